This is an optimization exercise on Yosys and OpenROAD, whose aim is small area, not a production implementation. RTL that was checked went through simulation tests only; none was proved equivalent to the original. The runs stand in the order in which they began. Some may have run side by side, so a run need not build on the results above it, and the first need not be the original design. Not every run is shown, and edits may drop behaviour that the tests do not exercise. Only the layout flow was run in runs 3 and 13; the RTL was not checked for function there. The clock input has no modelled driver; a real chip could not lean on it and would need a root buffer or a full tree.

`flow/design.v`:
```
`timescale 1ns / 1ps
module top(
    input clk,
    input rst,
    input start,
    input [7:0] txin,
    output reg tx, 
    input rx,
    output [7:0] rxout,
    output rxdone, 
    output txdone
);
parameter clk_value = 100_000;
parameter baud = 9600;
parameter wait_count = clk_value / baud;
reg bitDone;
integer count;
parameter idle = 0, send = 1, check = 2;
reg [1:0] state;
always@(posedge clk) begin
    if(rst) begin
        bitDone <= 1'b0;
        count   <= 0;
    end else if(state == idle) begin 
        count <= 0;
    end else begin
        if(count == wait_count) begin
            bitDone <= 1'b1;
            count   <= 0;  
        end else begin
            count   <= count + 1;
            bitDone <= 1'b0;  
        end    
    end
end
reg [9:0] txData;   
integer bitIndex;
reg [9:0] shifttx;
always@(posedge clk) begin
    if(rst) begin
        state    <= idle;
        tx       <= 1'b1;
        txData   <= 0;
        bitIndex <= 0;
        shifttx  <= 0;
    end else
    case(state)
        idle: begin
            tx       <= 1'b1;
            txData   <= 0;
            bitIndex <= 0;
            shifttx  <= 0;
            if(start == 1'b1) begin
                txData <= {1'b1, txin, 1'b0};  
                state  <= send;
            end else begin
                state <= idle;
            end
        end
        send: begin
            tx      <= (bitIndex <= 9) ? txData[bitIndex] : 1'b1;
            state   <= check;
            shifttx <= {((bitIndex <= 9) ? txData[bitIndex] : 1'b1), shifttx[9:1]};
        end
        check: begin
            if(bitIndex <= 9) begin
                if(bitDone == 1'b1) begin
                    state <= send;
                    bitIndex <= bitIndex + 1;
                end
            end else begin
                state <= idle;
                bitIndex <= 0;
            end
        end
        default: state <= idle;
    endcase
end
assign txdone = (bitIndex == 9 && bitDone == 1'b1) ? 1'b1 : 1'b0;
integer rcount;
integer rindex;
parameter ridle = 0, rwait = 1, recv = 2;
reg [1:0] rstate;
reg [9:0] rxdata;
always@(posedge clk) begin
    if(rst) begin
        rstate <= ridle;
        rxdata <= 0;
        rindex <= 0;
        rcount <= 0;
    end else
    case(rstate)
        ridle: begin
            rxdata <= 0;
            rindex <= 0;
            rcount <= 0;
            if(rx == 1'b0) begin
                rstate <= rwait;
            end else begin
                rstate <= ridle;
            end
        end
        rwait: begin
            if(rcount < wait_count / 2) begin
                rcount <= rcount + 1;
                rstate <= rwait;
            end else begin
                rcount <= 0;
                rstate <= recv;
                rxdata <= {rxdata[8:0], rx};  
            end
        end
        recv: begin
            if(rindex <= 9) begin
                if(bitDone == 1'b1) begin
                    rindex <= rindex + 1;
                    rstate <= rwait;
                end
            end else begin
                rstate <= ridle;
                rindex <= 0;
            end
        end
        default: rstate <= ridle;
    endcase
end
assign rxout = rxdata[8:1];  
assign rxdone = (rindex == 9 && bitDone == 1'b1) ? 1'b1 : 1'b0;
endmodule
```
`flow/constraint.sdc`:
```
create_clock -name core_clock -period 5.0 [get_ports {clk}]
set_input_delay 1.0000 -clock core_clock [delete_from_list [all_inputs] [get_ports {clk}]]
set_output_delay 1.0000 -clock core_clock [all_outputs]
set_load 0.01 [all_outputs]
```
`flow/run.sh`:
```
#!/bin/bash
# synth_recipe.tcl (not shown) runs the flow's synth.tcl, then flattens the netlist and writes it again
# the make line also repeats each setting of config.mk as NAME=value (left out here)
make -C /OpenROAD-flow-scripts/flow DESIGN_CONFIG=/design/flow/config.mk WORK_HOME=/design/flow/orfs CLKGATE_MAP_FILE= SYNTH_SCRIPT=/design/flow/synth_recipe.tcl finish
```
`flow/config.mk`:
```
export PLATFORM = sky130hd
export DESIGN_NAME = top
export DESIGN_NICKNAME = top
export VERILOG_FILES = /design/flow/design.v
export SDC_FILE = /design/flow/constraint.sdc
export NUM_CORES = 4
export LEC_CHECK = 0
export CAP_MARGIN = 20
export CORE_MARGIN = 2
export CORE_UTILIZATION = 40
export SLEW_MARGIN = 20
```
==> results of run 1 <==
-- registers in the layout, summed over array words and instances (netlist names) --
name	cells
state	2
rindex	32
rcount	32
tx	1
rstate	2
count	32
rxdata	9
bitIndex	32
bitDone	1
txData	9
-- per-stage QoR --
step	util, %	worst slack, ns	std cells	instance area (µm²)	hold WS (ns)
global placement	42.7	1.75	1159	7980	0.440
floorplan	-	2.43	952	7630	0.425
detailed placement	42.7	1.70	1160	7990	0.438
CTS	45.8	1.22	1192	8580	0.453
global route	45.8	1.13	1192	8580	0.468
finish	45.8	1.25	1192	8580	0.453
-- critical path, stage by stage (launching register included) --
cell and delay, ns:
dfxtp_1 0.39, nor4_1 0.38, nand4_1 0.29, or2_1 0.32
nor4_1 0.34, clkdlybuf4s50_1 0.61
-- area by class of cell --
type,instances,area [µm²],share of cell area (%)
Clock buffer,18,429,5.00
Clock inverter,14,154,1.79
Inverter,31,116,1.36
Multi-Input combinational cell,712,4250,49.6
Sequential cell,152,3040,35.5
Tap cell,234,293,3.41
Timing Repair Buffer,31,287,3.34
-- logic make-up after synthesis --
| group | Yosys count | share of synthesized area (%) |
|---|---|---|
| simple gates | 473 | 31.8 |
| compound gates | 156 | 13.4 |
| fa+ha+maj | 10 | 1.64 |
| xor+xnor | 64 | 7.35 |
| buf+inv | 88 | 4.74 |
| mux | 9 | 1.20 |
| flops | 152 | 39.9 |
-- layout by cell type, fill, tap and decap left out, drive strengths merged, types with 3 or more instances in the layout --
| cell | count |
|---|---|
| nand2 | 108 |
| or3 | 20 |
| a41oi | 4 |
| xor2 | 24 |
| and2 | 8 |
| o31ai | 9 |
| ha | 10 |
| dfxtp | 152 |
| mux2i | 8 |
| nand4 | 32 |
| o21ai | 37 |
| or2 | 5 |
| xnor2 | 40 |
| clkdlybuf4s50 | 21 |
| nand3 | 64 |
| nor4 | 49 |
| and4 | 12 |
| nor3 | 37 |
| o211ai | 4 |
| o22ai | 9 |
| o32ai | 3 |
| nor2b | 3 |
| a21o | 5 |
| o21a | 3 |
| buf | 10 |
| nor2 | 94 |
| clkbuf | 18 |
| and3 | 22 |
| nor4b | 7 |
| or4 | 6 |
| a21oi | 41 |
| inv | 41 |
| clkinv | 3 |
| a31oi | 16 |
-- final timing paths --
check	end	slack, ns	cells past startpoint
max	rxdone	1.25	5
min	txData[8]	0.45	2
max reg2reg	rindex[26]	2.18	7
min reg2reg	txData[8]	0.45	2
-- per-layer routing --
metal	part of all wire [%]	wire [µm]
met3	3.1	548
met4	1.3	231
met2	45	7830
met1	51	8960
met5	0	0
==> summary.txt, run 1 <==
Outcome
  • Outcome: finished clean

Floorplanning
  • Die height: 142 µm
  • Die area: 20200 µm²
  • Core area: 18700 µm²
  • Rows: 50
  • Io pins: 23
  • Die X: 142 µm
  • Initial Util: 40.8%

GRT
  • GRT Max-Usage Layer: met2
  • Met1 usage: 25.5%
  • Met3 usage: 3.26%
  • Gr usage total: 18.1%
  • Largest net degree at the start of global routing: 43
  • Overflow after GRT: 0
  • First-pass GRT wire length: 30100 µm
  • Number of global-route vias before repair: 6207
  • Initial antenna violation count: 0
  • M2 GR Usage: 28.2%

Cells and area
  • Nets: 967
  • Synth-to-Final Area Change: 12.4%
  • Share of cells above drive strength 1: 6.26%
  • # diodes: 0
  • Fill cells: 1783

Worst setup path
  • FF-to-FF Start: rindex[0]
  • Critical Path RT: 4.00 ns
  • CP startpoint kind: register
  • CP Capture Type: primary output
  • CP Class: reg2out
  • Critical path peak fanout: 8
  • Critical path arrival: 2.75 ns
  • CP Launch Point: rindex[14]

Synth
  • FFs w/ async S/R, synth: 0%
  • Syn Area/Cell: 8.01 µm²
  • Gate count after technology mapping: 952
  • Count leader, synth: dfxtp_1
  • Cell Area, Synth: 7630 µm²
  • Top_reg_cell synth: dfxtp_1
  • Synth top area share: 39.9%
  • Syn Nets: 974
  • Synth Warn #: 1
  • Leading area contributor after synthesis: dfxtp_1
  • #FFs+latches synth: 152
  • Distinct cells, synth: 65
  • Sequential area share after synthesis: 39.9%
  • Synth area leaders: dfxtp_1 40%, nand2_1 5.3%, nor2_1 4.6%, xnor2_1 4.6%, nand3_1 4.2%
  • Number of flops mapped to enable cells by yosys: 0
  • Leading cell types by count after synthesis: 152 x dfxtp_1, 108 x nand2_1, 94 x nor2_1

Clock tree
  • Number of CTS-inserted buffers: 17
  • Reg clk slew, reported paths: 0.07 ns
  • CTS-repair resized insts: 0
  • H-tree levels: 4
  • Clock Path Buffers: 2
  • Sink Count: 152
  • Setup Buffers After CTS: 0
  • Clk Latency, worst-skew pair: 0.43 ns
  • CTS tree: built
  • Hold_buf cts: 0
  • Clock root cell: clkbuf_16

Detailed routing
  • Initial drt markers: 486
  • Drt total wl: 17600 µm
  • Antenna Nets Post-Route: 0
  • Via count: 6675
  • Residual DRC: 0
  • Drt wl/cell: 14.7 µm
  • Via/cell ratio: 5.60
  • First-pass DRT Iterations: 4

Timing
  • Final setup fails: 0
  • Fin. max-slew vios: 0
  • Slew headroom: 33.0%
  • Worst clock skew: 0.0104 ns
  • Tmin final: 3.75 ns
  • RSZ-0062 raised after global routing: false
  • Total negative slack: 0 ns
  • Final worst-path cycle share: 74.9%
  • Worst-margin pin slew: 0.996 ns
  • FMAX: 0.267 GHz
  • Final hold viol count: 0

Flow run
  • Max-cap check violation count: 0

Place
  • Detailed Place HPWL: 11800 µm
  • Placer congestion estimate: 0.787
  • Buffers added on ports: 22

Worst hold path
  • Hold wc startpoint: txData[8]
  • Hold crit path type: reg2reg
Power of run 1 is not shown: the default activity estimate is doubtful for this run.
==> inputs of run 2 (changes only) <==
==> flow/design.v (replaced) <==
`timescale 1ns / 1ps
module top(
    input clk,
    input rst,
    input start,
    input [7:0] txin,
    output reg tx,
    input rx,
    output [7:0] rxout,
    output rxdone,
    output txdone
);
parameter clk_value = 100_000;
parameter baud = 9600;
parameter wait_count = clk_value / baud;
reg [3:0] tcnt;
reg [3:0] tidx;
reg [7:0] sh;       
wire tidle  = &tidx;
wire tfirst = (tidx == 4'd4);
wire twrap  = (tcnt == 4'd10);
wire bitDone = (tcnt == 4'd8) & ~tidle & ~tfirst;
always @(posedge clk) begin
    if (rst) begin
        tidx <= 4'd15;
    end else if (tidle) begin
        if (start) tidx <= 4'd4;
    end else if (twrap) begin
        tidx <= tidx + 4'd1;
    end
end
always @(posedge clk) begin
    if (tidle) tcnt <= 4'd8;
    else if (twrap) tcnt <= 4'd0;
    else tcnt <= tcnt + 4'd1;
end
always @(posedge clk) begin
    if (tidle) sh <= txin;
    else sh <= {sh[2:0], sh[7:3]};
end
always @(posedge clk) begin
    if (rst | tidle) tx <= 1'b1;
    else if (tfirst) tx <= 1'b0;
    else if (tcnt == 4'd9) tx <= (tidx[3] & tidx[2] & (tidx[1] | tidx[0])) ? 1'b1 : sh[4];
end
assign txdone = bitDone & (tidx == 4'd14);
reg [2:0] rsub;
reg [3:0] rindex;
reg [8:0] rxdata;
wire ridle = &rsub;
wire recv  = (rsub == 3'd6);
wire rlast = rindex[3] & rindex[1];    
always @(posedge clk) begin
    if (rst) rsub <= 3'd7;
    else if (ridle) begin
        if (!rx) rsub <= 3'd0;
    end else if (recv) begin
        if (rlast) rsub <= 3'd7;
        else if (bitDone) rsub <= 3'd0;
    end else
        rsub <= rsub + 3'd1;
end
always @(posedge clk) begin
    if (ridle) rindex <= 4'd0;
    else if (recv & bitDone & ~rlast) rindex <= rindex + 4'd1;
end
always @(posedge clk) begin
    if (rst | ridle) rxdata <= 9'd0;
    else if (rsub == 3'd5) rxdata <= {rxdata[7:0], rx};
end
assign rxout = rxdata[8:1];
assign rxdone = bitDone & (rindex == 4'd9);
endmodule
==> run 2 against run 1 <==
  * Still clean on timing, DRC and antenna
  * Global-route usage down 1.1 points
  * Clock skew down 0.0042 ns
  * Design area down 78%
  * Synthesized cell count down 80%
==> summary.txt, run 2 <==
Synth
  • Distinct cells, synth: 36
  • Syn Nets: 214
  • Synth Warn #: 1
  • Largest family of logic cells by synthesized area: simple AND/OR/NAND/NOR gates
  • Syn Area/Cell: 8.49 µm²
  • FFs w/ async S/R, synth: 0%
  • Simple-gate portion of the synthesized area: 22.9%
  • Gate count after technology mapping: 189
  • Top_reg_cell synth: dfxtp_1
  • Post-synthesis mux area share: 1.56%
  • Cell Area, Synth: 1600 µm²
  • Number of flops mapped to enable cells by yosys: 0
  • Compound-cell area share of the yosys netlist: 14.4%
  • #FFs+latches synth: 33
  • Sequential area share after synthesis: 41.2%
  • Leading area contributor after synthesis: dfxtp_1
  • Count leader, synth: nand2_1
  • Synth top area share: 41.2%
  • Area share of xor/xnor cells in the synthesized design: 1.64%
  • Adder-cell area share of the yosys netlist: 10.1%
  • Synth area leaders: dfxtp_1 41%, nand2_1 10%, ha_1 10%, a21oi_1 5.0%, nand3_1 4.4%
  • Leading cell types by count after synthesis: 44 x nand2_1, 33 x dfxtp_1, 16 x a21oi_1

Worst setup path
  • Crit path max-delay family: buffers and inverters
  • Critical Path RT: 4.00 ns
  • Slowest CP cell: clkdlybuf4s50_1
  • Register-to-Register Path Depth: 6
  • CP startpoint kind: register
  • Reg2Reg Setup Slack: 3.07 ns
  • CP Cell Sequence: inv_1, ha_1, mux2_4, a21o_2, nor3_1, clkdlybuf4s50_1
  • FF-to-FF Start: tidx[0]
  • Worst path bufs/invs: 2
  • CP Class: reg2out
  • RR Endpoint: rsub[1]
  • CP Capture Type: primary output
  • Critical path arrival: 2.25 ns
  • Critical path peak fanout: 5
  • Stages on worst setup path: 6
  • Max incr delay on CP: 0.56 ns

Clock tree
  • Clk Latency, worst-skew pair: 0.29 ns
  • Sink Count: 33
  • Hold_buf cts: 0
  • Number of CTS-inserted buffers: 5
  • Reg clk slew, reported paths: 0.07 ns
  • Clock Path Buffers: 2
  • CTS tree: built
  • H-tree levels: 2
  • Clock root cell: clkbuf_8
  • CTS-repair resized insts: 0
  • Setup Buffers After CTS: 0

Cells and area
  • Max reg flops: 9
  • Synth-to-Final Area Change: 20.0%
  • Commonest cells after routing, fill and taps aside: 44 x nand2_1, 33 x dfxtp_1, 22 x clkdlybuf4s50_1
  • Most common cell after layout, fill and taps aside: nand2_1
  • Share of cells above drive strength 1: 8.33%
  • # diodes: 0
  • Fill cells: 370
  • Largest register by flop count: rxdata
  • Largest regs: rxdata: 9 flops, sh: 8 flops
  • Nets: 228

GRT
  • Number of global-route vias before repair: 1324
  • Largest net degree at the start of global routing: 15
  • Initial antenna violation count: 0
  • M2 GR Usage: 27.8%
  • GRT Max-Usage Layer: met2
  • Gr usage total: 17.0%
  • Overflow after GRT: 0
  • Met3 usage: 4.17%
  • Met1 usage: 20.5%
  • First-pass GRT wire length: 5790 µm

Outcome
  • Outcome: finished clean

Worst hold path
  • Hold wc startpoint: sh[6]
  • Hold crit path type: reg2reg
  • Worst Hold Depth: 2
  • Min-Delay Endpoint: sh[3]

Floorplanning
  • Die height: 67.3 µm
  • Rows: 23
  • Initial Util: 40.7%
  • Die X: 67.3 µm
  • Core area: 3940 µm²
  • Die area: 4530 µm²
  • Io pins: 23

Detailed routing
  • Via count: 1301
  • First-pass DRT Iterations: 4
  • Initial drt markers: 67
  • Antenna Nets Post-Route: 0
  • Via/cell ratio: 5.12
  • Residual DRC: 0
  • Drt wl/cell: 12.6 µm
  • Drt total wl: 3200 µm

Timing
  • Worst clock skew: 0.00625 ns
  • RSZ-0062 raised after global routing: false
  • Final worst-path cycle share: 65.0%
  • Final setup fails: 0
  • Total negative slack: 0 ns
  • Slew headroom: 66.2%
  • FMAX: 0.308 GHz
  • Fin. max-slew vios: 0
  • Worst hold slack: 0.423 ns
  • Worst-margin pin slew: 0.505 ns
  • Tmin final: 3.25 ns
  • Final hold viol count: 0

Flow run
  • Max-cap check violation count: 0

Place
  • Buffers added on ports: 22
  • Detailed Place HPWL: 2240 µm
  • Placer congestion estimate: 0.810
==> run 2: changes by cell type in the layout (fill, tap and decap cells not counted), moves of 29 or more <==
| cell | delta |
|---|---|
| dfxtp_1 | -119 |
| nand2_1 | -64 |
| nand3_1 | -50 |
| nand4_1 | -29 |
| nor2_1 | -87 |
| nor3_1 | -32 |
| nor4_1 | -44 |
| o21ai_0 | -34 |
| xnor2_1 | -38 |
==> run 2: worst reg2reg max path, delay by kind of cell (launching register included) <==
family / cells / cell delay (ns)
buffers and inverters: 1 / 0.09
flip-flops: 1 / 0.40
multiplexers: 1 / 0.31
AND/OR/NAND/NOR: 1 / 0.12
adder cells (fa/ha/maj): 1 / 0.22
AO/OA/AOI/OAI: 2 / 0.68
==> run 2: worst max-delay path by stage <==
stage                  from  slack [ns]     end
global placement    tidx[0]        2.11  rxdone
CTS                 tidx[0]        1.73  rxdone
floorplan           tidx[0]        2.55  rxdone
finish              tidx[0]        1.75  rxdone
detailed placement  tidx[0]        2.04  rxdone
global route        tidx[0]        1.60  rxdone
==> run 2: area by class of cell <==
class                      count  area [µm²]  share of cell area, %
multi-input combinational    131         811                   42.1
clock buffer                   5        68.8                   3.57
inverter                      10        37.5                   1.95
clock inverter                 3        65.1                   3.38
timing repair buffer          22         220                   11.4
tap                           50        62.6                   3.25
sequential                    33         661                   34.3
==> run 2: metal layers <==
layer	part of all wire [%]	vias up	routed length [µm]
li1	-	662	-
met4	1.9	0	61
met1	46	601	1460
met3	4.2	8	135
met5	0	-	0
met2	48	30	1540
==> run 2: per-stage QoR <==
| stage | cell area [µm²] | utilization, % | std cells | setup WS (ns) |
|---|---|---|---|---|
| global route | 1930 | 48.8 | 254 | 1.60 |
| CTS | 1930 | 48.8 | 254 | 1.73 |
| finish | 1930 | 48.8 | 254 | 1.75 |
| floorplan | 1600 | - | 189 | 2.55 |
| detailed placement | 1790 | 45.4 | 246 | 2.04 |
| global placement | 1790 | 45.4 | 246 | 2.11 |
==> run 2: kinds of logic after synthesis <==
family / Yosys count
flops: 33
buf+inv: 25
mux: 2
fa+ha+maj: 13
simple gates: 81
xor+xnor: 3
compound gates: 32
Power of run 2 is not shown: the default activity estimate is doubtful for this run.
==> inputs of run 3 (changes only) <==
==> flow/design.v (replaced) <==
`timescale 1ns / 1ps
module top(
    input clk,
    input rst,
    input start,
    input [7:0] txin,
    output reg tx,
    input rx,
    output [7:0] rxout,
    output rxdone,
    output txdone
);
parameter clk_value = 100_000;
parameter baud = 9600;
parameter wait_count = clk_value / baud;
reg [3:0] tcnt;
reg [3:0] tidx;
reg [7:0] sh;       
wire tidle  = &tidx;
wire tfirst = ~tidx[3] & ~tidx[1] & ~tidx[0];        
wire tc8    = tcnt[3] & ~tcnt[1] & ~tcnt[0];         
wire tc9    = tcnt[3] & tcnt[0];
wire twrap  = tcnt[3] & tcnt[1];
wire bitDone = tc8 & ~tidle & ~tfirst;
always @(posedge clk) begin
    if (rst) tidx <= 4'd15;
    else if (tidle) tidx <= start ? 4'd4 : 4'd15;
    else begin
        tidx[0] <= tidx[0] ^ twrap;
        tidx[1] <= tidx[1] ^ (twrap & tidx[0]);
        tidx[2] <= tidx[2] ^ (twrap & tidx[0] & tidx[1]);
        tidx[3] <= tidx[3] | (twrap & tidx[0] & tidx[1] & tidx[2]);
    end
end
always @(posedge clk) begin
    tcnt[0] <= ~tidle & ~tcnt[0] & ~twrap;
    tcnt[1] <= ~tidle & (tcnt[0] ? ~tcnt[1] : (tcnt[1] & ~tcnt[3]));
    tcnt[2] <= ~tidle & (tcnt[2] ^ (tcnt[1] & tcnt[0]));
    tcnt[3] <= tidle | (tcnt[3] & ~tcnt[1]) | (tcnt[2] & tcnt[1] & tcnt[0]);
end
always @(posedge clk) begin
    if (tidle) sh <= txin;
    else sh <= {sh[2:0], sh[7:3]};
end
always @(posedge clk) begin
    if (rst | tidle) tx <= 1'b1;
    else if (tfirst) tx <= 1'b0;
    else if (tc9) tx <= (tidx[3] & tidx[2] & (tidx[1] | tidx[0])) | sh[4];
end
assign txdone = tc8 & tidx[3] & tidx[2] & tidx[1] & ~tidx[0];
reg [2:0] rsub;
reg [3:0] rindex;
reg [8:0] rxdata;
wire ridle = ~rsub[2] & ~rsub[1] & ~rsub[0];
wire recv  = rsub[2] & ~rsub[1] & ~rsub[0];
wire smp   = rsub[2] & rsub[1] & ~rsub[0];
wire rlast = rindex[3] & rindex[1];    
wire radv  = recv & bitDone;
always @(posedge clk) begin
    rsub[2] <= ~rst & (rsub[1] | (recv & ~bitDone & ~rlast));
    rsub[1] <= ~rst & rsub[0];
    rsub[0] <= ~rst & (ridle ? ~rx : recv ? (bitDone & ~rlast) : (rsub[2] ^ rsub[1]));
end
always @(posedge clk) begin
    if (ridle) rindex <= 4'd0;
    else if (radv) begin
        rindex[0] <= ~rindex[0];
        rindex[1] <= rindex[1] ^ rindex[0];
        rindex[2] <= rindex[2] ^ (rindex[1] & rindex[0]);
        rindex[3] <= rindex[3] | (rindex[2] & rindex[1] & rindex[0]);
    end
end
wire rclr = rst | ridle;
wire rhold = ~rclr & ~smp;
always @(posedge clk) begin
    rxdata <= ({9{smp & ~rst}} & {rxdata[7:0], rx}) | ({9{rhold}} & rxdata);
end
assign rxout = rxdata[8:1];
assign rxdone = bitDone & rindex[3] & rindex[0];    
endmodule
==> flow/flow/run.sh (new file) <==
#!/bin/bash
# Standard ORFS layout, with the port buffers made as buf_1 cells and a clock
# tree built without dummy loads.
set -euo pipefail
export BUFFER_PORTS_ARGS="-buffer_cell sky130_fd_sc_hd__buf_1"
export CTS_ARGS="-sink_clustering_enable -repair_clock_nets -dont_use_dummy_load"
bash standard.sh > flow.log 2>&1
==> flow/standard.sh (new file) <==
#!/bin/bash
# synth_recipe.tcl (not shown) runs the flow's synth.tcl, then flattens the netlist and writes it again
# the make line also repeats each setting of config.mk as NAME=value (left out here)
make -C /OpenROAD-flow-scripts/flow DESIGN_CONFIG=/design/flow/config.mk WORK_HOME=/design/flow/orfs CLKGATE_MAP_FILE= SYNTH_SCRIPT=/design/flow/synth_recipe.tcl "${@:-finish}"
removed: flow/run.sh
==> run 3 against run 2 <==
  * Design area shrank 24%
  * Clock-buffer cell count is the same
  * Non-clock buffer count is the same
  * Synthesized cell count shrank 24%
  * Core utilization shrank 4.5 points
  * Global-route usage shrank 4.2 points
  * Maximum frequency grew 16%
  * Worst setup slack gained 0.45 ns
  * Final cell count shrank 19%
  * Routed wire length shrank 30%
==> summary.txt, run 3 <==
GRT
  • Number of global-route vias before repair: 900
  • Overflow after GRT: 0
  • Gr usage total: 12.8%
  • Initial antenna violation count: 0
  • Largest net degree at the start of global routing: 19
  • First-pass GRT wire length: 3850 µm

Floorplanning
  • Initial Util: 41.3%
  • Die area: 3880 µm²
  • Rows: 21
  • Die height: 62.3 µm
  • Core area: 3280 µm²
  • Io pins: 23
  • Die X: 62.3 µm

Place
  • Dpl cells: 200
  • Detailed Place HPWL: 1620 µm
  • Buffers added on ports: 22
  • Placer congestion estimate: 0.739
  • Area after DPL: 1420 µm²

Synth
  • Distinct cells, synth: 37
  • Post-synthesis mux area share: 0%
  • Compound-cell area share of the yosys netlist: 13.2%
  • Synth top area share: 48.7%
  • Simple-gate portion of the synthesized area: 23.1%
  • Sequential area share after synthesis: 48.7%
  • #FFs+latches synth: 33
  • Leading cell types by count after synthesis: 33 x dfxtp_1, 27 x nand2_1, 9 x a22o_1, 9 x buf_4, 9 x nor2_1
  • Syn Nets: 163
  • Gate count after technology mapping: 144
  • Count leader, synth: dfxtp_1
  • Leading area contributor after synthesis: dfxtp_1
  • Cell Area, Synth: 1360 µm²
  • FFs w/ async S/R, synth: 0%
  • Synth Warn #: 1
  • Syn Area/Cell: 9.43 µm²
  • Top_reg_cell synth: dfxtp_1
  • Largest family of logic cells by synthesized area: simple AND/OR/NAND/NOR gates
  • Number of flops mapped to enable cells by yosys: 0
  • Synth area leaders: dfxtp_1 49%, nand2_1 7.5%, ha_1 6.5%, a22o_1 5.8%, buf_4 5.0%
  • Adder-cell area share of the yosys netlist: 6.45%
  • Area share of xor/xnor cells in the synthesized design: 1.94%

Worst setup path
  • Critical path arrival: 1.80 ns
  • FF-to-FF Start: tcnt[0]
  • Critical Path RT: 4.00 ns
  • Register-to-Register Path Depth: 4
  • Critical path peak fanout: 8
  • CP Capture Type: primary output
  • CP startpoint kind: register
  • Worst path bufs/invs: 1
  • Reg2Reg Setup Slack: 3.30 ns
  • CP Cell Sequence: or3b_4, nor3_1, and3_1, buf_1
  • CP Launch Point: tcnt[0]
  • Slowest CP cell: or3b_4
  • Max incr delay on CP: 0.44 ns
  • Crit path max-delay family: simple AND/OR/NAND/NOR gates
  • RR Endpoint: rindex[0]
  • CP Class: reg2out

Detailed routing
  • Drt total wl: 2260 µm
  • Via count: 1012
  • First-pass DRT Iterations: 4
  • Antenna Nets Post-Route: 0
  • Residual DRC: 0
  • Drt wl/cell: 11.0 µm
  • Initial drt markers: 35
  • Via/cell ratio: 4.94

Cells and area
  • Nets: 180
  • Max reg flops: 9
  • Final Util: 44.3%
  • Largest regs: rxdata: 9 flops, sh: 8 flops
  • Share of cells above drive strength 1: 8.18%
  • Commonest cells after routing, fill and taps aside: 33 x dfxtp_1, 27 x nand2_1, 22 x buf_1
  • Synth-to-Final Area Change: 7.28%
  • # diodes: 0
  • Final Non-Filler Cells: 205
  • Most common cell after layout, fill and taps aside: dfxtp_1
  • Largest register by flop count: rxdata
  • Post-route cell area: 1460 µm²

Timing
  • Final worst-path cycle share: 56.0%
  • Worst clock skew: 0.0281 ns
  • FMAX: 0.357 GHz
  • Slew headroom: 32.6%
  • Fin. max-slew vios: 0
  • Total negative slack: 0 ns
  • Final hold viol count: 0
  • Tmin final: 2.80 ns
  • Final setup fails: 0
  • RSZ-0062 raised after global routing: false
  • Worst-margin pin slew: 1.01 ns

Clock tree
  • Hold_buf cts: 0
  • Number of CTS-inserted buffers: 5
  • Clock root cell: clkbuf_4
  • CTS tree: built
  • CTS-repair resized insts: 0
  • Reg clk slew, reported paths: 0.10 ns
  • Sink Count: 33
  • Clk Latency, worst-skew pair: 0.33 ns
  • Setup Buffers After CTS: 0
  • H-tree levels: 2
  • Clock Path Buffers: 2

Worst hold path
  • Hold wc startpoint: sh[3]
  • Hold crit path type: reg2reg
  • Min-Delay Endpoint: sh[0]
  • Worst Hold Depth: 2

Flow run
  • Max-cap check violation count: 0

Outcome
  • Outcome: finished clean
[run 3: changes by cell type after synthesis, moves of 6 or more]
cell	previous run	this run
nand2_1	44	27
nand3_1	14	2
a21oi_1	16	5
a22o_1	0	9
inv_1	10	3
ha_1	13	7
[run 3: layer usage]
layer | global-route usage, % | routed length (µm) | share of wire, % | vias to the layer above
met5 | 0 | 0 | 0 | -
met4 | 5.83 | 29 | 1.3 | 0
met3 | 6.16 | 107 | 4.7 | 5
met2 | 19.8 | 1040 | 46 | 20
met1 | 15.0 | 1080 | 48 | 462
li1 | - | - | - | 525
[run 3: tightest hold or removal path, stage by stage (launching register included)]
cell,delay [ns]
dfxtp_1,0.31
nand2_1,0.05
nand2_1,0.04
[run 3: logic make-up after synthesis]
kind of cell,count (synthesis)
compound gates,24
xor+xnor,3
simple gates,62
flops,33
buf+inv,15
fa+ha+maj,7
[run 3: layout make-up]
cell class / instances / area [µm²]
clock buffers: 5 / 37.5
multi-input cells: 96 / 607
flip-flops and latches: 33 / 661
repair buffers: 22 / 82.6
well taps: 46 / 57.6
fillers: 353 / 1830
inverters: 3 / 11.3
[run 3: worst max path at each step]
stage,to,slack (ns),cells past startpoint
finish,rxdone,2.20,4
floorplan,rxdone,2.78,3
global route,rxdone,2.06,4
CTS,rxdone,2.16,4
global placement,rxdone,2.60,4
detailed placement,rxdone,2.54,4
[run 3: metrics by stage]
stage	worst slack (ns)	hold slack (ns)
after floorplan	2.78	0.399
after global placement	2.60	0.402
after detailed placement	2.54	0.409
after CTS	2.16	0.434
after global routing	2.06	0.452
final	2.20	0.431
Power of run 3 is not shown: the default activity estimate is doubtful for this run.
==> inputs of run 4 (changes only) <==
--- a/flow/design.v
+++ b/flow/design.v
@@ -16,27 +16,22 @@
 reg [3:0] tcnt;
 reg [3:0] tidx;
 reg [7:0] sh;       
-wire tidle  = &tidx;
-wire tfirst = ~tidx[3] & ~tidx[1] & ~tidx[0];        
-wire tc8    = tcnt[3] & ~tcnt[1] & ~tcnt[0];         
-wire tc9    = tcnt[3] & tcnt[0];
-wire twrap  = tcnt[3] & tcnt[1];
-wire bitDone = tc8 & ~tidle & ~tfirst;
+wire tidle  = ~tidx[3] & ~tidx[2];                   
+wire tload  = tidle | rst;
+wire bitDone = tcnt[3] & ~tcnt[2] & ~tcnt[1] & ~tcnt[0];
+wire tc9    = tcnt[3] & ~tcnt[2] & tcnt[0];           
+wire twrap  = tcnt[3] & tcnt[1];                     
+wire tfirst = tcnt[3] & tcnt[2] & ~tcnt[0];          
 always @(posedge clk) begin
-    if (rst) tidx <= 4'd15;
-    else if (tidle) tidx <= start ? 4'd4 : 4'd15;
-    else begin
-        tidx[0] <= tidx[0] ^ twrap;
-        tidx[1] <= tidx[1] ^ (twrap & tidx[0]);
-        tidx[2] <= tidx[2] ^ (twrap & tidx[0] & tidx[1]);
-        tidx[3] <= tidx[3] | (twrap & tidx[0] & tidx[1] & tidx[2]);
-    end
+    tcnt[0] <= ~tload & ~tcnt[0] & ~twrap;
+    tcnt[1] <= ~tload & (tcnt[0] ? ~tcnt[1] : (tcnt[1] & ~tcnt[3]));
+    tcnt[2] <= tload | (~tcnt[3] & (tcnt[2] ^ (tcnt[1] & tcnt[0]))) | (tcnt[3] & tcnt[2] & ~tcnt[0]);
+    tcnt[3] <= tload | (tcnt[3] & ~tcnt[1]) | (tcnt[2] & tcnt[1] & tcnt[0]);
 end
 always @(posedge clk) begin
-    tcnt[0] <= ~tidle & ~tcnt[0] & ~twrap;
-    tcnt[1] <= ~tidle & (tcnt[0] ? ~tcnt[1] : (tcnt[1] & ~tcnt[3]));
-    tcnt[2] <= ~tidle & (tcnt[2] ^ (tcnt[1] & tcnt[0]));
-    tcnt[3] <= tidle | (tcnt[3] & ~tcnt[1]) | (tcnt[2] & tcnt[1] & tcnt[0]);
+    if (rst) tidx <= 4'd0;
+    else if (tidle) tidx <= start ? 4'd5 : 4'd0;
+    else if (twrap) tidx <= tidx + 4'd1;
 end
 always @(posedge clk) begin
     if (tidle) sh <= txin;
@@ -45,9 +40,9 @@
 always @(posedge clk) begin
     if (rst | tidle) tx <= 1'b1;
     else if (tfirst) tx <= 1'b0;
-    else if (tc9) tx <= (tidx[3] & tidx[2] & (tidx[1] | tidx[0])) | sh[4];
+    else if (tc9) tx <= (tidx[3] & tidx[2] & tidx[1]) | sh[4];
 end
-assign txdone = tc8 & tidx[3] & tidx[2] & tidx[1] & ~tidx[0];
+assign txdone = bitDone & (&tidx);
 reg [2:0] rsub;
 reg [3:0] rindex;
 reg [8:0] rxdata;
==> flow/flow/run.sh (replaced) <==
#!/bin/bash
# ORFS layout through standard.sh, with three changes:
#  - synthesis maps the logic with an area-oriented ABC script (flow/area.abc)
#    and without half/full-adder cells; registers are mapped as usual;
#  - the port buffers are buf_1 cells;
#  - the clock tree is built without dummy loads.
set -euo pipefail
here=$(pwd)
flowdir=$here/flow

# Synthesis script: ORFS's synth.tcl with the ABC script swapped, then what
# synth_recipe.tcl does after it.
sed "s#log_cmd abc {\*}\$abc_args#lset abc_args 1 $flowdir/area.abc; log_cmd abc {*}\$abc_args#" \
    "$FLOW_HOME/scripts/synth.tcl" > "$here/area_synth.tcl"
grep -q "area.abc" "$here/area_synth.tcl"
sed "s#source \$::env(SCRIPTS_DIR)/synth.tcl#source $here/area_synth.tcl#" \
    "$here/synth_recipe.tcl" > "$here/my_synth.tcl"
grep -q "area_synth.tcl" "$here/my_synth.tcl"
sed "s#SYNTH_SCRIPT=[^ ]*synth_recipe.tcl#SYNTH_SCRIPT=$here/my_synth.tcl ADDER_MAP_FILE=#" \
    "$here/standard.sh" > "$here/my_standard.sh"
grep -q "my_synth.tcl" "$here/my_standard.sh"

export BUFFER_PORTS_ARGS="-buffer_cell sky130_fd_sc_hd__buf_1"
export CTS_ARGS="-sink_clustering_enable -repair_clock_nets -dont_use_dummy_load"
bash "$here/my_standard.sh" > "$here/flow.log" 2>&1
==> flow/flow/area.abc (new file) <==
strash
dc2
&get -n
&deepsyn -T 20
&dch -f
&nf -R 1000 -p
&put
topo
==> run 4 against run 3 <==
  * Still clean on timing, DRC and antenna
  * Hold slack improved by 0.012 ns
  * Via count fell by 12%
  * Global-route usage up 0.77 points
  * Critical path depth is 1 lower
  * Register-to-register slack lost 0.21 ns
  * Routed wire length fell by 12%
  * Clock skew is 0.010 ns lower
  * Core utilization shrank 0.057 points
  * First-iteration DRC count shrank 34%
  * Non-clock buffer count stayed put
  * Worst setup slack worse by 0.10 ns
  * Critical endpoint is now txdone
==> summary.txt, run 4 <==
Synth
  • FFs w/ async S/R, synth: 0%
  • Synth Warn #: 1
  • Number of flops mapped to enable cells by yosys: 0
  • Syn Nets: 133
  • #FFs+latches synth: 33
  • Syn Area/Cell: 10.1 µm²
  • Gate count after technology mapping: 121
  • Leading area contributor after synthesis: dfxtp_1
  • Leading cell types by count after synthesis: 33 x dfxtp_1, 14 x nor2_1, 9 x a22o_1
  • Sequential area share after synthesis: 54.3%
  • Top_reg_cell synth: dfxtp_1
  • Synth top area share: 54.3%
  • Count leader, synth: dfxtp_1
  • Distinct cells, synth: 24
  • Cell Area, Synth: 1220 µm²
  • Synth area leaders: dfxtp_1 54%, mux2_1 7.4%, a22o_1 6.5%, buf_4 4.9%, nor2_1 4.3%

Detailed routing
  • Drt wl/cell: 11.5 µm
  • Drt total wl: 1980 µm
  • Via/cell ratio: 5.17
  • Via count: 895
  • First-pass DRT Iterations: 4
  • Residual DRC: 0
  • Initial drt markers: 23
  • Antenna Nets Post-Route: 0

Cells and area
  • Synth-to-Final Area Change: 8.32%
  • Max reg flops: 9
  • Most common cell after layout, fill and taps aside: dfxtp_1
  • Largest regs: rxdata: 9 flops, sh: 8 flops
  • # diodes: 0
  • Share of cells above drive strength 1: 3.57%
  • Fill cells: 308
  • Nets: 154
  • Commonest cells after routing, fill and taps aside: 33 x dfxtp_1, 22 x buf_1, 14 x nor2_1
  • Post-route cell area: 1320 µm²
  • Largest register by flop count: rxdata

Floorplanning
  • Io pins: 23
  • Die height: 59.2 µm
  • Core area: 2980 µm²
  • Die X: 59.2 µm
  • Rows: 20
  • Die area: 3500 µm²
  • Initial Util: 40.9%

GRT
  • Initial antenna violation count: 0
  • Overflow after GRT: 0
  • Largest net degree at the start of global routing: 12
  • Number of global-route vias before repair: 797
  • Gr usage total: 13.6%
  • First-pass GRT wire length: 3430 µm

Clock tree
  • Number of CTS-inserted buffers: 5
  • Hold_buf cts: 0
  • Setup Buffers After CTS: 0
  • Clk Latency, worst-skew pair: 0.33 ns
  • CTS-repair resized insts: 0
  • Sink Count: 33
  • CTS tree: built
  • Clock Path Buffers: 2
  • Reg clk slew, reported paths: 0.09 ns
  • H-tree levels: 2
  • Clock root cell: clkbuf_4

Worst setup path
  • CP startpoint kind: register
  • Critical path arrival: 1.90 ns
  • Critical Path RT: 4.00 ns
  • CP Class: reg2out
  • CP Capture Type: primary output
  • Critical path peak fanout: 7

Timing
  • Final setup fails: 0
  • RSZ-0062 raised after global routing: false
  • Total negative slack: 0 ns
  • Final worst-path cycle share: 58.1%
  • Final hold viol count: 0
  • FMAX: 0.344 GHz
  • Tmin final: 2.90 ns
  • Fin. max-slew vios: 0
  • Slew headroom: 39.6%
  • Worst clock skew: 0.0176 ns
  • Worst-margin pin slew: 0.897 ns

Flow run
  • Max-cap check violation count: 0

Place
  • Detailed Place HPWL: 1480 µm
  • Placer congestion estimate: 0.722
  • Area after DPL: 1280 µm²
  • Buffers added on ports: 22

Outcome
  • Outcome: finished clean

Worst hold path
  • Hold crit path type: reg2reg
==> run 4: layout make-up <==
| type | instances | area (µm²) | area share [%] |
|---|---|---|---|
| Clock buffer | 5 | 37.5 | 2.85 |
| Inverter | 2 | 7.51 | 0.569 |
| Multi-Input combinational cell | 78 | 489 | 37.1 |
| Sequential cell | 33 | 661 | 50.1 |
| Tap cell | 33 | 41.3 | 3.13 |
| Timing Repair Buffer | 22 | 82.6 | 6.26 |
==> run 4: final timing paths <==
path / startpoint / end / depth (start not counted) / slack, ns
min: sh[3] / sh[0] / 1 / 0.44
max: tcnt[0] / txdone / 3 / 2.10
max reg2reg: tcnt[0] / rindex[2] / 4 / 3.09
min reg2reg: sh[3] / sh[0] / 1 / 0.44
==> run 4: cell families after synthesis <==
| family | Yosys count | share of synthesized area [%] |
|---|---|---|
| buf+inv | 10 | 5.55 |
| xor+xnor | 3 | 2.16 |
| flops | 33 | 54.3 |
| compound gates | 27 | 14.9 |
| mux | 8 | 7.40 |
| simple gates | 40 | 15.7 |
==> run 4: worst max-delay path, cell delays in order (launching register included) <==
cell and delay [ns]:
dfxtp_1 0.38, nor4b_1 0.78, and3_1 0.27, buf_1 0.15
==> run 4: layer usage <==
layer	track usage, %	wire length [µm]	vias to the layer above
met5	0	0	-
met4	7.79	47	0
met3	5.90	106	7
met2	21.6	953	16
met1	15.0	873	408
li1	-	-	464
==> run 4: stage by stage <==
step	hold slack, ns	instances	setup WS, ns	util, %
after global placement	0.416	168	2.45	43.0
after floorplan	0.410	121	2.80	-
after global routing	0.477	173	1.81	44.3
final	0.443	173	2.10	44.3
after detailed placement	0.425	168	2.39	43.0
after CTS	0.448	173	2.02	44.3
Power of run 4 is not shown: the default activity estimate is doubtful for this run.
==> inputs of run 5 (changes only) <==
--- a/flow/flow/run.sh
+++ b/flow/flow/run.sh
@@ -21,5 +21,5 @@
 grep -q "my_synth.tcl" "$here/my_standard.sh"
 
 export BUFFER_PORTS_ARGS="-buffer_cell sky130_fd_sc_hd__buf_1"
-export CTS_ARGS="-sink_clustering_enable -repair_clock_nets -dont_use_dummy_load"
+export CTS_ARGS="-repair_clock_nets -dont_use_dummy_load -root_buf sky130_fd_sc_hd__clkbuf_4 -buf_list sky130_fd_sc_hd__clkbuf_4"
 bash "$here/my_standard.sh" > "$here/flow.log" 2>&1
==> run 5 against run 4 <==
  * Highest routed layer unchanged
  * Critical path type unchanged
  * Non-clock buffer count stayed put
  * Design area stayed put
  * Clock skew stayed put
  * Still clean on timing, DRC and antenna
  * Final cell count stayed put
  * Die area stayed put
==> summary.txt, run 5 <==
Clock tree
  • CTS-repair resized insts: 0
  • Hold_buf cts: 0
  • Reg clk slew, reported paths: 0.09 ns
  • H-tree levels: 2
  • Clock Path Buffers: 2
  • Setup Buffers After CTS: 0
  • Sink Count: 33
  • Clk Latency, worst-skew pair: 0.33 ns
  • CTS tree: built
  • Number of CTS-inserted buffers: 5
  • Clock root cell: clkbuf_4

Detailed routing
  • Antenna Nets Post-Route: 0
  • Via count: 895
  • Residual DRC: 0
  • Via/cell ratio: 5.17
  • Drt total wl: 1980 µm
  • Drt wl/cell: 11.5 µm
  • First-pass DRT Iterations: 4
  • Initial drt markers: 23

Timing
  • Tmin final: 2.90 ns
  • Slew headroom: 39.6%
  • FMAX: 0.344 GHz
  • Worst clock skew: 0.0176 ns
  • Total negative slack: 0 ns
  • Worst-margin pin slew: 0.897 ns
  • Final setup fails: 0
  • Final worst-path cycle share: 58.1%
  • Worst hold slack: 0.443 ns
  • Final hold viol count: 0
  • Fin. max-slew vios: 0
  • RSZ-0062 raised after global routing: false

Synth
  • Gate count after technology mapping: 121
  • Leading area contributor after synthesis: dfxtp_1
  • FFs w/ async S/R, synth: 0%
  • Distinct cells, synth: 24
  • #FFs+latches synth: 33
  • Syn Nets: 133
  • Leading cell types by count after synthesis: 33 x dfxtp_1, 14 x nor2_1, 9 x a22o_1
  • Sequential area share after synthesis: 54.3%
  • Top_reg_cell synth: dfxtp_1
  • Cell Area, Synth: 1220 µm²
  • Number of flops mapped to enable cells by yosys: 0
  • Synth area leaders: dfxtp_1 54%, mux2_1 7.4%, a22o_1 6.5%, buf_4 4.9%, nor2_1 4.3%
  • Synth Warn #: 1
  • Syn Area/Cell: 10.1 µm²
  • Count leader, synth: dfxtp_1
  • Synth top area share: 54.3%

GRT
  • Largest net degree at the start of global routing: 12
  • M2 GR Usage: 21.6%
  • Initial antenna violation count: 0
  • Met1 usage: 15.0%
  • Met3 usage: 5.90%
  • Overflow after GRT: 0
  • Gr usage total: 13.6%
  • First-pass GRT wire length: 3430 µm
  • GRT Max-Usage Layer: met2
  • Number of global-route vias before repair: 797

Worst hold path
  • Worst Hold Depth: 1
  • Min-Delay Endpoint: sh[0]
  • Hold wc startpoint: sh[3]
  • Hold crit path type: reg2reg

Worst setup path
  • Critical path arrival: 1.90 ns
  • Register-to-Register Path Depth: 4
  • RR Endpoint: rindex[2]
  • Reg2Reg Setup Slack: 3.09 ns
  • CP startpoint kind: register
  • Critical path peak fanout: 7
  • CP Class: reg2out
  • FF-to-FF Start: tcnt[0]
  • Critical Path RT: 4.00 ns
  • CP Capture Type: primary output

Floorplanning
  • Initial Util: 40.9%
  • Rows: 20
  • Io pins: 23
  • Die height: 59.2 µm
  • Core area: 2980 µm²
  • Die area: 3500 µm²
  • Die X: 59.2 µm

Cells and area
  • Largest register by flop count: rxdata
  • Share of cells above drive strength 1: 3.57%
  • Nets: 154
  • # diodes: 0
  • Fill cells: 308
  • Commonest cells after routing, fill and taps aside: 33 x dfxtp_1, 22 x buf_1, 14 x nor2_1
  • Final Non-Filler Cells: 173
  • Most common cell after layout, fill and taps aside: dfxtp_1
  • Largest regs: rxdata: 9 flops, sh: 8 flops
  • Max reg flops: 9
  • Synth-to-Final Area Change: 8.32%

Place
  • Buffers added on ports: 22
  • Dpl cells: 168
  • Detailed Place HPWL: 1480 µm
  • Placer congestion estimate: 0.722

Outcome
  • Outcome: finished clean

Flow run
  • Max-cap check violation count: 0
==> run 5: through the flow <==
stage | utilization, % | setup WS (ns) | area [µm²]
after floorplan | - | 2.80 | 1220
after global placement | 43.0 | 2.45 | 1280
after detailed placement | 43.0 | 2.39 | 1280
after CTS | 44.3 | 2.02 | 1320
after global routing | 44.3 | 1.81 | 1320
final | 44.3 | 2.10 | 1320
==> run 5: layer usage <==
layer  up-vias  share of wire [%]
met5         -                  0
met2        16                 48
met3         7                5.4
met4         0                2.4
met1       408                 44
li1        464                  -
==> run 5: kinds of logic after synthesis <==
group | after synthesis | synth area share [%]
and+or+nand+nor | 40 | 15.7
DFF | 33 | 54.3
AOI/OAI and AO/OA | 27 | 14.9
buffers and inverters | 10 | 5.55
muxes | 8 | 7.40
xor gates and xnor gates | 3 | 2.16
==> run 5: critical path: stages, from the launching register on <==
cell	delay, ns
dfxtp_1	0.38
nor4b_1	0.78
and3_1	0.27
buf_1	0.15
==> run 5: layout make-up <==
cell class / instances / area [µm²] / share of cell area (%)
clock buffers: 5 / 37.5 / 2.85
well taps: 33 / 41.3 / 3.13
repair buffers: 22 / 82.6 / 6.26
flip-flops and latches: 33 / 661 / 50.1
multi-input cells: 78 / 489 / 37.1
inverters: 2 / 7.51 / 0.569
==> run 5: how the worst max path moves through the flow <==
stage	endpoint	from	slack (ns)	cells past startpoint
after floorplan	rxdone	tcnt[0]	2.80	2
after global placement	txdone	tcnt[0]	2.45	3
after detailed placement	txdone	tcnt[0]	2.39	3
after CTS	txdone	tcnt[0]	2.02	3
after global routing	txdone	tcnt[3]	1.81	3
final	txdone	tcnt[0]	2.10	3
Power of run 5 is not shown: the default activity estimate is doubtful for this run.
==> inputs of run 6 (changes only) <==
--- a/flow/flow/run.sh
+++ b/flow/flow/run.sh
@@ -21,5 +21,5 @@
 grep -q "my_synth.tcl" "$here/my_standard.sh"
 
 export BUFFER_PORTS_ARGS="-buffer_cell sky130_fd_sc_hd__buf_1"
-export CTS_ARGS="-repair_clock_nets -dont_use_dummy_load -root_buf sky130_fd_sc_hd__clkbuf_4 -buf_list sky130_fd_sc_hd__clkbuf_4"
+export CTS_ARGS="-sink_clustering_enable -sink_clustering_size 40 -sink_clustering_max_diameter 500 -repair_clock_nets -dont_use_dummy_load"
 bash "$here/my_standard.sh" > "$here/flow.log" 2>&1
==> run 6 against run 5 <==
  * Sequential share of layout area did not move
  * Highest routed layer unchanged
  * Final cell count did not move
  * Register-to-register slack barely moved
  * Synthesized area did not move
  * Largest cell class unchanged
  * Flip-flop and latch count did not move
  * Still clean
  * Via count did not move
  * Worst setup slack did not move
  * Critical endpoint unchanged
==> summary.txt, run 6 <==
Worst hold path
  • Worst Hold Depth: 1
  • Hold crit path type: reg2reg
  • Min-Delay Endpoint: sh[0]
  • Hold wc startpoint: sh[3]

Floorplanning
  • Die height: 59.2 µm
  • Rows: 20
  • Die X: 59.2 µm
  • Initial Util: 40.9%
  • Core area: 2980 µm²
  • Io pins: 23
  • Die area: 3500 µm²

Clock tree
  • CTS-repair resized insts: 0
  • Clk Latency, worst-skew pair: 0.33 ns
  • Hold_buf cts: 0
  • H-tree levels: 2
  • Reg clk slew, reported paths: 0.09 ns
  • Clock Path Buffers: 2
  • Number of CTS-inserted buffers: 5
  • Clock root cell: clkbuf_4
  • Setup Buffers After CTS: 0
  • CTS tree: built
  • Sink Count: 33

Synth
  • Syn Nets: 133
  • Count leader, synth: dfxtp_1
  • #FFs+latches synth: 33
  • Synth area leaders: dfxtp_1 54%, mux2_1 7.4%, a22o_1 6.5%, buf_4 4.9%, nor2_1 4.3%
  • Gate count after technology mapping: 121
  • Sequential area share after synthesis: 54.3%
  • Top_reg_cell synth: dfxtp_1
  • Synth top area share: 54.3%
  • Cell Area, Synth: 1220 µm²
  • Synth Warn #: 1
  • Leading area contributor after synthesis: dfxtp_1
  • Syn Area/Cell: 10.1 µm²
  • Leading cell types by count after synthesis: 33 x dfxtp_1, 14 x nor2_1, 9 x a22o_1
  • Number of flops mapped to enable cells by yosys: 0
  • FFs w/ async S/R, synth: 0%
  • Distinct cells, synth: 24

Timing
  • Final hold viol count: 0
  • Final setup fails: 0
  • FMAX: 0.344 GHz
  • Fin. max-slew vios: 0
  • Worst clock skew: 0.0176 ns
  • Final worst-path cycle share: 58.1%
  • Slew headroom: 39.6%
  • Tmin final: 2.90 ns
  • Total negative slack: 0 ns
  • RSZ-0062 raised after global routing: false
  • Worst-margin pin slew: 0.897 ns

Cells and area
  • Most common cell after layout, fill and taps aside: dfxtp_1
  • Synth-to-Final Area Change: 8.32%
  • Fill cells: 308
  • Largest register by flop count: rxdata
  • Largest regs: rxdata: 9 flops, sh: 8 flops
  • Max reg flops: 9
  • Nets: 154
  • # diodes: 0
  • Share of cells above drive strength 1: 3.57%
  • Commonest cells after routing, fill and taps aside: 33 x dfxtp_1, 22 x buf_1, 14 x nor2_1

GRT
  • Overflow after GRT: 0
  • First-pass GRT wire length: 3430 µm
  • Largest net degree at the start of global routing: 12
  • Number of global-route vias before repair: 797
  • Initial antenna violation count: 0
  • Gr usage total: 13.6%

Worst setup path
  • CP startpoint kind: register
  • Critical path peak fanout: 7
  • CP Capture Type: primary output
  • Register-to-Register Path Depth: 4
  • Critical Path RT: 4.00 ns
  • CP Class: reg2out
  • Critical path arrival: 1.90 ns
  • RR Endpoint: rindex[2]
  • FF-to-FF Start: tcnt[0]
  • Reg2Reg Setup Slack: 3.09 ns

Detailed routing
  • Antenna Nets Post-Route: 0
  • Initial drt markers: 23
  • Drt total wl: 1980 µm
  • Residual DRC: 0
  • Via count: 895
  • Via/cell ratio: 5.17
  • Drt wl/cell: 11.5 µm
  • First-pass DRT Iterations: 4

Place
  • Detailed Place HPWL: 1480 µm
  • Buffers added on ports: 22
  • Placer congestion estimate: 0.722

Outcome
  • Outcome: finished clean

Flow run
  • Max-cap check violation count: 0
## run 6: worst max-delay path, cell delays in order (launching register included)
cell     delay (ns)
dfxtp_1        0.38
nor4b_1        0.78
and3_1         0.27
buf_1          0.15
## run 6: stage by stage
stage                     setup slack [ns]  area, µm²  std cells  hold WS, ns  utilization (%)
final                                 2.10       1320        173        0.443             44.3
after global routing                  1.81       1320        173        0.477             44.3
after CTS                             2.02       1320        173        0.448             44.3
after detailed placement              2.39       1280        168        0.425             43.0
after global placement                2.45       1280        168        0.416             43.0
after floorplan                       2.80       1220        121        0.410                -
## run 6: layout make-up
| class | count | area (µm²) | share of cell area, % |
|---|---|---|---|
| clock buffers | 5 | 37.5 | 2.85 |
| inverters | 2 | 7.51 | 0.569 |
| multi-input cells | 78 | 489 | 37.1 |
| flip-flops and latches | 33 | 661 | 50.1 |
| well taps | 33 | 41.3 | 3.13 |
| repair buffers | 22 | 82.6 | 6.26 |
## run 6: how the worst max path moves through the flow
stage,slack [ns],from,endpoint
finish,2.10,tcnt[0],txdone
global route,1.81,tcnt[3],txdone
CTS,2.02,tcnt[0],txdone
detailed placement,2.39,tcnt[0],txdone
global placement,2.45,tcnt[0],txdone
floorplan,2.80,tcnt[0],rxdone
## run 6: per-layer routing
| metal | GRT usage [%] | vias to the layer above | routed length (µm) |
|---|---|---|---|
| li1 | - | 464 | - |
| met3 | 5.90 | 7 | 106 |
| met2 | 21.6 | 16 | 953 |
| met1 | 15.0 | 408 | 873 |
| met5 | 0 | - | 0 |
| met4 | 7.79 | 0 | 47 |
## run 6: kinds of logic (layout without fill, tap and decap cells)
| kind of cell | after synthesis | count (layout) | share of synthesized area [%] |
|---|---|---|---|
| AO/OA/AOI/OAI | 27 | 27 | 14.9 |
| XOR/XNOR | 3 | 3 | 2.16 |
| buffers and inverters | 10 | 29 | 5.55 |
| flip-flops | 33 | 33 | 54.3 |
| multiplexers | 8 | 8 | 7.40 |
| AND/OR/NAND/NOR | 40 | 40 | 15.7 |
Power of run 6 is not shown: the default activity estimate is doubtful for this run.
==> inputs of run 7 (changes only) <==
--- a/flow/flow/run.sh
+++ b/flow/flow/run.sh
@@ -3,7 +3,7 @@
 #  - synthesis maps the logic with an area-oriented ABC script (flow/area.abc)
 #    and without half/full-adder cells; registers are mapped as usual;
 #  - the port buffers are buf_1 cells;
-#  - the clock tree is built without dummy loads.
+#  - the clock tree is one buffer (flow/post_cts.tcl) of cell CLOCK_ROOT_CELL.
 set -euo pipefail
 here=$(pwd)
 flowdir=$here/flow
@@ -21,5 +21,7 @@
 grep -q "my_synth.tcl" "$here/my_standard.sh"
 
 export BUFFER_PORTS_ARGS="-buffer_cell sky130_fd_sc_hd__buf_1"
-export CTS_ARGS="-sink_clustering_enable -sink_clustering_size 40 -sink_clustering_max_diameter 500 -repair_clock_nets -dont_use_dummy_load"
+export CTS_ARGS="-sink_clustering_enable -repair_clock_nets -dont_use_dummy_load"
+export POST_CTS_TCL=$flowdir/post_cts.tcl
+export CLOCK_ROOT_CELL=${CLOCK_ROOT_CELL:-sky130_fd_sc_hd__clkbuf_16}
 bash "$here/my_standard.sh" > "$here/flow.log" 2>&1
==> flow/flow/post_cts.tcl (new file) <==
# Replace the clock tree that CTS built by one buffer: every clock sink is
# moved to the root buffer's output, the other tree buffers are removed, and
# the root buffer is given the cell in CLOCK_ROOT_CELL.
set block [ord::get_db_block]
set db [ord::get_db]
set clknet [[$block findBTerm clk] getNet]
set roots {}
foreach it [$clknet getITerms] {
  if { [$it isInputSignal] } { lappend roots [$it getInst] }
}
if { [llength $roots] != 1 } { error "expected one root clock buffer, found [llength $roots]" }
set root [lindex $roots 0]
set rootnet [[$root findITerm X] getNet]
set removed 0
set again 1
while { $again } {
  set again 0
  foreach it [$rootnet getITerms] {
    if { ![$it isInputSignal] } { continue }
    set inst [$it getInst]
    set mname [[$inst getMaster] getName]
    if { ![string match "sky130_fd_sc_hd__clkbuf_*" $mname] } { continue }
    set outnet [[$inst findITerm X] getNet]
    foreach sink [$outnet getITerms] {
      if { [$sink getInst] == $inst } { continue }
      $sink disconnect
      $sink connect $rootnet
    }
    $it disconnect
    odb::dbInst_destroy $inst
    odb::dbNet_destroy $outnet
    incr removed
    set again 1
    break
  }
}
$root swapMaster [$db findMaster $::env(CLOCK_ROOT_CELL)]
puts "post_cts: removed $removed clock buffers, root [$root getName] is $::env(CLOCK_ROOT_CELL)"
detailed_placement
estimate_parasitics -placement
report_clock_min_period
==> run 7 against run 6 <==
  * Synthesized cell count is 0.83% higher
  * Clock-buffer cell count is 4 lower
  * Maximum frequency is 28% higher
  * Synthesized area is 0.41% higher
  * Largest cell class unchanged
  * Register-to-register slack better by 0.37 ns
  * Still clean
  * Design area is 0.57% lower
  * Critical path type unchanged
  * Highest routed layer unchanged
==> summary.txt, run 7 <==
Outcome
  • Outcome: finished clean

Place
  • Placer congestion estimate: 0.799
  • Area after DPL: 1290 µm²
  • Buffers added on ports: 22
  • Detailed Place HPWL: 1540 µm

Synth
  • FFs w/ async S/R, synth: 0%
  • Largest family of logic cells by synthesized area: simple AND/OR/NAND/NOR gates
  • Count leader, synth: dfxtp_1
  • Syn Area/Cell: 10.0 µm²
  • Top_reg_cell synth: dfxtp_1
  • Post-synthesis mux area share: 7.37%
  • Synth top area share: 54.0%
  • Gate count after technology mapping: 122
  • Leading area contributor after synthesis: dfxtp_1
  • Syn Nets: 134
  • Cell Area, Synth: 1220 µm²
  • Adder-cell area share of the yosys netlist: 0%
  • Leading cell types by count after synthesis: 33 x dfxtp_1, 16 x nor2_1, 9 x a22o_1, 9 x nand2_1
  • Synth Warn #: 1
  • Number of flops mapped to enable cells by yosys: 0
  • Compound-cell area share of the yosys netlist: 13.1%
  • Distinct cells, synth: 25
  • Area share of xor/xnor cells in the synthesized design: 2.15%
  • Synth area leaders: dfxtp_1 54%, mux2_1 7.4%, a22o_1 6.4%, buf_4 4.9%, nor2_1 4.9%
  • #FFs+latches synth: 33
  • Sequential area share after synthesis: 54.0%
  • Simple-gate portion of the synthesized area: 17.5%

Detailed routing
  • Initial drt markers: 51
  • Via/cell ratio: 5.52
  • Residual DRC: 0
  • Via count: 938
  • Drt wl/cell: 12.1 µm
  • First-pass DRT Iterations: 4
  • Drt total wl: 2050 µm
  • Antenna Nets Post-Route: 0

Timing
  • Tmin final: 2.26 ns
  • Worst-margin pin slew: 0.920 ns
  • Final setup fails: 0
  • Slew headroom: 38.0%
  • FMAX: 0.443 GHz
  • Final worst-path cycle share: 45.2%
  • Final hold viol count: 0
  • RSZ-0062 raised after global routing: false
  • Total negative slack: 0 ns
  • Worst clock skew: 0.00891 ns
  • Fin. max-slew vios: 0

Worst setup path
  • Register-to-Register Path Depth: 4
  • Reg2Reg Setup Slack: 3.46 ns
  • Critical path's most frequent cell: and3_1
  • Critical path peak fanout: 6
  • Crit path max-delay family: simple AND/OR/NAND/NOR gates
  • Critical Path RT: 4.00 ns
  • CP Class: reg2out
  • CP startpoint kind: register
  • RR Endpoint: tcnt[1]
  • Worst path bufs/invs: 1
  • CP Capture Type: primary output
  • Slowest CP cell: dfxtp_1
  • CP Cell Sequence: nor2_1, and3_1, and3_1, buf_1
  • FF-to-FF Start: tidx[2]
  • Critical path arrival: 1.26 ns
  • Max incr delay on CP: 0.38 ns

Cells and area
  • Max reg flops: 9
  • Multi-input logic area: 490 µm²
  • Synth-to-Final Area Change: 7.27%
  • Commonest cells after routing, fill and taps aside: 33 x dfxtp_1, 22 x buf_1, 16 x nor2_1
  • Share of cells above drive strength 1: 0.730%
  • Nets: 151
  • Most common cell after layout, fill and taps aside: dfxtp_1
  • Fill cells: 305
  • Largest regs: rxdata: 9 flops, sh: 8 flops
  • Largest register by flop count: rxdata
  • # diodes: 0
  • Post-route cell area: 1310 µm²
  • Register area: 661 µm²

Floorplanning
  • Initial Util: 41.1%
  • Io pins: 23
  • Die height: 59.3 µm
  • Core area: 2980 µm²
  • Rows: 20
  • Die area: 3510 µm²
  • Die X: 59.3 µm

GRT
  • Initial antenna violation count: 0
  • Number of global-route vias before repair: 842
  • Largest net degree at the start of global routing: 34
  • Gr usage total: 16.1%
  • Overflow after GRT: 0
  • First-pass GRT wire length: 3530 µm

Worst hold path
  • Hold wc startpoint: sh[1]
  • Min-Delay Endpoint: sh[6]
  • Worst Hold Depth: 1
  • Hold crit path type: reg2reg

Flow run
  • Max-cap check violation count: 0

Clock tree
  • Reg clk slew, reported paths: 0.12 ns
  • Sink Count: 33
  • Clk Latency, worst-skew pair: 0.18 ns
## run 7: cell families after synthesis
logic type,count (synthesis)
AO/OA/AOI/OAI,22
buffers and inverters,11
flip-flops,33
multiplexers,8
AND/OR/NAND/NOR,45
XOR/XNOR,3
## run 7: per-stage QoR
stage          hold slack, ns  std cells  setup slack [ns]  utilization, %
6_report                0.445        170              2.74            44.0
5_1_grt                 0.472        170              2.62            44.0
3_5_place_dp            0.421        169              2.64            43.2
3_3_place_gp            0.413        169              2.72            43.2
2_1_floorplan           0.410        122              3.12               -
## run 7: layout make-up
cell class	instances	share of cell area [%]
flip-flops and latches	33	50.4
multi-input cells	78	37.4
repair buffers	22	6.30
well taps	33	3.15
clock buffers	1	1.91
inverters	3	0.859
## run 7: worst max-delay path by stage
stage	start	end	slack (ns)	cells after the start
after global routing	tcnt[0]	txdone	2.62	4
after detailed placement	rst	rxdata[4]	2.64	3
final	tcnt[0]	rxdone	2.74	4
after floorplan	tcnt[0]	txdone	3.12	3
after global placement	rst	rxdata[8]	2.72	3
## run 7: routing by layer
| layer | routed length [µm] | track usage [%] | share of wire (%) |
|---|---|---|---|
| met5 | 0 | 0 | 0 |
| met4 | 29 | 5.19 | 1.4 |
| met3 | 107 | 1.97 | 5.2 |
| met2 | 1010 | 31.1 | 49 |
| met1 | 907 | 17.9 | 44 |
Power of run 7 is not shown: the default activity estimate is doubtful for this run.
==> inputs of run 8 (changes only) <==
==> flow/design.v (replaced) <==
`timescale 1ns / 1ps
module top(
    input clk,
    input rst,
    input start,
    input [7:0] txin,
    output reg tx,
    input rx,
    output [7:0] rxout,
    output rxdone,
    output txdone
);
parameter clk_value = 100_000;
parameter baud = 9600;
parameter wait_count = clk_value / baud;
reg [3:0] tcnt;
reg [3:0] L;
reg [7:0] sh;       
wire tidle  = ~(L[3] | L[2] | L[1] | L[0]);
wire tload  = tidle | rst;
wire bitDone = (tcnt[0] & ~tcnt[1] & ~tcnt[2]);
wire tc9 = (tcnt[0] & ~tcnt[1] & ~tcnt[3]);
wire twrap = (tcnt[0] & tcnt[1] & ~tcnt[3]);
wire tfirst = (~tcnt[1] & ~tcnt[2] & ~tcnt[3]);
always @(posedge clk) begin
    tcnt[0] <= (~tcnt[1] & ~tload);
    tcnt[1] <= (tcnt[2] & ~tload);
    tcnt[2] <= ~((~tcnt[0] & tcnt[3]) | (tload) | (tcnt[1] & tcnt[2] & ~tcnt[3]));
    tcnt[3] <= (~tcnt[0] & ~tload);
end
wire tend  = twrap & (~L[2] & ~L[3]);        
wire tkill = rst | tend;
wire tgo   = tidle & start;
always @(posedge clk) begin
    L[3] <= ~tkill & (L[2] | tgo);
    L[2] <= ~tkill & (L[1]);
    L[1] <= ~tkill & (L[0] | tgo);
    L[0] <= ~tkill & ((L[3] ^ L[2]) | tgo);
end
always @(posedge clk) begin
    if (tidle) sh <= txin;
    else sh <= {sh[2:0], sh[7:3]};
end
wire tstop = (L[0] & ~L[2] & ~L[3]);    
always @(posedge clk) begin
    if (rst | tidle) tx <= 1'b1;
    else if (tfirst) tx <= 1'b0;
    else if (tc9) tx <= tstop | sh[4];
end
assign txdone = bitDone & (~L[0] & ~L[1]);
reg [2:0] rsub;
reg [3:0] rindex;
reg [8:0] rxdata;
wire ridle = ~rsub[2] & ~rsub[1] & ~rsub[0];
wire recv  = rsub[2] & ~rsub[1] & ~rsub[0];
wire smp   = rsub[2] & rsub[1] & ~rsub[0];
wire rlast = (~rindex[1] & rindex[2] & ~rindex[3]);    
wire radv  = recv & bitDone;
always @(posedge clk) begin
    rsub[2] <= ~rst & (rsub[1] | (recv & ~bitDone & ~rlast));
    rsub[1] <= ~rst & rsub[0];
    rsub[0] <= ~rst & (ridle ? ~rx : recv ? (bitDone & ~rlast) : (rsub[2] ^ rsub[1]));
end
always @(posedge clk) begin
    rindex[0] <= ~((~rindex[0] & ~radv) | (rindex[1] & ~rindex[2] & radv) | (ridle));
    rindex[1] <= (rindex[1] & ~radv & ~ridle) | (~rindex[2] & radv);
    rindex[2] <= (rindex[2] & ~radv & ~ridle) | (~rindex[3] & radv);
    rindex[3] <= ~((~rindex[3] & ~radv & ~ridle) | (rindex[0] & radv));
end
wire rclr = rst | ridle;
wire rhold = ~rclr & ~smp;
always @(posedge clk) begin
    rxdata <= ({9{smp & ~rst}} & {rxdata[7:0], rx}) | ({9{rhold}} & rxdata);
end
assign rxout = rxdata[8:1];
assign rxdone = bitDone & (rindex[0] & rindex[1] & rindex[2]);    
endmodule
--- a/flow/config.mk
+++ b/flow/config.mk
@@ -7,5 +7,5 @@
 export LEC_CHECK = 0
 export CAP_MARGIN = 20
 export CORE_MARGIN = 2
-export CORE_UTILIZATION = 40
+export CORE_UTILIZATION = 35
 export SLEW_MARGIN = 20
==> run 8 against run 7 <==
  * Synthesized area is 3.6% lower
  * Die area increased by 9.5%
  * Maximum frequency decreased by 0.14%
  * Highest routed layer unchanged
  * Critical endpoint unchanged
  * Routed wire length up 1.4%
==> summary.txt, run 8 <==
Outcome
  • Outcome: finished clean

GRT
  • Initial antenna violation count: 0
  • First-pass GRT wire length: 3310 µm
  • Gr usage total: 14.1%
  • Number of global-route vias before repair: 774
  • Largest net degree at the start of global routing: 34
  • Overflow after GRT: 0

Timing
  • FMAX: 0.442 GHz
  • Total negative slack: 0 ns
  • Worst clock skew: 0.0107 ns
  • Final worst-path cycle share: 45.3%
  • Final setup fails: 0
  • Tmin final: 2.26 ns
  • Slew headroom: 39.0%
  • RSZ-0062 raised after global routing: false
  • Fin. max-slew vios: 0
  • Final hold viol count: 0
  • Worst-margin pin slew: 0.909 ns

Place
  • Buffers added on ports: 22
  • Placer congestion estimate: 0.652
  • Detailed Place HPWL: 1450 µm

Clock tree
  • Sink Count: 33
  • Reg clk slew, reported paths: 0.12 ns
  • Clk Latency, worst-skew pair: 0.18 ns

Synth
  • #FFs+latches synth: 33
  • Syn Area/Cell: 10.6 µm²
  • Synth area leaders: dfxtp_1 56%, mux2_1 7.6%, a22o_1 6.7%, buf_4 5.1%, nor2_1 3.5%
  • Leading cell types by count after synthesis: 33 x dfxtp_1, 11 x nor2_1, 9 x a22o_1
  • Top_reg_cell synth: dfxtp_1
  • Syn Nets: 123
  • Sequential area share after synthesis: 56.1%
  • Synth top area share: 56.1%
  • Cell Area, Synth: 1180 µm²
  • Distinct cells, synth: 23
  • Count leader, synth: dfxtp_1
  • FFs w/ async S/R, synth: 0%
  • Leading area contributor after synthesis: dfxtp_1
  • Synth Warn #: 1
  • Number of flops mapped to enable cells by yosys: 0
  • Gate count after technology mapping: 111

Worst hold path
  • Hold crit path type: reg2reg

Cells and area
  • Register area: 661 µm²
  • Share of cells above drive strength 1: 2.36%
  • Most common cell after layout, fill and taps aside: dfxtp_1
  • Commonest cells after routing, fill and taps aside: 33 x dfxtp_1, 22 x buf_1, 11 x nor2_1
  • Multi-input logic area: 464 µm²
  • Largest regs: rxdata: 9 flops, sh: 8 flops
  • Synth-to-Final Area Change: 10.1%
  • Nets: 141
  • Max reg flops: 9
  • Fill cells: 355
  • # diodes: 0
  • Largest register by flop count: rxdata

Floorplanning
  • Die area: 3850 µm²
  • Rows: 21
  • Core area: 3280 µm²
  • Die height: 62.0 µm
  • Die X: 62.0 µm
  • Initial Util: 35.9%
  • Io pins: 23

Detailed routing
  • First-pass DRT Iterations: 5
  • Via/cell ratio: 5.15
  • Via count: 891
  • Initial drt markers: 103
  • Antenna Nets Post-Route: 0
  • Drt total wl: 2080 µm
  • Drt wl/cell: 12.0 µm
  • Residual DRC: 0

Worst setup path
  • Critical path peak fanout: 5
  • Critical path arrival: 1.26 ns
  • Critical Path RT: 4.00 ns
  • CP Class: reg2out
  • CP startpoint kind: register
  • CP Capture Type: primary output

Flow run
  • Max-cap check violation count: 0
run 8: cell count changes in the layout (fill, tap and decap cells not counted), moves of 2 or more:
cell      change
xnor2_1       -3
nand3_1       -2
o21ai_0       +3
a21oi_1       -2
a211oi_1      +2
nor2b_1       +4
and3_1        -4
clkinv_1      -3
o221ai_1      -2
nor2_1        -5
run 8: cell families after synthesis:
kind of cell | after synthesis | share of synthesized area, %
AOI/OAI and AO/OA | 28 | 17.1
buffers and inverters | 8 | 5.10
DFF | 33 | 56.1
muxes | 8 | 7.64
and+or+nand+nor | 34 | 14.1
run 8: layer usage:
metal	share of wire, %	vias up	GRT usage [%]	wire length, µm
li1	-	429	-	-
met4	0.38	0	1.82	8
met3	6.4	2	1.86	134
met1	42	424	18.8	875
met2	51	36	24.9	1070
met5	0	-	0	0
run 8: layout make-up:
cell class / instances / area share (%)
multi-input cells: 70 / 35.8
flip-flops and latches: 33 / 50.9
clock buffers: 1 / 1.93
well taps: 46 / 4.44
repair buffers: 23 / 6.94
run 8: worst max-delay path: stages (launching register included):
cell and delay, ns:
dfxtp_1 0.36, nor2_1 0.14, nand2_1 0.15, and4b_1 0.29
buf_1 0.16
run 8: path summary, 6_finish.rpt:
kind,to,slack (ns),start,cells past startpoint
max,rxdone,2.74,tcnt[2],4
min,sh[3],0.45,sh[6],1
max reg2reg,rindex[0],3.29,tcnt[2],6
min reg2reg,sh[3],0.45,sh[6],1
run 8: through the flow:
stage / hold slack [ns] / util [%] / area [µm²] / instances / setup slack (ns)
2_1_floorplan: 0.410 / - / 1180 / 111 / 2.71
5_1_grt: 0.473 / 39.5 / 1300 / 173 / 2.65
6_report: 0.453 / 39.5 / 1300 / 173 / 2.74
3_3_place_gp: 0.416 / 38.7 / 1270 / 172 / 2.74
3_5_place_dp: 0.428 / 38.7 / 1270 / 172 / 2.66
Power of run 8 is not shown: the default activity estimate is doubtful for this run.
==> inputs of run 9 (changes only) <==
--- a/flow/config.mk
+++ b/flow/config.mk
@@ -5,7 +5,7 @@
 export SDC_FILE = /design/flow/constraint.sdc
 export NUM_CORES = 4
 export LEC_CHECK = 0
-export CAP_MARGIN = 20
+export CAP_MARGIN = 0
 export CORE_MARGIN = 2
 export CORE_UTILIZATION = 35
-export SLEW_MARGIN = 20
+export SLEW_MARGIN = 0
==> run 9 against run 8 <==
  * Still clean
  * Register-to-register slack hardly changed
  * Via count stayed put
  * Hold slack stayed put
  * Synthesized area stayed put
  * Non-clock buffer count stayed put
  * Global-route usage stayed put
  * Sequential share of layout area stayed put
  * Final cell count stayed put
  * Core utilization stayed put
  * Critical path depth stayed put
  * Design area stayed put
  * Largest cell class unchanged
==> summary.txt, run 9 <==
Detailed routing
  • First-pass DRT Iterations: 5
  • Via count: 891
  • Drt wl/cell: 12.0 µm
  • Residual DRC: 0
  • Via/cell ratio: 5.15
  • Drt total wl: 2080 µm
  • Antenna Nets Post-Route: 0
  • Initial drt markers: 103

Synth
  • Cell Area, Synth: 1180 µm²
  • Top_reg_cell synth: dfxtp_1
  • Gate count after technology mapping: 111
  • #FFs+latches synth: 33
  • Syn Nets: 123
  • Synth top area share: 56.1%
  • Synth Warn #: 1
  • Count leader, synth: dfxtp_1
  • Synth area leaders: dfxtp_1 56%, mux2_1 7.6%, a22o_1 6.7%, buf_4 5.1%, nor2_1 3.5%
  • Number of flops mapped to enable cells by yosys: 0
  • Syn Area/Cell: 10.6 µm²
  • Distinct cells, synth: 23
  • Sequential area share after synthesis: 56.1%
  • Leading area contributor after synthesis: dfxtp_1
  • FFs w/ async S/R, synth: 0%
  • Leading cell types by count after synthesis: 33 x dfxtp_1, 11 x nor2_1, 9 x a22o_1

Cells and area
  • Synth-to-Final Area Change: 10.1%
  • Nets: 141
  • Final Non-Filler Cells: 173
  • Largest register by flop count: rxdata
  • # diodes: 0
  • Most common cell after layout, fill and taps aside: dfxtp_1
  • Share of cells above drive strength 1: 2.36%
  • Largest regs: rxdata: 9 flops, sh: 8 flops
  • Commonest cells after routing, fill and taps aside: 33 x dfxtp_1, 22 x buf_1, 11 x nor2_1
  • Max reg flops: 9

Timing
  • FMAX: 0.442 GHz
  • Worst-margin pin slew: 0.909 ns
  • Total negative slack: 0 ns
  • Worst hold slack: 0.453 ns
  • Final WS setup: 2.74 ns
  • Final worst-path cycle share: 45.3%
  • Fin. max-slew vios: 0
  • RSZ-0062 raised after global routing: false
  • Slew headroom: 39.0%
  • Final setup fails: 0
  • Worst clock skew: 0.0107 ns
  • Final hold viol count: 0
  • Tmin final: 2.26 ns

GRT
  • Initial antenna violation count: 0
  • Largest net degree at the start of global routing: 34
  • Gr usage total: 14.1%
  • First-pass GRT wire length: 3310 µm
  • Overflow after GRT: 0
  • Number of global-route vias before repair: 774

Worst setup path
  • Critical path peak fanout: 5
  • CP startpoint kind: register
  • CP Class: reg2out
  • Critical Path RT: 4.00 ns
  • Critical path arrival: 1.26 ns
  • CP Capture Type: primary output
  • Reg2Reg Setup Slack: 3.29 ns

Place
  • Dpl cells: 172
  • Buffers added on ports: 22
  • Place WS: 2.66 ns
  • Detailed Place HPWL: 1450 µm
  • Placer congestion estimate: 0.652

Floorplanning
  • Die area: 3850 µm²
  • Rows: 21
  • Die X: 62.0 µm
  • Io pins: 23
  • Die height: 62.0 µm
  • Core area: 3280 µm²
  • Initial Util: 35.9%

Clock tree
  • Sink Count: 33
  • Reg clk slew, reported paths: 0.12 ns
  • Clk Latency, worst-skew pair: 0.18 ns

Outcome
  • Outcome: finished clean

Flow run
  • Max-cap check violation count: 0

Worst hold path
  • Hold crit path type: reg2reg
## run 9: cell families (layout without fill, tap and decap cells)
family | after synthesis | in the layout | synth area share [%]
AND/OR/NAND/NOR | 34 | 34 | 14.1
flip-flops | 33 | 33 | 56.1
AO/OA/AOI/OAI | 28 | 28 | 17.1
multiplexers | 8 | 8 | 7.64
buffers and inverters | 8 | 24 | 5.10
## run 9: layout make-up
type | count | area (µm²)
fill | 355 | 1990
sequential | 33 | 661
multi-input combinational | 70 | 464
timing repair buffer | 23 | 90.1
tap | 46 | 57.6
clock buffer | 1 | 25.0
## run 9: worst paths after layout
check | startpoint | endpoint | depth (start not counted)
worst max-delay path | tcnt[2] | rxdone | 4
worst min-delay path | sh[6] | sh[3] | 1
worst max register to register | tcnt[2] | rindex[0] | 6
worst min register to register | sh[6] | sh[3] | 1
## run 9: critical path: stages, from the launching register on
cell     delay, ns
dfxtp_1       0.36
nor2_1        0.14
nand2_1       0.15
and4b_1       0.29
buf_1         0.16
## run 9: metal layers
metal,track usage [%],share of wire [%],vias up
met5,0,0,-
met3,1.86,6.4,2
li1,-,-,429
met1,18.8,42,424
met4,1.82,0.38,0
met2,24.9,51,36
## run 9: stage by stage
| stage | instance area, µm² | utilization [%] |
|---|---|---|
| floorplan | 1180 | - |
| global route | 1300 | 39.5 |
| global placement | 1270 | 38.7 |
| finish | 1300 | 39.5 |
| detailed placement | 1270 | 38.7 |
Power of run 9 is not shown: the default activity estimate is doubtful for this run.
==> inputs of run 10 (changes only) <==
--- a/flow/flow/run.sh
+++ b/flow/flow/run.sh
@@ -1,7 +1,9 @@
 #!/bin/bash
 # ORFS layout through standard.sh, with three changes:
 #  - synthesis maps the logic with an area-oriented ABC script (flow/area.abc)
-#    and without half/full-adder cells; registers are mapped as usual;
+#    and without half/full-adder cells, then turns each mux2 cell into an
+#    a22o cell with one inverter per select net (flow/mux2a22o.v); registers
+#    are mapped as usual;
 #  - the port buffers are buf_1 cells;
 #  - the clock tree is one buffer (flow/post_cts.tcl) of cell CLOCK_ROOT_CELL.
 set -euo pipefail
@@ -10,7 +12,7 @@
 
 # Synthesis script: ORFS's synth.tcl with the ABC script swapped, then what
 # synth_recipe.tcl does after it.
-sed "s#log_cmd abc {\*}\$abc_args#lset abc_args 1 $flowdir/area.abc; log_cmd abc {*}\$abc_args#" \
+sed "s#log_cmd abc {\*}\$abc_args#lset abc_args 1 $flowdir/area.abc; log_cmd abc {*}\$abc_args; techmap -map $flowdir/mux2a22o.v; opt_merge -share_all; opt_clean#" \
     "$FLOW_HOME/scripts/synth.tcl" > "$here/area_synth.tcl"
 grep -q "area.abc" "$here/area_synth.tcl"
 sed "s#source \$::env(SCRIPTS_DIR)/synth.tcl#source $here/area_synth.tcl#" \
==> flow/flow/mux2a22o.v (new file) <==
module sky130_fd_sc_hd__mux2_1 (input A0, input A1, input S, output X);
  wire sn;
  sky130_fd_sc_hd__clkinv_1 _TECHMAP_REPLACE_.inv (.A(S), .Y(sn));
  sky130_fd_sc_hd__a22o_1 _TECHMAP_REPLACE_.ao (.A1(A1), .A2(S), .B1(A0), .B2(sn), .X(X));
endmodule
==> run 10 against run 9 <==
  * Non-clock buffer count unchanged
  * Routed wire length decreased by 4.4%
  * Synthesized cell count increased by 0.90%
  * Clock skew decreased by 0.0077 ns
  * Critical path type unchanged
  * Still clean on timing, DRC and antenna
  * Synthesized area decreased by 1.4%
  * Critical path depth unchanged
==> summary.txt, run 10 <==
Timing
  • FMAX: 0.450 GHz
  • Slew headroom: 43.0%
  • Final worst-path cycle share: 44.4%
  • Final setup fails: 0
  • Worst-margin pin slew: 0.849 ns
  • Total negative slack: 0 ns
  • Final hold viol count: 0
  • Worst clock skew: 0.00300 ns
  • Fin. max-slew vios: 0
  • RSZ-0062 raised after global routing: false
  • Tmin final: 2.22 ns

Floorplanning
  • Io pins: 23
  • Core area: 3100 µm²
  • Die X: 61.6 µm
  • Initial Util: 37.5%
  • Die height: 61.6 µm
  • Die area: 3800 µm²
  • Rows: 20

Flow run
  • Max-cap check violation count: 0

Cells and area
  • Post-route cell area: 1280 µm²
  • Nets: 142
  • Share of cells above drive strength 1: 2.34%
  • Largest register by flop count: rxdata
  • Final Non-Filler Cells: 172
  • Commonest cells after routing, fill and taps aside: 33 x dfxtp_1, 22 x buf_1, 17 x a22o_1
  • Max reg flops: 9
  • # diodes: 0
  • Register area: 661 µm²
  • Most common cell after layout, fill and taps aside: dfxtp_1
  • Fill cells: 323
  • Synth-to-Final Area Change: 10.0%
  • Largest regs: rxdata: 9 flops, sh: 8 flops
  • Multi-input logic area: 444 µm²

Synth
  • Leading cell types by count after synthesis: 33 x dfxtp_1, 17 x a22o_1, 11 x nor2_1
  • Sequential area share after synthesis: 56.8%
  • Gate count after technology mapping: 112
  • Syn Nets: 124
  • Number of flops mapped to enable cells by yosys: 0
  • FFs w/ async S/R, synth: 0%
  • Synth Warn #: 1
  • Cell Area, Synth: 1160 µm²
  • Synth area leaders: dfxtp_1 57%, a22o_1 13%, buf_4 5.2%, nor2_1 3.6%, nor2b_1 2.7%
  • Synth top area share: 56.8%
  • Distinct cells, synth: 23
  • Leading area contributor after synthesis: dfxtp_1
  • #FFs+latches synth: 33
  • Top_reg_cell synth: dfxtp_1
  • Syn Area/Cell: 10.4 µm²
  • Count leader, synth: dfxtp_1

Place
  • Dpl cells: 171
  • Placer congestion estimate: 0.791
  • Buffers added on ports: 22
  • Area after DPL: 1250 µm²
  • Detailed Place HPWL: 1430 µm

Detailed routing
  • First-pass DRT Iterations: 7
  • Via count: 893
  • Residual DRC: 0
  • Antenna Nets Post-Route: 0
  • Drt wl/cell: 11.6 µm
  • Initial drt markers: 91
  • Drt total wl: 1990 µm
  • Via/cell ratio: 5.19

Worst setup path
  • Slowest CP cell: dfxtp_1
  • CP Class: reg2out
  • Critical path arrival: 1.22 ns
  • CP Capture Type: primary output
  • Crit path max-delay family: simple AND/OR/NAND/NOR gates
  • CP startpoint kind: register
  • Worst path bufs/invs: 1
  • Max incr delay on CP: 0.36 ns
  • Critical Path RT: 4.00 ns
  • CP Cell Sequence: nor2_1, nand2_1, and4b_1, buf_1
  • Critical path peak fanout: 5

GRT
  • Overflow after GRT: 0
  • Gr usage total: 13.5%
  • Largest net degree at the start of global routing: 34
  • Number of global-route vias before repair: 758
  • Initial antenna violation count: 0
  • First-pass GRT wire length: 3240 µm

Worst hold path
  • Hold crit path type: reg2reg

Clock tree
  • Reg clk slew, reported paths: 0.11 ns
  • Clk Latency, worst-skew pair: 0.17 ns
  • Sink Count: 33

Outcome
  • Outcome: finished clean
run 10: cell count changes after synthesis:
cell	previous run	this run
a22o_1	9	17
mux2_1	8	0
clkinv_1	0	1
run 10: metal layers:
metal	global-route usage (%)	up-vias	share of wire (%)
li1	-	437	-
met1	20.6	415	46
met2	20.5	41	46
met3	1.89	0	7.3
met4	2.13	0	0
met5	0	-	0
run 10: metrics by stage:
step	utilization (%)	worst slack (ns)	hold WS [ns]
6_report	41.2	2.78	0.454
5_1_grt	41.2	2.63	0.475
3_5_place_dp	40.4	2.72	0.431
3_3_place_gp	40.4	2.75	0.418
2_1_floorplan	-	2.57	0.416
run 10: path summary, 6_finish.rpt:
kind	cells past startpoint	end	from	slack, ns
hold reg to reg	1	sh[5]	sh[0]	0.45
hold / removal	1	sh[5]	sh[0]	0.45
setup reg to reg	6	rindex[0]	tcnt[2]	3.37
setup / recovery	4	rxdone	tcnt[2]	2.78
run 10: kinds of logic after synthesis:
group	share of synthesized area, %
flops	56.8
compound gates	23.4
simple gates	14.3
buf+inv	5.49
run 10: layout make-up:
class	instances	area share, %
timing repair buffer	23	7.04
clock buffer	1	1.96
inverter	1	0.294
sequential	33	51.7
tap	44	4.31
multi-input combinational	70	34.7
Power of run 10 is not shown: the default activity estimate is doubtful for this run.
==> inputs of run 11 (changes only) <==
==> flow/flow/area.abc (replaced) <==
strash
dc2
&get -n
&deepsyn -I 5 -J 100
&dch -f
&nf -R 1000 -p
&put
topo
--- a/flow/config.mk
+++ b/flow/config.mk
@@ -8,4 +8,5 @@
 export CAP_MARGIN = 0
 export CORE_MARGIN = 2
 export CORE_UTILIZATION = 35
+export GPL_TIMING_DRIVEN = 0
 export SLEW_MARGIN = 0
==> run 11 against run 10 <==
  * Via count rose by 2.0%
  * Largest cell class unchanged
  * Still clean on timing, DRC and antenna
  * Final cell count rose by 4.7%
  * Critical endpoint unchanged
  * Hold slack got worse by 0.0052 ns
  * Sequential share of layout area fell by 2.3 points
  * Core utilization rose by 1.9 points
  * First-iteration DRC count fell by 30%
  * Design area rose by 4.7%
  * Clock skew rose by 0.00063 ns
  * Register-to-register slack barely moved
  * Clock-buffer cell count did not move
  * Maximum frequency fell by 0.63%
  * Non-clock buffer count rose by 8
==> summary.txt, run 11 <==
Outcome
  • Outcome: finished clean

GRT
  • First-pass GRT wire length: 3220 µm
  • Largest net degree at the start of global routing: 34
  • Gr usage total: 13.8%
  • Initial antenna violation count: 0
  • Number of global-route vias before repair: 763
  • Overflow after GRT: 0

Worst hold path
  • Hold crit path type: reg2reg
  • Hold wc startpoint: sh[3]

Synth
  • Top_reg_cell synth: dfxtp_1
  • Count leader, synth: dfxtp_1
  • Leading cell types by count after synthesis: 33 x dfxtp_1, 17 x a22o_1, 11 x nor2_1
  • Syn Nets: 124
  • Synth area leaders: dfxtp_1 57%, a22o_1 13%, buf_4 5.2%, nor2_1 3.6%, nor2b_1 2.7%
  • Sequential area share after synthesis: 56.8%
  • Synth Warn #: 1
  • #FFs+latches synth: 33
  • Gate count after technology mapping: 112
  • Synth top area share: 56.8%
  • Number of flops mapped to enable cells by yosys: 0
  • Syn Area/Cell: 10.4 µm²
  • Distinct cells, synth: 23
  • Leading area contributor after synthesis: dfxtp_1
  • Cell Area, Synth: 1160 µm²
  • FFs w/ async S/R, synth: 0%

Place
  • Buffers added on ports: 22
  • Dpl cells: 179
  • Detailed Place HPWL: 1450 µm
  • Placer congestion estimate: 0.743
  • Place WS: 2.64 ns

Detailed routing
  • Drt total wl: 2050 µm
  • Via/cell ratio: 5.06
  • Via count: 911
  • Met2 WL post-DR: 964 µm
  • Routed wl met3: 154 µm
  • Uppermost layer routed: met4
  • Drt wl/cell: 11.4 µm
  • Initial drt markers: 64
  • Antenna Nets Post-Route: 0
  • First-pass DRT Iterations: 5
  • Met1 Routed Length: 921 µm
  • Residual DRC: 0

Worst setup path
  • CP Launch Point: tcnt[0]
  • Reg2Reg Setup Slack: 3.36 ns
  • CP Capture Type: primary output
  • Critical Path RT: 4.00 ns
  • CP Class: reg2out
  • CP startpoint kind: register
  • FF-to-FF Start: L[0]
  • Critical path peak fanout: 7
  • Critical path arrival: 1.24 ns

Cells and area
  • Final Non-Filler Cells: 180
  • Nets: 150
  • Fill cells: 331
  • Most common cell after layout, fill and taps aside: dfxtp_1
  • Commonest cells after routing, fill and taps aside: 33 x dfxtp_1, 22 x buf_1, 17 x a22o_1
  • Max reg flops: 9
  • Synth-to-Final Area Change: 15.2%
  • Largest register by flop count: rxdata
  • Largest regs: rxdata: 9 flops, sh: 8 flops
  • # diodes: 0
  • Final Util: 43.1%
  • Share of cells above drive strength 1: 8.09%

Clock tree
  • Sink Count: 33
  • Clk Latency, worst-skew pair: 0.17 ns
  • Reg clk slew, reported paths: 0.11 ns

Timing
  • Total negative slack: 0 ns
  • Final worst-path cycle share: 44.7%
  • Final setup fails: 0
  • Worst-margin pin slew: 0.903 ns
  • RSZ-0062 raised after global routing: false
  • FMAX: 0.447 GHz
  • Tmin final: 2.24 ns
  • Final hold viol count: 0
  • Fin. max-slew vios: 0
  • Final WS setup: 2.76 ns
  • Slew headroom: 39.3%
  • Worst clock skew: 0.00363 ns

Floorplanning
  • Die X: 61.6 µm
  • Initial Util: 37.5%
  • Die height: 61.6 µm
  • Die area: 3800 µm²
  • Io pins: 23
  • Core area: 3100 µm²
  • Rows: 20

Flow run
  • Max-cap check violation count: 0
-- run 11: cell count changes in the layout (fill, tap and decap cells not counted), sizes merged --
cell  previous run  this run
buf             23        31
-- run 11: routing by layer --
metal / GRT usage [%] / vias to the layer above
li1: - / 450
met1: 22.0 / 422
met2: 19.8 / 37
met3: 2.31 / 2
met4: 2.13 / 0
met5: 0 / -
-- run 11: kinds of logic (layout without fill, tap and decap cells) --
logic type / after synthesis / after routing / share of synthesized area (%)
buffers and inverters: 9 / 33 / 5.49
flip-flops: 33 / 33 / 56.8
AND/OR/NAND/NOR: 34 / 34 / 14.3
AO/OA/AOI/OAI: 36 / 36 / 23.4
-- run 11: final cells by class --
class	count	area, µm²	share of cell area [%]
Tap cell	44	55.1	4.11
Inverter	1	3.75	0.280
Sequential cell	33	661	49.3
Buffer	8	60.1	4.49
Clock buffer	1	25.0	1.87
Multi-Input combinational cell	70	444	33.2
Timing Repair Buffer	23	90.1	6.73
-- run 11: final timing paths --
kind / endpoint / depth (start not counted)
hold reg to reg: sh[0] / 1
setup reg to reg: sh[1] / 4
hold / removal: sh[0] / 1
setup / recovery: rxdone / 3
-- run 11: worst max-delay path, stage by stage (launching register included) --
cell	delay, ns
dfxtp_1	0.47
nand2_1	0.18
and4b_1	0.27
buf_1	0.14
-- run 11: per-stage QoR --
stage	hold slack, ns	instance area (µm²)
floorplan	0.416	1160
global placement	0.419	1300
detailed placement	0.422	1310
global route	0.473	1340
finish	0.449	1340
Power of run 11 is not shown: the default activity estimate is doubtful for this run.
==> inputs of run 12 (changes only) <==
==> flow/flow/run.sh (replaced) <==
#!/bin/bash
# ORFS layout through standard.sh, with these changes:
#  - synthesis maps the logic with an area-oriented ABC script (flow/area.abc)
#    and without half/full-adder cells, then turns each mux2 cell into an
#    a22o cell with one inverter per select net (flow/mux2a22o.v); registers
#    are mapped as usual;
#  - the port buffers are buf_1 cells;
#  - the clock tree is one buffer (flow/post_cts.tcl) of cell CLOCK_ROOT_CELL.
# If a try does not finish (the detailed router can get stuck on a last
# violation), the layout is made again from scratch with another core
# utilization.
set -uo pipefail
here=$(pwd)
flowdir=$here/flow

# Synthesis script: ORFS's synth.tcl with the ABC script swapped, then what
# synth_recipe.tcl does after it.
sed "s#log_cmd abc {\*}\$abc_args#lset abc_args 1 $flowdir/area.abc; log_cmd abc {*}\$abc_args; techmap -map $flowdir/mux2a22o.v; opt_merge -share_all; opt_clean#" \
    "$FLOW_HOME/scripts/synth.tcl" > "$here/area_synth.tcl"
grep -q "area.abc" "$here/area_synth.tcl" || exit 1
sed "s#source \$::env(SCRIPTS_DIR)/synth.tcl#source $here/area_synth.tcl#" \
    "$here/synth_recipe.tcl" > "$here/my_synth.tcl"
grep -q "area_synth.tcl" "$here/my_synth.tcl" || exit 1
sed "s#SYNTH_SCRIPT=[^ ]*synth_recipe.tcl#SYNTH_SCRIPT=$here/my_synth.tcl ADDER_MAP_FILE=#" \
    "$here/standard.sh" > "$here/my_standard.sh"
grep -q "my_synth.tcl" "$here/my_standard.sh" || exit 1

export BUFFER_PORTS_ARGS="-buffer_cell sky130_fd_sc_hd__buf_1"
export CTS_ARGS="-sink_clustering_enable -repair_clock_nets -dont_use_dummy_load"
export POST_CTS_TCL=$flowdir/post_cts.tcl
export CLOCK_ROOT_CELL=${CLOCK_ROOT_CELL:-sky130_fd_sc_hd__clkbuf_16}

try=0
for util in "" 30 45; do
  try=$((try + 1))
  rm -rf "$here/orfs" "$here/out/final.def"
  if [[ -n "$util" ]]; then extra="CORE_UTILIZATION=$util"; else extra=""; fi
  setsid bash "$here/my_standard.sh" $extra finish > "$here/flow_try$try.log" 2>&1 &
  pid=$!
  for ((s = 0; s < 1500; s += 5)); do
    kill -0 "$pid" 2>/dev/null || break
    sleep 5
  done
  if kill -0 "$pid" 2>/dev/null; then
    kill -TERM -- "-$pid" 2>/dev/null
    sleep 10
    kill -KILL -- "-$pid" 2>/dev/null
  fi
  wait "$pid"
  status=$?
  if [[ $status -eq 0 && -f "$here/out/final.def" ]]; then
    exit 0
  fi
  echo "try $try (utilization ${util:-default}) did not finish" >&2
done
exit 1
==> flow/flow/mux2a22o.v (replaced) <==
// A mux2 cell becomes an a22o cell fed by the select through two inverters
// (the select's two polarities); opt_merge -share_all then keeps one pair of
// inverters per select net, so the select itself drives a single input.
module sky130_fd_sc_hd__mux2_1 (input A0, input A1, input S, output X);
  wire sn, sp;
  sky130_fd_sc_hd__clkinv_1 _TECHMAP_REPLACE_.invn (.A(S), .Y(sn));
  sky130_fd_sc_hd__clkinv_1 _TECHMAP_REPLACE_.invp (.A(sn), .Y(sp));
  sky130_fd_sc_hd__a22o_1 _TECHMAP_REPLACE_.ao (.A1(A1), .A2(sp), .B1(A0), .B2(sn), .X(X));
endmodule
--- a/flow/flow/post_cts.tcl
+++ b/flow/flow/post_cts.tcl
@@ -35,6 +35,20 @@
   }
 }
 $root swapMaster [$db findMaster $::env(CLOCK_ROOT_CELL)]
+# Put the buffer at the centre of its sinks; detailed_placement legalizes it.
+set sx 0
+set sy 0
+set n 0
+foreach it [$rootnet getITerms] {
+  if { ![$it isInputSignal] } { continue }
+  set bb [[$it getInst] getBBox]
+  set sx [expr { $sx + ([$bb xMin] + [$bb xMax]) / 2 }]
+  set sy [expr { $sy + ([$bb yMin] + [$bb yMax]) / 2 }]
+  incr n
+}
+if { $n > 0 } {
+  $root setLocation [expr { $sx / $n }] [expr { $sy / $n }]
+}
 puts "post_cts: removed $removed clock buffers, root [$root getName] is $::env(CLOCK_ROOT_CELL)"
 detailed_placement
 estimate_parasitics -placement
--- a/flow/config.mk
+++ b/flow/config.mk
@@ -8,5 +8,4 @@
 export CAP_MARGIN = 0
 export CORE_MARGIN = 2
 export CORE_UTILIZATION = 35
-export GPL_TIMING_DRIVEN = 0
 export SLEW_MARGIN = 0
==> run 12 against run 11 <==
  * Non-clock buffer count decreased by 9
  * Clock skew decreased by 0.0020 ns
  * First-iteration DRC count increased by 20%
  * Hold slack improved by 0.0062 ns
  * Critical path type unchanged
  * Critical endpoint unchanged
==> summary.txt, run 12 <==
Timing
  • Worst-margin pin slew: 0.987 ns
  • Total negative slack: 0 ns
  • Fin. max-slew vios: 0
  • Final setup fails: 0
  • Slew headroom: 33.6%
  • FMAX: 0.445 GHz
  • RSZ-0062 raised after global routing: false
  • Final hold viol count: 0
  • Final worst-path cycle share: 45.0%
  • Tmin final: 2.25 ns
  • Worst clock skew: 0.00164 ns

GRT
  • Number of global-route vias before repair: 758
  • Initial antenna violation count: 0
  • Gr usage total: 14.6%
  • Overflow after GRT: 0
  • Largest net degree at the start of global routing: 34
  • First-pass GRT wire length: 3350 µm

Clock tree
  • Clk Latency, worst-skew pair: 0.17 ns
  • Reg clk slew, reported paths: 0.11 ns
  • Sink Count: 33

Cells and area
  • Register area: 661 µm²
  • Largest regs: rxdata: 9 flops, sh: 8 flops
  • Fill cells: 326
  • # diodes: 0
  • Commonest cells after routing, fill and taps aside: 33 x dfxtp_1, 22 x buf_1, 17 x a22o_1
  • Most common cell after layout, fill and taps aside: dfxtp_1
  • Share of cells above drive strength 1: 0.781%
  • Multi-input logic area: 438 µm²
  • Synth-to-Final Area Change: 8.80%
  • Max reg flops: 9
  • Nets: 142
  • Largest register by flop count: rxdata

Synth
  • Cell Area, Synth: 1170 µm²
  • Distinct cells, synth: 23
  • Compound-cell area share of the yosys netlist: 23.3%
  • FFs w/ async S/R, synth: 0%
  • Post-synthesis mux area share: 0%
  • #FFs+latches synth: 33
  • Syn Nets: 125
  • Adder-cell area share of the yosys netlist: 0%
  • Synth Warn #: 1
  • Count leader, synth: dfxtp_1
  • Synth area leaders: dfxtp_1 57%, a22o_1 13%, buf_4 5.2%, nor2_1 3.5%, nor2b_1 2.7%
  • Gate count after technology mapping: 113
  • Largest family of logic cells by synthesized area: compound AO/OA/AOI/OAI gates
  • Simple-gate portion of the synthesized area: 14.3%
  • Synth top area share: 56.7%
  • Top_reg_cell synth: dfxtp_1
  • Area share of xor/xnor cells in the synthesized design: 0%
  • Syn Area/Cell: 10.3 µm²
  • Leading area contributor after synthesis: dfxtp_1
  • Leading cell types by count after synthesis: 33 x dfxtp_1, 17 x a22o_1, 11 x nor2_1
  • Number of flops mapped to enable cells by yosys: 0
  • Sequential area share after synthesis: 56.7%

Floorplanning
  • Die X: 61.7 µm
  • Io pins: 23
  • Core area: 3100 µm²
  • Rows: 20
  • Die height: 61.7 µm
  • Die area: 3810 µm²
  • Initial Util: 37.6%

Detailed routing
  • Via count: 877
  • Drt wl/cell: 11.9 µm
  • Via/cell ratio: 5.10
  • Initial drt markers: 77
  • Drt total wl: 2040 µm
  • First-pass DRT Iterations: 5
  • Residual DRC: 0
  • Antenna Nets Post-Route: 0

Outcome
  • Outcome: finished clean

Place
  • Placer congestion estimate: 0.700
  • Buffers added on ports: 22
  • Detailed Place HPWL: 1450 µm

Worst setup path
  • Critical path arrival: 1.25 ns
  • Critical path peak fanout: 5
  • RR Endpoint: sh[6]
  • Worst Setup EP: rxdone
  • Critical Path RT: 4.00 ns
  • Reg2Reg Setup Slack: 2.78 ns
  • CP Launch Point: tcnt[1]
  • CP Class: reg2out
  • CP Capture Type: primary output
  • CP startpoint kind: register
  • FF-to-FF Start: L[2]
  • Register-to-Register Path Depth: 4

Flow run
  • Max-cap check violation count: 0

Worst hold path
  • Hold crit path type: reg2reg
[run 12: per-layer routing]
layer,wire length [µm],vias to the layer above,GRT usage [%]
met1,951,405,23.2
met5,0,-,0
met2,957,34,22.0
met4,0,0,0
li1,-,438,-
met3,132,0,2.48
[run 12: logic make-up (layout without fill, tap and decap cells)]
family,count (synthesis),in the layout
AOI/OAI and AO/OA,36,36
buffers and inverters,10,25
and+or+nand+nor,34,34
DFF,33,33
[run 12: worst min-delay path by stage]
stage / slack [ns] / end / startpoint / cells past startpoint
after floorplan: 0.42 / sh[0] / sh[3] / 1
after global routing: 0.47 / sh[0] / sh[3] / 1
final: 0.46 / sh[0] / sh[3] / 1
after global placement: 0.42 / sh[5] / sh[0] / 1
after detailed placement: 0.43 / sh[5] / sh[0] / 1
[run 12: worst max-delay path, cell delays in order, from the launching register on]
cell     delay, ns
dfxtp_1       0.36
nor2_1        0.15
nand2_1       0.14
and4b_1       0.27
buf_1         0.15
[run 12: layout make-up]
type / instances / area share, %
clock buffer: 1 / 1.97
inverter: 2 / 0.592
multi-input combinational: 70 / 34.5
sequential: 33 / 52.1
tap: 44 / 4.34
timing repair buffer: 22 / 6.51
[run 12: metrics by stage]
stage	util (%)	setup WS, ns	cells	hold WS, ns	instance area (µm²)
final	40.9	2.75	172	0.455	1270
after global routing	40.9	2.53	172	0.466	1270
after global placement	40.1	2.76	171	0.420	1240
after floorplan	-	3.15	113	0.416	1170
after detailed placement	40.1	2.69	171	0.431	1240
Power of run 12 is not shown: the default activity estimate is doubtful for this run.
==> inputs of run 13 (changes only) <==
--- a/flow/design.v
+++ b/flow/design.v
@@ -51,21 +51,21 @@
 reg [2:0] rsub;
 reg [3:0] rindex;
 reg [8:0] rxdata;
-wire ridle = ~rsub[2] & ~rsub[1] & ~rsub[0];
-wire recv  = rsub[2] & ~rsub[1] & ~rsub[0];
-wire smp   = rsub[2] & rsub[1] & ~rsub[0];
-wire rlast = (~rindex[1] & rindex[2] & ~rindex[3]);    
+wire ridle = (rsub[0] & rsub[1] & ~rsub[2]);
+wire recv = (rsub[0] & rsub[1] & rsub[2]);
+wire smp = (~rsub[0] & rsub[1] & ~rsub[2]);
+wire rlast = (rindex[0] & ~rindex[1] & ~rindex[3]);    
 wire radv  = recv & bitDone;
 always @(posedge clk) begin
-    rsub[2] <= ~rst & (rsub[1] | (recv & ~bitDone & ~rlast));
-    rsub[1] <= ~rst & rsub[0];
-    rsub[0] <= ~rst & (ridle ? ~rx : recv ? (bitDone & ~rlast) : (rsub[2] ^ rsub[1]));
+    rsub[0] <= ~((~rsub[1] & ~rst));
+    rsub[1] <= ~((~rsub[1] & ~rsub[2] & ~rst) | (rsub[0] & ~rsub[2] & ~rx & ~rst) | (~rsub[0] & rsub[1] & rsub[2] & ~rst) | (rsub[1] & rsub[2] & bitDone & ~rlast & ~rst));
+    rsub[2] <= (~rsub[0] & ~rst) | (rsub[1] & rsub[2] & ~bitDone & ~rlast & ~rst);
 end
 always @(posedge clk) begin
-    rindex[0] <= ~((~rindex[0] & ~radv) | (rindex[1] & ~rindex[2] & radv) | (ridle));
-    rindex[1] <= (rindex[1] & ~radv & ~ridle) | (~rindex[2] & radv);
-    rindex[2] <= (rindex[2] & ~radv & ~ridle) | (~rindex[3] & radv);
-    rindex[3] <= ~((~rindex[3] & ~radv & ~ridle) | (rindex[0] & radv));
+    rindex[0] <= ~((~rindex[0] & ~radv & ~ridle) | (rindex[0] & radv));
+    rindex[1] <= ~((~rindex[3] & radv) | (~rindex[1] & ~radv & ~ridle) | (rindex[0] & ~rindex[1] & ~ridle));
+    rindex[2] <= (rindex[2] & ~radv & ~ridle) | (~rindex[1] & radv);
+    rindex[3] <= (rindex[3] & ~radv & ~ridle) | (~rindex[2] & radv);
 end
 wire rclr = rst | ridle;
 wire rhold = ~rclr & ~smp;
@@ -73,5 +73,5 @@
     rxdata <= ({9{smp & ~rst}} & {rxdata[7:0], rx}) | ({9{rhold}} & rxdata);
 end
 assign rxout = rxdata[8:1];
-assign rxdone = bitDone & (rindex[0] & rindex[1] & rindex[2]);    
+assign rxdone = bitDone & (~rindex[0] & rindex[2] & ~rindex[3]);    
 endmodule
==> run 13 against run 12 <==
  * Worst setup slack worse by 0.30 ns
  * Design area down 0.89%
  * Via count is 4.6% lower
  * Sequential share of layout area is 0.47 points higher
  * Flip-flop and latch count did not move
  * Highest routed layer is now met4
  * Critical path type unchanged
  * Critical path depth unchanged
  * Global-route usage shrank 0.26 points
  * Register-to-register slack better by 0.51 ns
  * Hold slack got worse by 0.0024 ns
  * Synthesized area decreased by 1.6%
==> summary.txt, run 13 <==
Synth
  • Count leader, synth: dfxtp_1
  • Gate count after technology mapping: 110
  • Compound-cell area share of the yosys netlist: 21.7%
  • Post-synthesis mux area share: 0%
  • #FFs+latches synth: 33
  • Synth area leaders: dfxtp_1 58%, a22o_1 13%, buf_4 5.2%, nor2_1 2.6%, a21oi_1 2.2%
  • Largest family of logic cells by synthesized area: compound AO/OA/AOI/OAI gates
  • Cell Area, Synth: 1150 µm²
  • Leading area contributor after synthesis: dfxtp_1
  • Syn Nets: 122
  • Distinct cells, synth: 23
  • Leading cell types by count after synthesis: 33 x dfxtp_1, 17 x a22o_1, 8 x buf_4, 8 x nor2_1, 6 x nand2_1
  • Sequential area share after synthesis: 57.6%
  • Syn Area/Cell: 10.4 µm²
  • Synth top area share: 57.6%
  • Synth Warn #: 1
  • Area share of xor/xnor cells in the synthesized design: 0%
  • Simple-gate portion of the synthesized area: 13.8%
  • Adder-cell area share of the yosys netlist: 0%
  • FFs w/ async S/R, synth: 0%
  • Number of flops mapped to enable cells by yosys: 0
  • Top_reg_cell synth: dfxtp_1

Cells and area
  • Nets: 140
  • Max reg flops: 9
  • Synth-to-Final Area Change: 9.60%
  • Register area: 661 µm²
  • Largest regs: rxdata: 9 flops, sh: 8 flops
  • Multi-input logic area: 408 µm²
  • Fill cells: 320
  • Final Util: 40.9%
  • Most common cell after layout, fill and taps aside: dfxtp_1
  • # diodes: 0
  • Largest register by flop count: rxdata
  • Share of cells above drive strength 1: 1.59%
  • Commonest cells after routing, fill and taps aside: 33 x dfxtp_1, 22 x buf_1, 17 x a22o_1

Detailed routing
  • Antenna Nets Post-Route: 0
  • Residual DRC: 0
  • Drt total wl: 1840 µm
  • Drt wl/cell: 10.8 µm
  • Initial drt markers: 53
  • Via count: 837
  • Via/cell ratio: 4.92
  • First-pass DRT Iterations: 4

Worst setup path
  • Critical Path RT: 4.00 ns
  • CP startpoint kind: register
  • Crit path max-delay family: simple AND/OR/NAND/NOR gates
  • Critical path arrival: 1.55 ns
  • Max incr delay on CP: 0.39 ns
  • CP Capture Type: primary output
  • Stages on worst setup path: 4
  • RR Endpoint: sh[4]
  • CP Class: reg2out
  • Worst path bufs/invs: 2
  • CP Cell Sequence: clkinv_1, or3_1, nor4b_1, buf_1
  • Reg2Reg Setup Slack: 3.29 ns
  • Slowest CP cell: or3_1
  • Critical path peak fanout: 4
  • Register-to-Register Path Depth: 4
  • FF-to-FF Start: L[0]

Floorplanning
  • Rows: 20
  • Core area: 3080 µm²
  • Die area: 3750 µm²
  • Initial Util: 37.3%
  • Io pins: 23
  • Die X: 61.3 µm
  • Die height: 61.3 µm

GRT
  • Gr usage total: 14.3%
  • Largest net degree at the start of global routing: 34
  • Overflow after GRT: 0
  • First-pass GRT wire length: 3350 µm
  • Number of global-route vias before repair: 788
  • Initial antenna violation count: 0

Clock tree
  • Clk Latency, worst-skew pair: 0.17 ns
  • Sink Count: 33
  • Reg clk slew, reported paths: 0.11 ns

Worst hold path
  • Hold wc startpoint: sh[3]
  • Worst Hold Depth: 1
  • Min-Delay Endpoint: sh[0]
  • Hold crit path type: reg2reg

Flow run
  • Max-cap check violation count: 0

Place
  • Buffers added on ports: 22
  • Detailed Place HPWL: 1360 µm
  • Placer congestion estimate: 0.712

Timing
  • Final setup fails: 0
  • Worst clock skew: 0.00602 ns
  • Slew headroom: 54.0%
  • Worst hold slack: 0.453 ns
  • RSZ-0062 raised after global routing: false
  • Fin. max-slew vios: 0
  • Total negative slack: 0 ns
  • Final hold viol count: 0
  • Final worst-path cycle share: 51.0%
  • FMAX: 0.392 GHz
  • Worst-margin pin slew: 0.690 ns
  • Tmin final: 2.55 ns

Outcome
  • Outcome: finished clean
## run 13: how the worst max path moves through the flow
stage | slack [ns] | to | startpoint
2_1_floorplan | 2.76 | rxdone | tcnt[0]
3_3_place_gp | 2.73 | rxdone | tcnt[0]
3_5_place_dp | 2.65 | rxdone | tcnt[0]
5_1_grt | 2.29 | rxdone | tcnt[0]
6_report | 2.45 | rxdone | tcnt[0]
## run 13: cells by family (layout without fill, tap and decap cells)
| logic type | count (synthesis) | in the layout |
|---|---|---|
| AO/OA/AOI/OAI | 33 | 33 |
| flip-flops | 33 | 33 |
| AND/OR/NAND/NOR | 31 | 31 |
| buffers and inverters | 13 | 29 |
## run 13: worst reg2reg max path, cell delays in order, from the launching register on
cell and delay, ns:
dfxtp_1 0.36, nor4_1 0.51, clkinv_1 0.38, clkinv_1 0.24, a22o_1 0.17
## run 13: area by class of cell
class / count / share of cell area, %
Inverter: 5 / 1.49
Timing Repair Buffer: 23 / 7.16
Multi-Input combinational cell: 64 / 32.4
Tap cell: 44 / 4.38
Clock buffer: 1 / 1.99
Sequential cell: 33 / 52.5
## run 13: metal layers
layer,vias up,share of wire (%),GRT usage [%]
met5,-,0,0
met4,0,0.82,1.55
met3,2,5.1,2.73
met2,16,44,21.1
met1,391,50,22.2
li1,428,-,-
## run 13: through the flow
step | worst slack (ns) | area, µm² | std cells
after floorplan | 2.76 | 1150 | 110
final | 2.45 | 1260 | 170
after global placement | 2.73 | 1230 | 169
after detailed placement | 2.65 | 1230 | 169
after global routing | 2.29 | 1260 | 170
Power of run 13 is not shown: the default activity estimate is doubtful for this run.
==> inputs of run 14 (changes only) <==
--- a/flow/design.v
+++ b/flow/design.v
@@ -51,15 +51,15 @@
 reg [2:0] rsub;
 reg [3:0] rindex;
 reg [8:0] rxdata;
-wire ridle = (rsub[0] & rsub[1] & ~rsub[2]);
-wire recv = (rsub[0] & rsub[1] & rsub[2]);
-wire smp = (~rsub[0] & rsub[1] & ~rsub[2]);
+wire ridle = (rsub[0] & ~rsub[1] & ~rsub[2]);
+wire recv = (rsub[0] & ~rsub[1] & rsub[2]);
+wire smp = (rsub[0] & rsub[1] & ~rsub[2]);
 wire rlast = (rindex[0] & ~rindex[1] & ~rindex[3]);    
 wire radv  = recv & bitDone;
 always @(posedge clk) begin
-    rsub[0] <= ~((~rsub[1] & ~rst));
-    rsub[1] <= ~((~rsub[1] & ~rsub[2] & ~rst) | (rsub[0] & ~rsub[2] & ~rx & ~rst) | (~rsub[0] & rsub[1] & rsub[2] & ~rst) | (rsub[1] & rsub[2] & bitDone & ~rlast & ~rst));
-    rsub[2] <= (~rsub[0] & ~rst) | (rsub[1] & rsub[2] & ~bitDone & ~rlast & ~rst);
+    rsub[0] <= ~((~rsub[1] & ~rsub[2] & ~rx & ~rst) | (~rsub[0] & ~rsub[2] & ~rst) | (rsub[0] & rsub[1] & rsub[2] & ~rst) | (rsub[0] & rsub[2] & bitDone & ~rlast & ~rst));
+    rsub[1] <= (~rsub[0] & ~rst);
+    rsub[2] <= (rsub[1] & ~rst) | (rsub[0] & rsub[2] & ~bitDone & ~rlast & ~rst);
 end
 always @(posedge clk) begin
     rindex[0] <= ~((~rindex[0] & ~radv & ~ridle) | (rindex[0] & radv));
--- a/flow/flow/run.sh
+++ b/flow/flow/run.sh
@@ -37,7 +37,7 @@
   if [[ -n "$util" ]]; then extra="CORE_UTILIZATION=$util"; else extra=""; fi
   setsid bash "$here/my_standard.sh" $extra finish > "$here/flow_try$try.log" 2>&1 &
   pid=$!
-  for ((s = 0; s < 1500; s += 5)); do
+  for ((s = 0; s < 600; s += 5)); do
     kill -0 "$pid" 2>/dev/null || break
     sleep 5
   done
==> run 14 against run 13 <==
  * Worst setup slack improved by 0.031 ns
  * Clock skew down 0.0023 ns
  * Critical path depth unchanged
  * Sequential share of layout area rose by 0.64 points
  * Critical path type unchanged
  * Largest cell class unchanged
==> summary.txt, run 14 <==
Timing
  • Slew headroom: 40.4%
  • Final setup fails: 0
  • Worst clock skew: 0.00374 ns
  • Worst-margin pin slew: 0.887 ns
  • Final worst-path cycle share: 50.4%
  • Fin. max-slew vios: 0
  • Tmin final: 2.52 ns
  • Total negative slack: 0 ns
  • Final hold viol count: 0
  • FMAX: 0.397 GHz
  • RSZ-0062 raised after global routing: false

Worst setup path
  • CP Capture Type: primary output
  • CP startpoint kind: register
  • CP Class: reg2out
  • Critical path peak fanout: 4
  • Critical Path RT: 4.00 ns
  • Critical path arrival: 1.52 ns

Synth
  • Synth top area share: 58.0%
  • Count leader, synth: dfxtp_1
  • Synth area leaders: dfxtp_1 58%, a22o_1 13%, buf_4 5.3%, nor2_1 3.3%, a21oi_1 2.2%
  • FFs w/ async S/R, synth: 0%
  • Leading cell types by count after synthesis: 33 x dfxtp_1, 17 x a22o_1, 10 x nor2_1
  • Syn Nets: 122
  • Top_reg_cell synth: dfxtp_1
  • Sequential area share after synthesis: 58.0%
  • Distinct cells, synth: 22
  • Leading area contributor after synthesis: dfxtp_1
  • Cell Area, Synth: 1140 µm²
  • Number of flops mapped to enable cells by yosys: 0
  • Syn Area/Cell: 10.4 µm²
  • Gate count after technology mapping: 110
  • Synth Warn #: 1
  • #FFs+latches synth: 33

GRT
  • M2 GR Usage: 21.0%
  • First-pass GRT wire length: 2960 µm
  • Gr usage total: 13.5%
  • Met3 usage: 2.52%
  • Number of global-route vias before repair: 700
  • Initial antenna violation count: 0
  • Met1 usage: 20.0%
  • Overflow after GRT: 0
  • Largest net degree at the start of global routing: 34
  • GRT Max-Usage Layer: met2

Detailed routing
  • First-pass DRT Iterations: 7
  • Residual DRC: 0
  • Initial drt markers: 147
  • Drt total wl: 1790 µm
  • Via/cell ratio: 4.98
  • Drt wl/cell: 10.6 µm
  • Antenna Nets Post-Route: 0
  • Via count: 841

Cells and area
  • Max reg flops: 9
  • Largest regs: rxdata: 9 flops, sh: 8 flops
  • Nets: 139
  • Synth-to-Final Area Change: 9.00%
  • # diodes: 0
  • Share of cells above drive strength 1: 0.800%
  • Largest register by flop count: rxdata
  • Commonest cells after routing, fill and taps aside: 33 x dfxtp_1, 22 x buf_1, 17 x a22o_1
  • Most common cell after layout, fill and taps aside: dfxtp_1

Clock tree
  • Sink Count: 33
  • Clk Latency, worst-skew pair: 0.17 ns
  • Reg clk slew, reported paths: 0.11 ns

Flow run
  • Max-cap check violation count: 0

Floorplanning
  • Initial Util: 37.0%
  • Die area: 3730 µm²
  • Io pins: 23
  • Rows: 20
  • Core area: 3080 µm²
  • Die X: 61.1 µm
  • Die height: 61.1 µm

Place
  • Placer congestion estimate: 0.770
  • Detailed Place HPWL: 1310 µm
  • Buffers added on ports: 22

Outcome
  • Outcome: finished clean

Worst hold path
  • Hold crit path type: reg2reg
[run 14: worst paths after layout]
kind / startpoint / endpoint / slack, ns / depth (start not counted)
worst max register to register: L[0] / sh[6] / 3.32 / 4
worst max-delay path: tcnt[0] / rxdone / 2.48 / 4
worst min register to register: sh[3] / sh[0] / 0.45 / 1
worst min-delay path: sh[3] / sh[0] / 0.45 / 1
[run 14: critical path, stage by stage, from the launching register on]
cell	delay [ns]
dfxtp_1	0.37
clkinv_1	0.12
or3_1	0.39
nor4b_1	0.28
buf_1	0.18
[run 14: cells by family after synthesis]
kind of cell           share of synthesized area (%)
DFF                                             58.0
AOI/OAI and AO/OA                               21.8
and+or+nand+nor                                 13.3
buffers and inverters                           6.92
[run 14: metrics by stage]
stage | std cells | hold slack (ns) | instance area (µm²) | util (%) | setup WS [ns]
floorplan | 110 | 0.416 | 1140 | - | 2.76
global placement | 168 | 0.418 | 1220 | 39.6 | 2.74
detailed placement | 168 | 0.425 | 1220 | 39.6 | 2.67
global route | 169 | 0.475 | 1240 | 40.4 | 2.37
finish | 169 | 0.451 | 1240 | 40.4 | 2.48
[run 14: final cells by class]
cell class	count	area, µm²
fillers	317	1840
flip-flops and latches	33	661
multi-input cells	64	400
repair buffers	22	82.6
well taps	44	55.1
clock buffers	1	25.0
inverters	5	18.8
[run 14: layer usage]
metal,share of wire (%),vias to the layer above
li1,-,422
met1,46,384
met2,45,33
met3,8.5,2
met4,0.22,0
met5,0,-
Power of run 14 is not shown: the default activity estimate is doubtful for this run.
==> inputs of run 15 (changes only) <==
--- a/flow/flow/run.sh
+++ b/flow/flow/run.sh
@@ -28,7 +28,7 @@
 export BUFFER_PORTS_ARGS="-buffer_cell sky130_fd_sc_hd__buf_1"
 export CTS_ARGS="-sink_clustering_enable -repair_clock_nets -dont_use_dummy_load"
 export POST_CTS_TCL=$flowdir/post_cts.tcl
-export CLOCK_ROOT_CELL=${CLOCK_ROOT_CELL:-sky130_fd_sc_hd__clkbuf_16}
+export CLOCK_ROOT_CELL=${CLOCK_ROOT_CELL:-sky130_fd_sc_hd__buf_12}
 
 try=0
 for util in "" 30 45; do
==> run 15 against run 14 <==
  * Flip-flop and latch count unchanged
  * Worst setup slack improved by 0.025 ns
  * First-iteration DRC count decreased by 7.5%
  * Sequential share of layout area increased by 0.21 points
  * Synthesized cell count unchanged
  * Highest routed layer is now met3
  * Synthesized area unchanged
  * Die area unchanged
  * Non-clock buffer count unchanged
  * Clock skew increased by 0.0016 ns
  * Via count decreased by 0.36%
==> summary.txt, run 15 <==
Synth
  • Top_reg_cell synth: dfxtp_1
  • Number of flops mapped to enable cells by yosys: 0
  • Count leader, synth: dfxtp_1
  • Gate count after technology mapping: 110
  • FFs w/ async S/R, synth: 0%
  • Leading cell types by count after synthesis: 33 x dfxtp_1, 17 x a22o_1, 10 x nor2_1
  • Distinct cells, synth: 22
  • Sequential area share after synthesis: 58.0%
  • Syn Nets: 122
  • Syn Area/Cell: 10.4 µm²
  • Synth area leaders: dfxtp_1 58%, a22o_1 13%, buf_4 5.3%, nor2_1 3.3%, a21oi_1 2.2%
  • #FFs+latches synth: 33
  • Synth top area share: 58.0%
  • Leading area contributor after synthesis: dfxtp_1
  • Cell Area, Synth: 1140 µm²
  • Synth Warn #: 1

Worst setup path
  • Slowest CP cell: or3_1
  • Worst path bufs/invs: 2
  • CP Capture Type: primary output
  • CP Cell Sequence: clkinv_1, or3_1, nor4b_1, buf_1
  • Register-to-Register Path Depth: 4
  • CP Class: reg2out
  • CP Launch Point: tcnt[0]
  • Critical Path RT: 4.00 ns
  • Max incr delay on CP: 0.39 ns
  • CP startpoint kind: register
  • FF-to-FF Start: L[0]
  • Critical path peak fanout: 4
  • Critical path arrival: 1.49 ns
  • Crit path max-delay family: simple AND/OR/NAND/NOR gates
  • Stages on worst setup path: 4

Cells and area
  • Largest regs: rxdata: 9 flops, sh: 8 flops
  • Final Non-Filler Cells: 169
  • Nets: 139
  • Largest register by flop count: rxdata
  • # diodes: 0
  • Share of cells above drive strength 1: 0.800%
  • Synth-to-Final Area Change: 8.56%
  • Most common cell after layout, fill and taps aside: dfxtp_1
  • Max reg flops: 9
  • Commonest cells after routing, fill and taps aside: 33 x dfxtp_1, 22 x buf_1, 17 x a22o_1

Clock tree
  • Clk Latency, worst-skew pair: 0.15 ns
  • Sink Count: 33
  • Reg clk slew, reported paths: 0.12 ns

Detailed routing
  • Drt wl/cell: 10.6 µm
  • Antenna Nets Post-Route: 0
  • Residual DRC: 0
  • Via/cell ratio: 4.96
  • Initial drt markers: 136
  • Via count: 838
  • Drt total wl: 1800 µm
  • First-pass DRT Iterations: 4

Flow run
  • Max-cap check violation count: 0

Floorplanning
  • Die height: 61.1 µm
  • Initial Util: 37.0%
  • Io pins: 23
  • Core area: 3080 µm²
  • Die X: 61.1 µm
  • Rows: 20
  • Die area: 3730 µm²

Place
  • Dpl cells: 168
  • Detailed Place HPWL: 1310 µm
  • Buffers added on ports: 22
  • Placer congestion estimate: 0.770

Timing
  • Final worst-path cycle share: 49.9%
  • Tmin final: 2.49 ns
  • Fin. max-slew vios: 0
  • Worst clock skew: 0.00535 ns
  • Worst-margin pin slew: 0.887 ns
  • Slew headroom: 40.4%
  • Total negative slack: 0 ns
  • FMAX: 0.401 GHz
  • Final hold viol count: 0
  • Final setup fails: 0
  • RSZ-0062 raised after global routing: false

GRT
  • Overflow after GRT: 0
  • First-pass GRT wire length: 2960 µm
  • Number of global-route vias before repair: 700
  • Initial antenna violation count: 0
  • Largest net degree at the start of global routing: 34
  • Gr usage total: 13.5%

Worst hold path
  • Hold crit path type: reg2reg
  • Hold wc startpoint: sh[3]
  • Worst Hold Depth: 1

Outcome
  • Outcome: finished clean
==> run 15: cell counts after synthesis <==
No cell type changed its count.
==> run 15: worst paths after layout <==
| kind | to | slack, ns |
|---|---|---|
| worst min register to register | sh[0] | 0.45 |
| worst max-delay path | rxdone | 2.51 |
| worst min-delay path | sh[0] | 0.45 |
| worst max register to register | sh[6] | 3.32 |
==> run 15: metrics by stage <==
stage | hold slack [ns] | setup slack, ns | cell area, µm² | util (%)
after floorplan | 0.416 | 2.76 | 1140 | -
after global placement | 0.418 | 2.74 | 1220 | 39.6
after detailed placement | 0.425 | 2.67 | 1220 | 39.6
after global routing | 0.476 | 2.39 | 1240 | 40.2
final | 0.452 | 2.51 | 1240 | 40.2
==> run 15: kinds of logic (layout without fill, tap and decap cells) <==
kind of cell | after synthesis | after routing | share of synthesized area, %
flip-flops | 33 | 33 | 58.0
buffers and inverters | 13 | 28 | 6.92
AND/OR/NAND/NOR | 31 | 31 | 13.3
AO/OA/AOI/OAI | 33 | 33 | 21.8
==> run 15: final cells by class <==
cell class              count  area [µm²]
clock buffers               1        20.0
fillers                   317        1840
inverters                   5        18.8
multi-input cells          64         400
flip-flops and latches     33         661
well taps                  44        55.1
repair buffers             22        82.6
==> run 15: layer usage <==
layer	part of all wire, %	vias up	wire length [µm]	global-route usage [%]
met4	0	0	0	2.17
met5	0	-	0	0
met1	47	388	840	20.0
li1	-	422	-	-
met3	7.8	0	140	2.52
met2	45	28	814	21.0
Power of run 15 is not shown: the default activity estimate is doubtful for this run.
==> inputs of run 16 (changes only) <==
--- a/flow/flow/post_cts.tcl
+++ b/flow/flow/post_cts.tcl
@@ -52,4 +52,21 @@
 puts "post_cts: removed $removed clock buffers, root [$root getName] is $::env(CLOCK_ROOT_CELL)"
 detailed_placement
 estimate_parasitics -placement
+
+proc worst_clock_slew { } {
+  set worst 0
+  foreach pin [get_pins -hierarchical */CLK] {
+    set s [get_property $pin slew_max]
+    if { $s > $worst } { set worst $s }
+  }
+  return $worst
+}
+set slew [worst_clock_slew]
+puts "post_cts: worst clock pin slew estimate [format %.1f [expr { $slew * 1000 }]] ps"
+if { $slew > 0.132 && [[$root getMaster] getName] ne "sky130_fd_sc_hd__clkbuf_16" } {
+  $root swapMaster [$db findMaster sky130_fd_sc_hd__clkbuf_16]
+  detailed_placement
+  estimate_parasitics -placement
+  puts "post_cts: root is now sky130_fd_sc_hd__clkbuf_16, estimate [format %.1f [expr { [worst_clock_slew] * 1000 }]] ps"
+}
 report_clock_min_period
==> run 16 against run 15 <==
  * Synthesized cell count did not move
  * Global-route usage did not move
  * Clock-buffer cell count did not move
  * Routed wire length did not move
  * Critical endpoint unchanged
  * Core utilization did not move
  * Non-clock buffer count did not move
  * Final cell count did not move
  * Critical path depth did not move
  * Sequential share of layout area did not move
  * Via count did not move
  * Hold slack did not move
  * Largest cell class unchanged
  * Worst setup slack did not move
==> summary.txt, run 16 <==
Floorplanning
  • Die area: 3730 µm²
  • Core area: 3080 µm²
  • Initial Util: 37.0%
  • Rows: 20
  • Io pins: 23
  • Die height: 61.1 µm
  • Die X: 61.1 µm

Synth
  • Gate count after technology mapping: 110
  • Number of flops mapped to enable cells by yosys: 0
  • Syn Nets: 122
  • Leading cell types by count after synthesis: 33 x dfxtp_1, 17 x a22o_1, 10 x nor2_1
  • Synth area leaders: dfxtp_1 58%, a22o_1 13%, buf_4 5.3%, nor2_1 3.3%, a21oi_1 2.2%
  • Sequential area share after synthesis: 58.0%
  • FFs w/ async S/R, synth: 0%
  • Top_reg_cell synth: dfxtp_1
  • Synth top area share: 58.0%
  • Synth Warn #: 1
  • Leading area contributor after synthesis: dfxtp_1
  • Distinct cells, synth: 22
  • Syn Area/Cell: 10.4 µm²
  • #FFs+latches synth: 33
  • Count leader, synth: dfxtp_1
  • Cell Area, Synth: 1140 µm²

Timing
  • Final WS setup: 2.51 ns
  • Worst-margin pin slew: 0.887 ns
  • RSZ-0062 raised after global routing: false
  • Final hold viol count: 0
  • Fin. max-slew vios: 0
  • Slew headroom: 40.4%
  • Total negative slack: 0 ns
  • Final worst-path cycle share: 49.9%
  • Final setup fails: 0
  • Tmin final: 2.49 ns
  • FMAX: 0.401 GHz
  • Worst clock skew: 0.00535 ns

Cells and area
  • Final Non-Filler Cells: 169
  • Max reg flops: 9
  • Largest register by flop count: rxdata
  • Largest regs: rxdata: 9 flops, sh: 8 flops
  • # diodes: 0
  • Share of cells above drive strength 1: 0.800%
  • Most common cell after layout, fill and taps aside: dfxtp_1
  • Nets: 139
  • Synth-to-Final Area Change: 8.56%
  • Commonest cells after routing, fill and taps aside: 33 x dfxtp_1, 22 x buf_1, 17 x a22o_1

Detailed routing
  • Routed wl met3: 140 µm
  • Residual DRC: 0
  • Met1 Routed Length: 840 µm
  • Via count: 838
  • Antenna Nets Post-Route: 0
  • First-pass DRT Iterations: 4
  • Drt wl/cell: 10.6 µm
  • Uppermost layer routed: met3
  • Initial drt markers: 136
  • Drt total wl: 1800 µm
  • Via/cell ratio: 4.96
  • Met2 WL post-DR: 814 µm

Worst hold path
  • Hold crit path type: reg2reg

Place
  • Dpl cells: 168
  • Place WS: 2.67 ns
  • Placer congestion estimate: 0.770
  • Detailed Place HPWL: 1310 µm
  • Buffers added on ports: 22

Worst setup path
  • Critical path peak fanout: 4
  • Max incr delay on CP: 0.39 ns
  • Critical path arrival: 1.49 ns
  • CP startpoint kind: register
  • CP Capture Type: primary output
  • CP Class: reg2out
  • Critical Path RT: 4.00 ns
  • CP Cell Sequence: clkinv_1, or3_1, nor4b_1, buf_1
  • Slowest CP cell: or3_1

Outcome
  • Outcome: finished clean

GRT
  • Initial antenna violation count: 0
  • Largest net degree at the start of global routing: 34
  • First-pass GRT wire length: 2960 µm
  • Gr usage total: 13.5%
  • Overflow after GRT: 0
  • Number of global-route vias before repair: 700

Flow run
  • Max-cap check violation count: 0

Clock tree
  • Reg clk slew, reported paths: 0.12 ns
  • Sink Count: 33
  • Clk Latency, worst-skew pair: 0.15 ns
## run 16: kinds of logic (layout without fill, tap and decap cells)
family / count (synthesis) / after routing / synth area share (%)
DFF: 33 / 33 / 58.0
and+or+nand+nor: 31 / 31 / 13.3
AOI/OAI and AO/OA: 33 / 33 / 21.8
buffers and inverters: 13 / 28 / 6.92
## run 16: final timing paths
| kind | startpoint | slack (ns) | cells after the start | end |
|---|---|---|---|---|
| setup / recovery | tcnt[0] | 2.51 | 4 | rxdone |
| hold / removal | sh[3] | 0.45 | 1 | sh[0] |
| setup reg to reg | L[0] | 3.32 | 4 | sh[6] |
| hold reg to reg | sh[3] | 0.45 | 1 | sh[0] |
## run 16: final cells by class
cell class | count | area, µm²
inverters | 5 | 18.8
clock buffers | 1 | 20.0
fillers | 317 | 1840
well taps | 44 | 55.1
repair buffers | 22 | 82.6
multi-input cells | 64 | 400
flip-flops and latches | 33 | 661
## run 16: critical path: cells and delay by family, from the launching register on
kind,cells,cell delay [ns]
AND/OR/NAND/NOR,2,0.67
flip-flops,1,0.37
buffers and inverters,2,0.30
## run 16: per-layer routing
layer	track usage, %	vias up
li1	-	422
met4	2.17	0
met2	21.0	28
met5	0	-
met3	2.52	0
met1	20.0	388
## run 16: per-stage QoR
stage               hold slack, ns  util, %  instance area (µm²)
finish                       0.452     40.2                 1240
global route                 0.476     40.2                 1240
detailed placement           0.425     39.6                 1220
global placement             0.418     39.6                 1220
floorplan                    0.416        -                 1140
Power of run 16 is not shown: the default activity estimate is doubtful for this run.
==> inputs of run 17 (changes only) <==
--- a/flow/flow/run.sh
+++ b/flow/flow/run.sh
@@ -5,7 +5,8 @@
 #    a22o cell with one inverter per select net (flow/mux2a22o.v); registers
 #    are mapped as usual;
 #  - the port buffers are buf_1 cells;
-#  - the clock tree is one buffer (flow/post_cts.tcl) of cell CLOCK_ROOT_CELL.
+#  - the clock tree is one buffer (flow/post_cts.tcl), the smallest cell of
+#    CLOCK_ROOT_CELLS that keeps the clock pins' slew well inside the limit.
 # If a try does not finish (the detailed router can get stuck on a last
 # violation), the layout is made again from scratch with another core
 # utilization.
@@ -28,7 +29,8 @@
 export BUFFER_PORTS_ARGS="-buffer_cell sky130_fd_sc_hd__buf_1"
 export CTS_ARGS="-sink_clustering_enable -repair_clock_nets -dont_use_dummy_load"
 export POST_CTS_TCL=$flowdir/post_cts.tcl
-export CLOCK_ROOT_CELL=${CLOCK_ROOT_CELL:-sky130_fd_sc_hd__buf_12}
+export CLOCK_ROOT_CELL=sky130_fd_sc_hd__buf_12
+export CLOCK_ROOT_CELLS="sky130_fd_sc_hd__buf_8 sky130_fd_sc_hd__buf_12"
 
 try=0
 for util in "" 30 45; do
--- a/flow/flow/post_cts.tcl
+++ b/flow/flow/post_cts.tcl
@@ -61,12 +61,22 @@
   }
   return $worst
 }
-set slew [worst_clock_slew]
-puts "post_cts: worst clock pin slew estimate [format %.1f [expr { $slew * 1000 }]] ps"
-if { $slew > 0.132 && [[$root getMaster] getName] ne "sky130_fd_sc_hd__clkbuf_16" } {
+# Try the cells of CLOCK_ROOT_CELLS from the smallest and keep the first whose
+# estimate stays below 132 ps (about 125 ps once routed); else clkbuf_16.
+set chosen ""
+foreach cell $::env(CLOCK_ROOT_CELLS) {
+  $root swapMaster [$db findMaster $cell]
+  detailed_placement
+  estimate_parasitics -placement
+  set slew [worst_clock_slew]
+  puts "post_cts: $cell gives a worst clock pin slew estimate of [format %.1f [expr { $slew * 1000 }]] ps"
+  if { $slew <= 0.132 } { set chosen $cell; break }
+}
+if { $chosen eq "" } {
   $root swapMaster [$db findMaster sky130_fd_sc_hd__clkbuf_16]
   detailed_placement
   estimate_parasitics -placement
-  puts "post_cts: root is now sky130_fd_sc_hd__clkbuf_16, estimate [format %.1f [expr { [worst_clock_slew] * 1000 }]] ps"
+  set chosen sky130_fd_sc_hd__clkbuf_16
 }
+puts "post_cts: root is $chosen"
 report_clock_min_period
==> run 17 against run 16 <==
  * Worst setup slack unchanged
  * Sequential share of layout area is the same
  * Via count unchanged
  * Routed wire length did not move
  * Die area stayed put
  * Critical path depth unchanged
  * Clock skew is the same
  * Synthesized cell count did not move
  * Final cell count unchanged
  * Flip-flop and latch count unchanged
  * Non-clock buffer count is the same
  * Clock-buffer cell count unchanged
  * Critical endpoint unchanged
  * Largest cell class unchanged
  * Highest routed layer unchanged
==> summary.txt, run 17 <==
Outcome
  • Outcome: finished clean

GRT
  • M2 GR Usage: 21.0%
  • First-pass GRT wire length: 2960 µm
  • Met1 usage: 20.0%
  • Largest net degree at the start of global routing: 34
  • GRT Max-Usage Layer: met2
  • Number of global-route vias before repair: 700
  • Gr usage total: 13.5%
  • Overflow after GRT: 0
  • Met3 usage: 2.52%
  • Initial antenna violation count: 0

Worst setup path
  • Slowest CP cell: or3_1
  • Max incr delay on CP: 0.39 ns
  • Critical path peak fanout: 4
  • CP Cell Sequence: clkinv_1, or3_1, nor4b_1, buf_1
  • CP Capture Type: primary output
  • Critical path arrival: 1.49 ns
  • CP Class: reg2out
  • Crit path max-delay family: simple AND/OR/NAND/NOR gates
  • Critical Path RT: 4.00 ns
  • CP startpoint kind: register
  • Worst path bufs/invs: 2

Synth
  • Sequential area share after synthesis: 58.0%
  • Top_reg_cell synth: dfxtp_1
  • Synth top area share: 58.0%
  • Syn Area/Cell: 10.4 µm²
  • Distinct cells, synth: 22
  • Syn Nets: 122
  • Leading cell types by count after synthesis: 33 x dfxtp_1, 17 x a22o_1, 10 x nor2_1
  • Count leader, synth: dfxtp_1
  • Leading area contributor after synthesis: dfxtp_1
  • Synth area leaders: dfxtp_1 58%, a22o_1 13%, buf_4 5.3%, nor2_1 3.3%, a21oi_1 2.2%
  • #FFs+latches synth: 33
  • FFs w/ async S/R, synth: 0%
  • Gate count after technology mapping: 110
  • Cell Area, Synth: 1140 µm²
  • Number of flops mapped to enable cells by yosys: 0
  • Synth Warn #: 1

Cells and area
  • Register area: 661 µm²
  • Synth-to-Final Area Change: 8.56%
  • Nets: 139
  • Fill cells: 317
  • Max reg flops: 9
  • Largest register by flop count: rxdata
  • # diodes: 0
  • Commonest cells after routing, fill and taps aside: 33 x dfxtp_1, 22 x buf_1, 17 x a22o_1
  • Share of cells above drive strength 1: 0.800%
  • Multi-input logic area: 400 µm²
  • Largest regs: rxdata: 9 flops, sh: 8 flops
  • Most common cell after layout, fill and taps aside: dfxtp_1

Timing
  • Total negative slack: 0 ns
  • Final setup fails: 0
  • Tmin final: 2.49 ns
  • Worst-margin pin slew: 0.887 ns
  • Fin. max-slew vios: 0
  • Slew headroom: 40.4%
  • Worst clock skew: 0.00535 ns
  • FMAX: 0.401 GHz
  • RSZ-0062 raised after global routing: false
  • Final hold viol count: 0
  • Final worst-path cycle share: 49.9%

Detailed routing
  • Residual DRC: 0
  • Antenna Nets Post-Route: 0
  • Via count: 838
  • Drt total wl: 1800 µm
  • Initial drt markers: 136
  • Drt wl/cell: 10.6 µm
  • Via/cell ratio: 4.96
  • First-pass DRT Iterations: 4

Place
  • Detailed Place HPWL: 1310 µm
  • Buffers added on ports: 22
  • Placer congestion estimate: 0.770

Floorplanning
  • Die area: 3730 µm²
  • Core area: 3080 µm²
  • Rows: 20
  • Initial Util: 37.0%
  • Die X: 61.1 µm
  • Io pins: 23
  • Die height: 61.1 µm

Clock tree
  • Sink Count: 33
  • Reg clk slew, reported paths: 0.12 ns
  • Clk Latency, worst-skew pair: 0.15 ns

Flow run
  • Max-cap check violation count: 0

Worst hold path
  • Hold crit path type: reg2reg
## run 17: cell counts after synthesis
Identical to the previous run, type by type.
## run 17: cells by family (layout without fill, tap and decap cells)
kind of cell	count (synthesis)	after routing	share of synthesized area, %
compound gates	33	33	21.8
flops	33	33	58.0
simple gates	31	31	13.3
buf+inv	13	28	6.92
## run 17: layout make-up
| cell class | count | area share, % |
|---|---|---|
| Inverter | 5 | 1.52 |
| Timing Repair Buffer | 22 | 6.67 |
| Clock buffer | 1 | 1.62 |
| Sequential cell | 33 | 53.4 |
| Tap cell | 44 | 4.45 |
| Multi-Input combinational cell | 64 | 32.4 |
## run 17: path summary, 6_finish.rpt
| path | cells after the start | startpoint | slack (ns) | to |
|---|---|---|---|---|
| hold reg to reg | 1 | sh[3] | 0.45 | sh[0] |
| hold / removal | 1 | sh[3] | 0.45 | sh[0] |
| setup / recovery | 4 | tcnt[0] | 2.51 | rxdone |
| setup reg to reg | 4 | L[0] | 3.32 | sh[6] |
## run 17: per-stage QoR
stage                     area, µm²  hold slack [ns]  cells  utilization [%]  setup slack (ns)
after global routing           1240            0.476    169             40.2              2.39
final                          1240            0.452    169             40.2              2.51
after global placement         1220            0.418    168             39.6              2.74
after detailed placement       1220            0.425    168             39.6              2.67
after floorplan                1140            0.416    110                -              2.76
## run 17: layer usage
metal,vias to the layer above,routed length [µm]
li1,422,-
met1,388,840
met2,28,814
met3,0,140
met4,0,0
met5,-,0
Power of run 17 is not shown: the default activity estimate is doubtful for this run.

[separate check: timing with driven ports]
No port has a modelled driver above. Below, the same layouts with a new extraction and two added sets of constraints. Step 1: set_driving_cell puts a clkbuf_16 on clk and a buf_2 on each other input, an assumption about the parent block. Step 2, shift: input delay + t, output delay - t, t = (earliest + latest rising clock arrival at the registers) / 2. This alone moves slack from input paths to output paths. Three values: ideal ports, drivers, drivers and shift; two values: the first two.
run	t, ns	slack for setup (ns)	slew at the worst register clock pin (ns)
run 1	0.471	1.255 / 1.211 / 1.682	0.07 / 0.07
run 2	0.308	1.750 / 1.725 / 2.034	0.07 / 0.07
run 3	0.337	2.199 / 2.180 / 2.517	0.10 / 0.10
run 4	0.338	2.097 / 2.076 / 2.414	0.09 / 0.09
run 5	0.338	2.097 / 2.076 / 2.414	0.09 / 0.09
run 6	0.338	2.097 / 2.076 / 2.414	0.09 / 0.09
run 7	0.204	2.740 / 2.710 / 2.667	0.12 / 0.12
run 8	0.201	2.737 / 2.709 / 2.668	0.12 / 0.12
run 9	0.201	2.737 / 2.709 / 2.668	0.12 / 0.12
run 10	0.199	2.778 / 2.751 / 2.722	0.11 / 0.11
run 11	0.199	2.764 / 2.736 / 2.672	0.11 / 0.11
run 12	0.197	2.752 / 2.725 / 2.697	0.11 / 0.11
run 13	0.195	2.449 / 2.422 / 2.616	0.11 / 0.11
run 14	0.197	2.480 / 2.453 / 2.650	0.11 / 0.11
run 15	0.173	2.506 / 2.476 / 2.650	0.12 / 0.12
run 16	0.173	2.506 / 2.476 / 2.650	0.12 / 0.12
run 17	0.173	2.506 / 2.476 / 2.650	0.12 / 0.12
After both steps setup and hold are still met in every run listed. For run 11, which loses most, drivers alone change the setup slack by -0.028 ns; drivers and shift together by -0.092 ns.
